From an optimization exercise on the open Yosys and OpenROAD flow, aimed at small area; shortcuts taken in it are not production practice.
Where RTL was checked, it was by simulation tests only, not by an equivalence proof against the original.
Order is by start time. A run may have started before the one above it ended, and the first run may already hold edits.
Not every run is shown, and edits may drop behaviour that the tests do not exercise.
Only the layout flow was run in runs 3 and 4; the RTL was not checked for function there.
No activity file was given, so power comes from the tool's default toggle rates. No driver is modelled on the clock port, so clocking that relies on it looks cheaper here than on a real chip.

`flow/config.mk`:
```
export PLATFORM = sky130hd
export DESIGN_NAME = sample_dsp
export DESIGN_NICKNAME = sample_dsp
export VERILOG_FILES = /design/flow/design.v
export SDC_FILE = /design/flow/constraint.sdc
export NUM_CORES = 4
export LEC_CHECK = 0
export CAP_MARGIN = 20
export CORE_MARGIN = 2
export CORE_UTILIZATION = 40
export SLEW_MARGIN = 20
```
`flow/constraint.sdc`:
```
create_clock -name core_clock -period 5.0 [get_ports {clk_20M}]
set_input_delay 1.0000 -clock core_clock [delete_from_list [all_inputs] [get_ports {clk_20M}]]
set_output_delay 1.0000 -clock core_clock [all_outputs]
set_load 0.01 [all_outputs]
```
`flow/design.v`:
```
	module clk_1M(clk0, rst_n, clk_1M, tick);
	input clk0, rst_n;
	output clk_1M;
	output tick;	 
	reg [7:0] cnt;
	reg clk_1M;
	assign tick = (cnt == 8'd19) && !clk_1M;
	always@(posedge clk0 or negedge rst_n)
	begin
		if(!rst_n)	
		begin
			cnt <= 0;
			clk_1M <= 0;
		end
		else
		begin
			if(cnt == 8'd19) 
			begin
				cnt <= 0;
				clk_1M <= ~clk_1M;
			end
			else	cnt <= cnt + 8'h1;
		end
	end
	endmodule
module Encoder(clk, en, clk_rd, chA, chB, rst_n, data);
  input       clk;
  input       en;
  input       rst_n;
  input       chA, chB;
  input       clk_rd;
  output[15:0] data;
  reg[15:0]    data;                                     
  reg[15:0]    databuf;
  reg[1:0]     state;                                     
  reg[1:0]	   state_r1, state_r2;
  wire         outputflag;                                
  reg          clk_rd_r1;
  reg		   	clk_rd_r0;
  wire [1:0]	state_pre, state_last;
  assign outputflag = (clk_rd_r0 & (~clk_rd_r1));
  assign state_pre = state & state_r1;
  assign state_last = state_r1 & state_r2;
  always@(posedge clk or negedge rst_n)
  begin
    if(!rst_n)
    begin
      state <= 0;
      databuf <= 0;
      data <= 0;
      clk_rd_r0 <= 0;
      clk_rd_r1 <= 0;
      state_r1 <= 0;
      state_r2 <= 0;
    end
    else if(en)
      begin
        state[0] <= chA;
        state[1] <= chB;
        clk_rd_r0 <= clk_rd;
        clk_rd_r1 <= clk_rd_r0;
        state_r1 <= state;
        state_r2 <= state_r1;
        if(outputflag)  
        begin
          data <= databuf;
          databuf <= 0;
        end
        else
        begin
			case({state_last, state_pre})
			4'b0010:  databuf <= databuf - 16'd1;
			4'b1011:  databuf <= databuf - 16'd1;
			4'b1101:  databuf <= databuf - 16'd1;
			4'b0100:  databuf <= databuf - 16'd1;
			4'b0001:  databuf <= databuf + 16'd1;
			4'b0111:  databuf <= databuf + 16'd1;
			4'b1110:  databuf <= databuf + 16'd1;
			4'b1000:  databuf <= databuf + 16'd1;
			default:  databuf <= databuf;
			endcase
		end
      end
  end
  endmodule
module IncEncoderGroup(clk_encoder, en, rst_n, RD, chA, chB,
								data_out0, data_out1, data_out2, data_out3, data_out4, data_out5, data_out6);
input clk_encoder, en, rst_n;
input RD;
input [6:0]chA;
input [6:0]chB;
output [15:0]data_out0;
output [15:0]data_out1;
output [15:0]data_out2;
output [15:0]data_out3;
output [15:0]data_out4;
output [15:0]data_out5;
output [15:0]data_out6;
	Encoder	encoder_0(
					.clk(clk_encoder), 
					.en(en), 
					.clk_rd(~RD), 
					.chA(chA[0]), 
					.chB(chB[0]), 
					.rst_n(rst_n), 
					.data(data_out0)
					);
	Encoder	encoder_1(
					.clk(clk_encoder), 
					.en(en), 
					.clk_rd(~RD), 
					.chA(chA[1]), 
					.chB(chB[1]), 
					.rst_n(rst_n), 
					.data(data_out1)
					);
	Encoder	encoder_2(
					.clk(clk_encoder), 
					.en(en), 
					.clk_rd(~RD), 
					.chA(chA[2]), 
					.chB(chB[2]), 
					.rst_n(rst_n), 
					.data(data_out2)
					);
	Encoder	encoder_3(
					.clk(clk_encoder), 
					.en(en), 
					.clk_rd(~RD), 
					.chA(chA[3]), 
					.chB(chB[3]), 
					.rst_n(rst_n), 
					.data(data_out3)
					);
	Encoder	encoder_4(
					.clk(clk_encoder), 
					.en(en), 
					.clk_rd(~RD), 
					.chA(chA[4]), 
					.chB(chB[4]), 
					.rst_n(rst_n), 
					.data(data_out4)
					);
	Encoder	encoder_5(
					.clk(clk_encoder), 
					.en(en), 
					.clk_rd(~RD), 
					.chA(chA[5]), 
					.chB(chB[5]), 
					.rst_n(rst_n), 
					.data(data_out5)
					);
	Encoder	encoder_6(
					.clk(clk_encoder), 
					.en(en), 
					.clk_rd(~RD), 
					.chA(chA[6]), 
					.chB(chB[6]), 
					.rst_n(rst_n), 
					.data(data_out6)
					);
	endmodule
module AbsEncoder(clk, 
						clk_rd, 
						rst_n, data_in, cs0_n, cs1_n, busy0, convst, enc_rst, 
						data_out0, data_out1, data_out2, data_out3, data_out4, data_out5, data_out6, data_out7, 
						data_out8, data_out9, data_outA, data_outB, data_outC, data_outD, data_outE, data_outF 
						);
	input clk, rst_n, busy0;
	input clk_rd;
	input[15:0] 	data_in;
	output 			convst, enc_rst, cs0_n, cs1_n;
	output[15:0]	data_out0;
	output[15:0]	data_out1;
	output[15:0]	data_out2;
	output[15:0]	data_out3;
	output[15:0]	data_out4;
	output[15:0]	data_out5;
	output[15:0]	data_out6;
	output[15:0]	data_out7;
	output[15:0]	data_out8;
	output[15:0]	data_out9;
	output[15:0]	data_outA;
	output[15:0]	data_outB;
	output[15:0]	data_outC;
	output[15:0]	data_outD;
	output[15:0]	data_outE;
	output[15:0]	data_outF;
	reg[15:0]		data_out0;	
	reg[15:0]		data_out1;
	reg[15:0]		data_out2;
	reg[15:0]		data_out3;
	reg[15:0]		data_out4;
	reg[15:0]		data_out5;
	reg[15:0]		data_out6;
	reg[15:0]		data_out7;
	reg[15:0]		data_out8;
	reg[15:0]		data_out9;
	reg[15:0]		data_outA;
	reg[15:0]		data_outB;
	reg[15:0]		data_outC;
	reg[15:0]		data_outD;
	reg[15:0]		data_outE;
	reg[15:0]		data_outF;
	reg				convst, enc_rst, cs0_n, cs1_n;
	reg[2:0]		enc_rst_cnt;
	reg[7:0]		data_cnt;
	reg[3:0]		convst_cnt;
	wire        outputflag;                                
	reg         clk_rd_r1;
	reg		   clk_rd_r0;
	assign outputflag = (clk_rd_r0 & (~clk_rd_r1));
	always@ (posedge clk or negedge rst_n)
	begin
		if(!rst_n)
		begin
			enc_rst <= 1'b1;
			enc_rst_cnt <= 0;
		end
		else
		begin
			if(enc_rst_cnt == 3'b111)
				enc_rst <= 0;
			else
				enc_rst_cnt <= enc_rst_cnt + 3'b001;
		end
	end
	reg busy0_r;
	reg rd_start;
	wire busy0_neg;
	assign busy0_neg = (busy0_r & (~busy0));	 
	always@ (posedge clk or negedge rst_n)
	begin
		if(!rst_n)
		begin
			busy0_r <= 1'b0;
			clk_rd_r0 <= 1'b0;
			clk_rd_r1 <= 1'b0;
		end
		else
		begin
			busy0_r <= busy0;
         clk_rd_r0 <= clk_rd;
         clk_rd_r1 <= clk_rd_r0;
		end
	end
	always@ (posedge clk or negedge rst_n)
	begin
		if(!rst_n)
		begin
			data_cnt <= 0;
		end
		else
		begin
			if(rd_start)
				data_cnt <= data_cnt + 8'h1;
			else
				data_cnt <= 8'd0;
		end
	end
	always@ (posedge clk or negedge rst_n)
	begin
		if(!rst_n)
		begin
			convst_cnt <= 0;
		end
		else
		begin
			if(!convst)
				convst_cnt <= convst_cnt + 4'h1;
			else
				convst_cnt <= 4'd0;
		end
	end	
	always@ (posedge clk or negedge rst_n)
	begin
		if(!rst_n)
		begin
			data_out0 <= 0;
			data_out1 <= 0;
			data_out2 <= 0;
			data_out3 <= 0;
			data_out4 <= 0;
			data_out5 <= 0;
			data_out6 <= 0;
			data_out7 <= 0;
			data_out8 <= 0;
			data_out9 <= 0;
			data_outA <= 0;
			data_outB <= 0;
			data_outC <= 0;
			data_outD <= 0;
			data_outE <= 0;
			data_outF <= 0;
			convst <= 1'b1;			
			cs0_n <= 1'b1;
			cs1_n <= 1'b1;
			rd_start <= 1'b0;
		end
		else
		begin
			if(outputflag && (!enc_rst))
			begin
				convst <= 1'b0;		 
			end
			if(convst_cnt == 4'd4)
				convst <= 1'b1;		 
			if(busy0_neg)				 
			begin
				rd_start <= 1'b1;
			end
			if(rd_start)
			begin
				case(data_cnt)
					8'd0:	
					begin
						cs0_n <= 0;
						cs1_n <= 1;
					end
					8'd1:
					begin
						cs0_n <= 1;
						cs1_n <= 1;
						data_out0 <= data_in;
					end
					8'd2:	
					begin
						cs0_n <= 0;
						cs1_n <= 1;
					end
					8'd3:
					begin
						cs0_n <= 1;
						cs1_n <= 1;
						data_out1 <= data_in;
					end
					8'd4:	
					begin
						cs0_n <= 0;
						cs1_n <= 1;
					end
					8'd5:
					begin
						cs0_n <= 1;
						cs1_n <= 1;
						data_out2 <= data_in;
					end
					8'd6:	
					begin
						cs0_n <= 0;
						cs1_n <= 1;
					end
					8'd7:
					begin
						cs0_n <= 1;
						cs1_n <= 1;
						data_out3 <= data_in;
					end
					8'd8:	
					begin
						cs0_n <= 0;
						cs1_n <= 1;
					end
					8'd9:
					begin
						cs0_n <= 1;
						cs1_n <= 1;
						data_out4 <= data_in;
					end
					8'd10:	
					begin
						cs0_n <= 0;
						cs1_n <= 1;
					end
					8'd11:
					begin
						cs0_n <= 1;
						cs1_n <= 1;
						data_out5 <= data_in;
					end
					8'd12:
					begin
						cs0_n <= 0;
						cs1_n <= 1;
					end
					8'd13:
					begin
						cs0_n <= 1;
						cs1_n <= 1;
						data_out6 <= data_in;
					end
					8'd14:	
					begin
						cs0_n <= 0;
						cs1_n <= 1;
					end
					8'd15:
					begin
						cs0_n <= 1;
						cs1_n <= 1;
						data_out7 <= data_in;
					end
					8'd16:
					begin
						cs0_n <= 1;
						cs1_n <= 0;				
					end
					8'd17:
					begin
						cs0_n <= 1;
						cs1_n <= 1;
						data_out8 <= data_in;
					end
					8'd18:
					begin
						cs0_n <= 1;
						cs1_n <= 0;
					end
					8'd19:
					begin
						cs0_n <= 1;
						cs1_n <= 1;
						data_out9 <= data_in;
					end
					8'd20:	
					begin
						cs0_n <= 1;
						cs1_n <= 0;
					end
					8'd21:
					begin
						cs0_n <= 1;
						cs1_n <= 1;
						data_outA <= data_in;
					end
					8'd22:
					begin
						cs0_n <= 1;
						cs1_n <= 0;
					end
					8'd23:
					begin
						cs0_n <= 1;
						cs1_n <= 1;
						data_outB <= data_in;
					end
					8'd24:
					begin
						cs0_n <= 1;
						cs1_n <= 0;
					end
					8'd25:
					begin
						cs0_n <= 1;
						cs1_n <= 1;
						data_outC <= data_in;
					end
					8'd26:
					begin
						cs0_n <= 1;
						cs1_n <= 0;					
					end
					8'd27:
					begin
						cs0_n <= 1;
						cs1_n <= 1;
						data_outD <= data_in;
					end
					8'd28:
					begin
						cs0_n <= 1;
						cs1_n <= 0;	
					end
					8'd29:
					begin
						cs0_n <= 1;
						cs1_n <= 1;	
						data_outE <= data_in;
					end
					8'd30:
					begin
						cs0_n <= 1;
						cs1_n <= 0;
					end
					8'd31:
					begin
						cs0_n <= 1;
						cs1_n <= 1;	
						data_outF <= data_in;
						rd_start <= 0;
					end
					default:
					begin
						cs0_n <= 1;
						cs1_n <= 1;
					end
				endcase
			end
		end
	end
endmodule
module ParaBus(clk, rst_n, DSP_Add, DSP_Data_in, DSP_Data_out, DSP_Data_oe, WR, RD, CS0, LED,
					IncEncoder1, IncEncoder2, IncEncoder3, IncEncoder4,
					IncEncoder5, IncEncoder6, IncEncoder7, IncEncoderRd,
					AbsEncoder0, AbsEncoder1, AbsEncoder2, AbsEncoder3,
					AbsEncoder4, AbsEncoder5, AbsEncoder6, AbsEncoder7,
					AbsEncoder8, AbsEncoder9, AbsEncoderA, AbsEncoderB,
					AbsEncoderC, AbsEncoderD, AbsEncoderE, AbsEncoderF); 
input clk, rst_n;
input [7:0] DSP_Add;			 
input WR,RD,CS0;				 
input [15:0] IncEncoder1;
input [15:0] IncEncoder2;
input [15:0] IncEncoder3;
input [15:0] IncEncoder4;
input [15:0] IncEncoder5;
input [15:0] IncEncoder6;
input [15:0] IncEncoder7;
input [15:0] AbsEncoder0;
input [15:0] AbsEncoder1;
input [15:0] AbsEncoder2;
input [15:0] AbsEncoder3;
input [15:0] AbsEncoder4;
input [15:0] AbsEncoder5;
input [15:0] AbsEncoder6;
input [15:0] AbsEncoder7;
input [15:0] AbsEncoder8;
input [15:0] AbsEncoder9;
input [15:0] AbsEncoderA;
input [15:0] AbsEncoderB;
input [15:0] AbsEncoderC;
input [15:0] AbsEncoderD;
input [15:0] AbsEncoderE;
input [15:0] AbsEncoderF;
output [3:0] LED;				 
output IncEncoderRd;
input [15:0] DSP_Data_in;
output [15:0] DSP_Data_out;
output DSP_Data_oe;		 
reg [15:0] DSP_Data_reg;
reg [15:0] Control_reg;
reg [3:0] LED_reg; 
reg WR_r, RD_r, oe_reg;
wire wr_rise = WR & ~WR_r;
wire rd_fall = ~RD & RD_r;
always @ (posedge clk or negedge rst_n) 
begin 
	if(!rst_n)
	begin
		Control_reg <= 16'h0000;
		LED_reg <= 4'h0;
	end
	else if(wr_rise && CS0==1'b0)	 
	begin 
		case(DSP_Add)
			6'h00:	
			begin
				Control_reg <= DSP_Data_in;
			end
			6'h01: 		 
			begin 
				LED_reg <= DSP_Data_in[3:0]; 
			end
		endcase 
	end 
end 
always @ (posedge clk or negedge rst_n)
begin 
if(!rst_n)
    DSP_Data_reg <= 16'h0000;
else if(rd_fall && CS0 == 1'b0)	 
    begin
		case(DSP_Add)
			6'h00:
			begin
				DSP_Data_reg <= Control_reg;
			end
        	6'h10:	
			begin 
				DSP_Data_reg <= IncEncoder1;	
			end
        	6'h11:	
			begin 
				DSP_Data_reg <= IncEncoder2;	
			end
        	6'h12:	
			begin 
				DSP_Data_reg <= IncEncoder3;	
			end
        	6'h13:	
			begin 
				DSP_Data_reg <= IncEncoder4;	
			end
        	6'h14:	
			begin 
				DSP_Data_reg <= IncEncoder5;	
			end
        	6'h15:	
			begin 
				DSP_Data_reg <= IncEncoder6;	
			end
        	6'h16:	
			begin 
				DSP_Data_reg <= IncEncoder7;	
			end
        	6'h20:	
			begin 
				DSP_Data_reg <= AbsEncoder0;	
			end
        	6'h21:	
			begin 
				DSP_Data_reg <= AbsEncoder1;	
			end
        	6'h22:	
			begin 
				DSP_Data_reg <= AbsEncoder2;	
			end
        	6'h23:	
			begin 
				DSP_Data_reg <= AbsEncoder3;	
			end
        	6'h24:	
			begin 
				DSP_Data_reg <= AbsEncoder4;	
			end
        	6'h25:	
			begin 
				DSP_Data_reg <= AbsEncoder5;	
			end
        	6'h26:	
			begin 
				DSP_Data_reg <= AbsEncoder6;	
			end			
       	6'h27:	
			begin 
				DSP_Data_reg <= AbsEncoder7;	
			end
        	6'h28:	
			begin 
				DSP_Data_reg <= AbsEncoder8;	
			end
        	6'h29:	
			begin 
				DSP_Data_reg <= AbsEncoder9;	
			end
        	6'h2A:	
			begin 
				DSP_Data_reg <= AbsEncoderA;	
			end
        	6'h2B:	
			begin 
				DSP_Data_reg <= AbsEncoderB;	
			end
        	6'h2C:	
			begin 
				DSP_Data_reg <= AbsEncoderC;	
			end
        	6'h2D:	
			begin 
				DSP_Data_reg <= AbsEncoderD;	
			end
        	6'h2E:	
			begin 
				DSP_Data_reg <= AbsEncoderE;	
			end			
       	6'h2F:	
			begin 
				DSP_Data_reg <= AbsEncoderF;	
			end	
			endcase 
	end 
end
assign IncEncoderRd = Control_reg[0];
assign LED = LED_reg;
always @ (posedge clk or negedge rst_n)
begin
	if(!rst_n)
	begin
		WR_r <= 1'b1;
		RD_r <= 1'b1;
		oe_reg <= 1'b0;
	end
	else
	begin
		WR_r <= WR;
		RD_r <= RD;
		oe_reg <= (CS0 == 1'b0 && RD == 1'b0);
	end
end
assign DSP_Data_out = DSP_Data_reg;
assign DSP_Data_oe = oe_reg;
endmodule 
module sample_dsp(
	input         clk_20M,
	input         rst_n,
	input         WR,
	input         RD,
	input         CS0,
	input  [7:0]  DSP_Add,
	input  [15:0] DSP_Data_in,
	output [15:0] DSP_Data_out,
	output        DSP_Data_oe,
	input  [6:0]  chAn,
	input  [6:0]  chBn,
	input  [15:0] data_in,
	input         busy0,
	output [3:0]  LED,
	output        cs0_n,
	output        cs1_n,
	output        convst,
	output        enc_rst
);
	wire        clk_1M, tick_1M;
	wire        IncEncoderRd;
	wire [15:0] inc0, inc1, inc2, inc3, inc4, inc5, inc6;
	wire [15:0] abs0, abs1, abs2, abs3, abs4, abs5, abs6, abs7;
	wire [15:0] abs8, abs9, absA, absB, absC, absD, absE, absF;
	clk_1M inst45(.clk0(clk_20M), .rst_n(rst_n), .clk_1M(clk_1M), .tick(tick_1M));
	IncEncoderGroup inst(
		.clk_encoder(clk_20M), .en(tick_1M), .rst_n(rst_n), .RD(IncEncoderRd),
		.chA(~chAn), .chB(~chBn),
		.data_out0(inc0), .data_out1(inc1), .data_out2(inc2), .data_out3(inc3),
		.data_out4(inc4), .data_out5(inc5), .data_out6(inc6));
	AbsEncoder inst1(
		.clk(clk_20M), .clk_rd(IncEncoderRd), .rst_n(rst_n),
		.data_in(data_in), .cs0_n(cs0_n), .cs1_n(cs1_n), .busy0(busy0),
		.convst(convst), .enc_rst(enc_rst),
		.data_out0(abs0), .data_out1(abs1), .data_out2(abs2), .data_out3(abs3),
		.data_out4(abs4), .data_out5(abs5), .data_out6(abs6), .data_out7(abs7),
		.data_out8(abs8), .data_out9(abs9), .data_outA(absA), .data_outB(absB),
		.data_outC(absC), .data_outD(absD), .data_outE(absE), .data_outF(absF));
	ParaBus ParaBusInst(
		.clk(clk_20M), .rst_n(rst_n),
		.DSP_Add(DSP_Add), .DSP_Data_in(DSP_Data_in), .DSP_Data_out(DSP_Data_out),
		.DSP_Data_oe(DSP_Data_oe), .WR(WR), .RD(RD), .CS0(CS0), .LED(LED),
		.IncEncoder1(inc0), .IncEncoder2(inc1), .IncEncoder3(inc2), .IncEncoder4(inc3),
		.IncEncoder5(inc4), .IncEncoder6(inc5), .IncEncoder7(inc6), .IncEncoderRd(IncEncoderRd),
		.AbsEncoder0(abs0), .AbsEncoder1(abs1), .AbsEncoder2(abs2), .AbsEncoder3(abs3),
		.AbsEncoder4(abs4), .AbsEncoder5(abs5), .AbsEncoder6(abs6), .AbsEncoder7(abs7),
		.AbsEncoder8(abs8), .AbsEncoder9(abs9), .AbsEncoderA(absA), .AbsEncoderB(absB),
		.AbsEncoderC(absC), .AbsEncoderD(absD), .AbsEncoderE(absE), .AbsEncoderF(absF));
endmodule
```
`flow/run.sh`:
```
#!/bin/bash
# synth_recipe.tcl (not shown) runs the flow's synth.tcl, then flattens the netlist and writes it again
# the make line also repeats each setting of config.mk as NAME=value (left out here)
make -C /OpenROAD-flow-scripts/flow DESIGN_CONFIG=/design/flow/config.mk WORK_HOME=/design/flow/orfs CLKGATE_MAP_FILE= SYNTH_SCRIPT=/design/flow/synth_recipe.tcl finish
```
==> flow_summary.ini, run 1 <==
[setup_path]
slowest_stage = o41ai_1
cpPeakStageDelay_ns = 0.56
cp-end-kind = register
worstPathArrival_ns = 4.87
rr_endpoint = inst.encoder_2.databuf[15]$_DFFE_PN0P_
rr_worst_depth = 16
rrSetupSlack_ns = 0.61
crit_family = compound AO/OA/AOI/OAI gates
crit_path_start_kind = register
crit_chain = nand3_1 -> o21a_1 -> o22ai_1 -> a21oi_1 -> o21ai_0 -> inv_1 -> ha_1 -> and3_1 -> a2111oi_2 -> o41ai_1 -> a21oi_1 -> o21ai_0 -> xnor2_1 -> a21oi_1 -> o21ai_0 -> o31ai_1
worstPathRequired_ns = 5.48
cp_num_buf_inv = 1
path_class = reg2reg
r2r_start = inst.encoder_2.state[1]$_DFFE_PN0P_
cp_max_fo = 14

[layout]
area_delta_synth_final_pct = 14.3
n_antenna_cell = 0
final_common_cell = dfrtp_1
postLayoutCellArea_sq_mm = 0.0348
final_net_count = 2958
final_cell_mix = 589 x dfrtp_1, 401 x mux2_2, 298 x nand2_1
drive_gt1_share_pct = 21.5

[global_route]
grt_pass1_wl_microns = 134000
antenna_found_initial = 5
gr-total-overflow = 0
grtUsageTotal_pct = 22.0
grt_pass1_vias = 22294
grt_max_degree = 113

[detailed_routing]
dr.first_iter.drc_count = 1851
num_vias = 22216
viasPerCell = 5.82
wl_microns = 85400
drt_pass1_iterations = 6
drc = 0
drt-wirelength-per-cell_microns = 22.4
ant_nets = 0

[power]
fin_total_pwr_w = 0.0143
p_leak_nw = 15.6
power-per-cell-area_mw_per_mm2 = 412
peakVddDrop_v = 0.000262

[sta]
post-route-min-period_ns = 4.39
worst_pin_slew_ns = 1.13
final_max_slew_viol_count = 0
clock_skew_ns = 0.0244
grt_setup_unrepaired = no
finalSetupViolCount = 0
hold_viol = 0
fmax_mhz = 228
fin_crit_sh_pct = 87.7
slew_headroom_pct = 24.5
fin_setup_tns_ns = 0

[floorplan]
ios = 85
rows = 101
die_w_microns = 280
die_area_sq_mm = 0.0784
coreArea_sq_mm = 0.0757
die_height_microns = 280
start_util_pct = 40.2

[yosys]
synth.avg_cell_area_sq_um = 11.2
synth_warnings = 4
synth.distinct_cells = 76
synth_area_leaders = dfrtp_1 48%, mux2_2 15%, ha_1 4.4%
syn-num-nets = 2900
ys_seq_area_share_pct = 48.9
synthCells = 2726
ys_ff_latch = 595
synth_enable_flop_cells = 0
synthFlopType = dfrtp_1
synth_top_area_cell = dfrtp_1
async_reset_ff_share_pct = 100
synth_top_area_share_pct = 48.4
netlist_area_sq_mm = 0.0305

[cts]
clockBufferDepth = 3
cts_setup_buffers = 0
clkTransAtPathRegs_ns = 0.06
holdBufCountCts = 0
clockRootBuffer = clkbuf_16
cts_tree = done
cts_sinks = 595
htree_num_levels = 3
insertion_delay_ns = 0.63
cts_resized = 0
cts-buffers-inserted = 71

[worst_hold_path]
min_path_cells = 0
hold_path_class = reg2reg
hold_end = inst1.clk_rd_r1$_DFF_PN0_
hold_path.startpoint = inst1.clk_rd_r0$_DFF_PN0_

[run]
max_cap_violations = 0

[place]
place_area_sq_mm = 0.0324
place_congestion = 0.961
port_buffers = 84
hpwl_microns = 59100

[status]
outcome = finished clean
==> cell usage after synthesis, drive strengths merged, types with 50 or more instances <==
cell	count
nand3	55
dfrtp	589
clkbuf	108
ha	107
o21ai	146
mux2	407
nor2	99
a21oi	96
nand2	298
a22oi	53
buf	50
xnor2	64
==> area by class of cell <==
type	instances	area [sq um]
clock buffer	103	2090
timing repair buffer	143	1370
sequential	595	14900
inverter	48	180
multi-input combinational	1925	14700
clock inverter	27	348
fill	6762	40900
tap	978	1220
==> through the flow <==
step	hold slack (ns)	cells	utilization [%]	setup WS [ns]
3_5_place_dp	0.374	3689	42.8	0.710
5_1_grt	0.420	3819	46.0	0.308
6_report	0.397	3819	46.0	0.613
3_3_place_gp	0.380	3689	42.8	0.767
2_1_floorplan	0.354	2726	-	1.19
4_1_cts	0.393	3819	46.0	0.688
==> report_power, final <==
group          leakage, nW  internal (W)  switching [W]  total (W)
sequential            7.56       0.00595       0.000621    0.00657
combinational         6.83       0.00134        0.00107    0.00242
clock                 1.21       0.00323        0.00212    0.00535
==> worst max path at each step <==
stage,start,end,cells after the start
detailed placement,inst.encoder_2.state[1]$_DFFE_PN0P_,inst.encoder_2.databuf[15]$_DFFE_PN0P_,16
floorplan,inst.encoder_1.state[1]$_DFFE_PN0P_,inst.encoder_1.databuf[15]$_DFFE_PN0P_,17
global route,inst.encoder_2.state[1]$_DFFE_PN0P_,inst.encoder_2.databuf[15]$_DFFE_PN0P_,16
CTS,inst.encoder_2.state[1]$_DFFE_PN0P_,inst.encoder_2.databuf[15]$_DFFE_PN0P_,16
finish,inst.encoder_2.state[1]$_DFFE_PN0P_,inst.encoder_2.databuf[15]$_DFFE_PN0P_,16
global placement,inst.encoder_2.state[1]$_DFFE_PN0P_,inst.encoder_2.databuf[15]$_DFFE_PN0P_,16
==> kinds of logic after synthesis <==
logic type | Yosys count | synth area share (%)
mux | 450 | 16.6
buf+inv | 206 | 2.90
compound gates | 630 | 14.2
simple gates | 619 | 9.31
flops | 595 | 48.9
xor+xnor | 112 | 3.22
fa+ha+maj | 114 | 4.86
==> routing by layer <==
layer	global-route usage [%]	routed length (microns)	vias to the layer above
li1	-	-	10147
met1	31.4	39000	11205
met2	34.2	38800	695
met3	3.39	4920	161
met4	7.34	2680	8
met5	0	51	-
==> inputs of run 2 (changes only) <==
==> flow/design.v (replaced) <==
module clk_1M(clk0, rst_n, c80, tick);
	input clk0, rst_n;
	output [6:0] c80;
	output tick;
	reg [6:0] c80;
	assign tick = (c80 == 7'd19) || (c80 == 7'd59);
	always @(posedge clk0 or negedge rst_n)
	begin
		if (!rst_n)
			c80 <= 7'd0;
		else if (c80 == 7'd79)
			c80 <= 7'd0;
		else
			c80 <= c80 + 7'd1;
	end
endmodule
module Encoder(clk, rst_n, tick, latch, act, clr_g, go0, k15, chA, chB, snap);
	input clk, rst_n;
	input tick;      
	input latch;     
	input act;       
	input clr_g;     
	input go0;       
	input k15;       
	input chA, chB;
	output [15:0] snap;
	reg [1:0] state, state_r1, state_r2;
	reg [15:0] acc;
	reg [15:0] snap;
	reg t;
	wire [1:0] state_pre  = state & state_r1;
	wire [1:0] state_last = state_r1 & state_r2;
	reg inc, dec;
	always @(*) begin
		inc = 1'b0; dec = 1'b0;
		case ({state_last, state_pre})
			4'b0010, 4'b1011, 4'b1101, 4'b0100: dec = 1'b1;
			4'b0001, 4'b0111, 4'b1110, 4'b1000: inc = 1'b1;
			default: ;
		endcase
	end
	wire q     = acc[0] & ~clr_g;
	wire t_eff = t | ((inc | dec) & go0);
	wire sbit  = q ^ t_eff;
	always @(posedge clk or negedge rst_n)
	begin
		if (!rst_n) begin
			state <= 2'b00;
			state_r1 <= 2'b00;
			state_r2 <= 2'b00;
			t <= 1'b0;
		end else begin
			t <= t_eff & (q ^ dec) & ~k15;
			if (tick) begin
				state <= {chB, chA};
				state_r1 <= state;
				state_r2 <= state_r1;
			end
		end
	end
	always @(posedge clk)
	begin
		acc <= {sbit, acc[15:1]};
		if (latch)
			snap <= {acc[12:0], acc[15:13]};
	end
endmodule
module IncEncoderGroup(clk_encoder, rst_n, c80, tick, RD, chA, chB,
								rd_sel, data_out, snap_ok);
input clk_encoder, rst_n;
input [6:0] c80;
input tick;
input RD;
input [6:0] chA;
input [6:0] chB;
input [2:0] rd_sel;
output [15:0] data_out;
output snap_ok;
	reg clk_rd_r0, clk_rd_r1;
	reg clr;
	reg snap_ok;
	reg rot;
	wire outputflag = clk_rd_r0 & ~clk_rd_r1;
	wire latch = tick & outputflag;
	wire act   = ~c80[6] & ~c80[4];             
	wire k0    = (c80[3:0] == 4'd0);
	wire k15   = (c80[3:0] == 4'd15);
	wire clr_g = act & clr;
	wire go0   = act & k0 & ~outputflag;
	always @(posedge clk_encoder or negedge rst_n)
	begin
		if (!rst_n) begin
			clk_rd_r0 <= 1'b0;
			clk_rd_r1 <= 1'b0;
			clr <= 1'b1;
			snap_ok <= 1'b0;
		end else if (tick) begin
			clk_rd_r0 <= ~RD;
			clk_rd_r1 <= clk_rd_r0;
			clr <= outputflag;
			if (outputflag)
				snap_ok <= 1'b1;
		end
	end
	always @(posedge clk_encoder)
		if (latch)
			rot <= c80[5];
	wire [15:0] s0, s1, s2, s3, s4, s5, s6;
	Encoder encoder_0(.clk(clk_encoder), .rst_n(rst_n), .tick(tick), .latch(latch), .act(act), .clr_g(clr_g), .go0(go0), .k15(k15), .chA(chA[0]), .chB(chB[0]), .snap(s0));
	Encoder encoder_1(.clk(clk_encoder), .rst_n(rst_n), .tick(tick), .latch(latch), .act(act), .clr_g(clr_g), .go0(go0), .k15(k15), .chA(chA[1]), .chB(chB[1]), .snap(s1));
	Encoder encoder_2(.clk(clk_encoder), .rst_n(rst_n), .tick(tick), .latch(latch), .act(act), .clr_g(clr_g), .go0(go0), .k15(k15), .chA(chA[2]), .chB(chB[2]), .snap(s2));
	Encoder encoder_3(.clk(clk_encoder), .rst_n(rst_n), .tick(tick), .latch(latch), .act(act), .clr_g(clr_g), .go0(go0), .k15(k15), .chA(chA[3]), .chB(chB[3]), .snap(s3));
	Encoder encoder_4(.clk(clk_encoder), .rst_n(rst_n), .tick(tick), .latch(latch), .act(act), .clr_g(clr_g), .go0(go0), .k15(k15), .chA(chA[4]), .chB(chB[4]), .snap(s4));
	Encoder encoder_5(.clk(clk_encoder), .rst_n(rst_n), .tick(tick), .latch(latch), .act(act), .clr_g(clr_g), .go0(go0), .k15(k15), .chA(chA[5]), .chB(chB[5]), .snap(s5));
	Encoder encoder_6(.clk(clk_encoder), .rst_n(rst_n), .tick(tick), .latch(latch), .act(act), .clr_g(clr_g), .go0(go0), .k15(k15), .chA(chA[6]), .chB(chB[6]), .snap(s6));
	reg [15:0] s;
	always @(*) begin
		case (rd_sel)
			3'd0: s = s0;
			3'd1: s = s1;
			3'd2: s = s2;
			3'd3: s = s3;
			3'd4: s = s4;
			3'd5: s = s5;
			default: s = s6;
		endcase
	end
	assign data_out = rot ? {s[7:0], s[15:8]} : s;
endmodule
module AbsEncoder(clk, clk_rd, rst_n, c80, data_in, cs0_n, cs1_n, busy0, convst, enc_rst,
						rd_sel, data_out, word_ok);
	input clk, rst_n, busy0;
	input clk_rd;
	input [6:0] c80;
	input [15:0] data_in;
	input [3:0] rd_sel;
	output convst, enc_rst, cs0_n, cs1_n;
	output [15:0] data_out;
	output word_ok;
	reg enc_rst;
	reg [4:0] data_cnt;
	reg [2:0] cv;
	reg rd_start;
	reg busy0_r, clk_rd_r0, clk_rd_r1;
	reg abs_all;
	reg [15:0] w [0:15];
	wire outputflag = clk_rd_r0 & ~clk_rd_r1;
	wire busy0_neg = busy0_r & ~busy0;
	assign convst = (cv == 3'd0);
	assign cs0_n = ~(data_cnt[0] & ~data_cnt[4]);
	assign cs1_n = ~(data_cnt[0] & data_cnt[4]);
	always @(posedge clk or negedge rst_n)
	begin
		if (!rst_n) begin
			enc_rst <= 1'b1;
			busy0_r <= 1'b0;
			clk_rd_r0 <= 1'b0;
			clk_rd_r1 <= 1'b0;
			data_cnt <= 5'd0;
			rd_start <= 1'b0;
			cv <= 3'd0;
			abs_all <= 1'b0;
		end else begin
			if (c80 == 7'd7)
				enc_rst <= 1'b0;
			busy0_r <= busy0;
			clk_rd_r0 <= clk_rd;
			clk_rd_r1 <= clk_rd_r0;
			if (rd_start)
				data_cnt <= data_cnt + 5'd1;
			else
				data_cnt <= 5'd0;
			if (rd_start && data_cnt == 5'd31)
				rd_start <= 1'b0;
			else if (busy0_neg)
				rd_start <= 1'b1;
			if (data_cnt == 5'd31)
				abs_all <= 1'b1;
			if (cv == 3'd0) begin
				if (outputflag && !enc_rst)
					cv <= 3'd1;
			end else if (cv == 3'd5)
				cv <= 3'd0;
			else
				cv <= cv + 3'd1;
		end
	end
	integer k;
	always @(posedge clk)
		for (k = 0; k < 16; k = k + 1)
			if (data_cnt[0] && data_cnt[4:1] == k)
				w[k] <= data_in;
	assign data_out = w[rd_sel];
	assign word_ok = abs_all | (data_cnt[4:1] > rd_sel);
endmodule
module ParaBus(clk, rst_n, DSP_Add, DSP_Data_in, DSP_Data_out, DSP_Data_oe, WR, RD, CS0, LED,
					IncEncoderRd, inc_data, inc_ok, abs_data, abs_ok);
input clk, rst_n;
input [7:0] DSP_Add;
input WR, RD, CS0;
input [15:0] DSP_Data_in;
input [15:0] inc_data;
input inc_ok;
input [15:0] abs_data;
input abs_ok;
output [15:0] DSP_Data_out;
output DSP_Data_oe;
output [3:0] LED;
output IncEncoderRd;
reg [15:0] DSP_Data_reg;
reg Control0;
reg [15:1] Control_hi;      
reg ctrl_ok;
reg [3:0] LED_reg;
reg WR_r, RD_r, oe_reg;
wire wr_en = WR & ~WR_r & ~CS0;
wire rd_en = ~RD & RD_r & ~CS0;
wire a_ctrl = (DSP_Add == 8'h00);
wire a_inc  = (DSP_Add[7:4] == 4'h1) && (DSP_Add[3:0] < 4'd7);
wire a_abs  = (DSP_Add[7:4] == 4'h2);
always @(posedge clk or negedge rst_n)
begin
	if (!rst_n) begin
		Control0 <= 1'b0;
		ctrl_ok <= 1'b0;
		LED_reg <= 4'h0;
	end else if (wr_en) begin
		if (DSP_Add == 8'h00) begin
			Control0 <= DSP_Data_in[0];
			ctrl_ok <= 1'b1;
		end
		if (DSP_Add == 8'h01)
			LED_reg <= DSP_Data_in[3:0];
	end
end
always @(posedge clk)
	if (wr_en && DSP_Add == 8'h00)
		Control_hi <= DSP_Data_in[15:1];
wire [15:0] rdata = ({16{a_ctrl & ctrl_ok}} & {Control_hi, Control0}) |
                    ({16{a_inc & inc_ok}} & inc_data) |
                    ({16{a_abs & abs_ok}} & abs_data);
always @(posedge clk or negedge rst_n)
begin
	if (!rst_n)
		DSP_Data_reg <= 16'h0000;
	else if (rd_en && (a_ctrl || a_inc || a_abs))
		DSP_Data_reg <= rdata;
end
always @(posedge clk or negedge rst_n)
begin
	if (!rst_n) begin
		WR_r <= 1'b1;
		RD_r <= 1'b1;
		oe_reg <= 1'b0;
	end else begin
		WR_r <= WR;
		RD_r <= RD;
		oe_reg <= (CS0 == 1'b0 && RD == 1'b0);
	end
end
assign IncEncoderRd = Control0;
assign LED = LED_reg;
assign DSP_Data_out = DSP_Data_reg;
assign DSP_Data_oe = oe_reg;
endmodule
module sample_dsp(
	input         clk_20M,
	input         rst_n,
	input         WR,
	input         RD,
	input         CS0,
	input  [7:0]  DSP_Add,
	input  [15:0] DSP_Data_in,
	output [15:0] DSP_Data_out,
	output        DSP_Data_oe,
	input  [6:0]  chAn,
	input  [6:0]  chBn,
	input  [15:0] data_in,
	input         busy0,
	output [3:0]  LED,
	output        cs0_n,
	output        cs1_n,
	output        convst,
	output        enc_rst
);
	wire [6:0]  c80;
	wire        tick;
	wire        IncEncoderRd;
	wire [15:0] inc_data, abs_data;
	wire        inc_ok, abs_ok;
	clk_1M inst45(.clk0(clk_20M), .rst_n(rst_n), .c80(c80), .tick(tick));
	IncEncoderGroup inst(
		.clk_encoder(clk_20M), .rst_n(rst_n), .c80(c80), .tick(tick), .RD(IncEncoderRd),
		.chA(~chAn), .chB(~chBn), .rd_sel(DSP_Add[2:0]), .data_out(inc_data), .snap_ok(inc_ok));
	AbsEncoder inst1(
		.clk(clk_20M), .clk_rd(IncEncoderRd), .rst_n(rst_n), .c80(c80),
		.data_in(data_in), .cs0_n(cs0_n), .cs1_n(cs1_n), .busy0(busy0),
		.convst(convst), .enc_rst(enc_rst), .rd_sel(DSP_Add[3:0]), .data_out(abs_data), .word_ok(abs_ok));
	ParaBus ParaBusInst(
		.clk(clk_20M), .rst_n(rst_n),
		.DSP_Add(DSP_Add), .DSP_Data_in(DSP_Data_in), .DSP_Data_out(DSP_Data_out),
		.DSP_Data_oe(DSP_Data_oe), .WR(WR), .RD(RD), .CS0(CS0), .LED(LED),
		.IncEncoderRd(IncEncoderRd), .inc_data(inc_data), .inc_ok(inc_ok),
		.abs_data(abs_data), .abs_ok(abs_ok));
endmodule
==> run 2 against run 1 <==
- via count is 43% lower
- global-route usage is 3.1 points lower
- area after synthesis shrank 27%
- flip-flop and latch count unchanged
- final cell count shrank 39%
- critical path depth is 7 lower
- non-clock buffer count fell by 27
- critical endpoint is now ParaBusInst.DSP_Data_reg[12]$_DFFE_PN0P_
==> flow_summary.ini, run 2 <==
[detailed_routing]
num_vias = 12644
drt-wirelength-per-cell_microns = 23.2
drc = 0
drt_pass1_iterations = 5
dr.first_iter.drc_count = 1148
wl_microns = 53900
viasPerCell = 5.44
ant_nets = 0

[setup_path]
crit_path_start_kind = primary input
path_class = in2reg
cp_max_fo = 23
r2r_start = inst1.data_cnt[1]$_DFF_PN0_
endpoint = ParaBusInst.DSP_Data_reg[12]$_DFFE_PN0P_
worstPathArrival_ns = 3.87
crit_chain = buf_2 -> inv_1 -> buf_4 -> ha_1 -> nand3_1 -> o2111ai_1 -> nor2_1 -> o221ai_1 -> a31oi_1
cp-end-kind = register
critPathLaunch = DSP_Add[2]
rr_worst_depth = 7
worstPathRequired_ns = 5.54
rr_endpoint = ParaBusInst.DSP_Data_reg[12]$_DFFE_PN0P_
rrSetupSlack_ns = 1.93
cpPeakStageDelay_ns = 0.74
slowest_stage = nor2_1

[cts]
cts_resized = 0
cts_setup_buffers = 0
cts-buffers-inserted = 59
cts_sinks = 595
clockRootBuffer = clkbuf_16
clkTransAtPathRegs_ns = 0.06
clockBufferDepth = 3
htree_num_levels = 2
insertion_delay_ns = 0.62
holdBufCountCts = 0
cts_tree = done

[sta]
fin_setup_tns_ns = 0
setup_slack_ns = 1.67
final_max_slew_viol_count = 0
fin_crit_sh_pct = 66.6
worst_pin_slew_ns = 1.07
finalSetupViolCount = 0
slew_headroom_pct = 28.4
post-route-min-period_ns = 3.33
grt_setup_unrepaired = no
fmax_mhz = 300
clock_skew_ns = 0.0287
hold_viol = 0

[power]
p_leak_nw = 9.12
peakVddDrop_v = 0.000294
power-per-cell-area_mw_per_mm2 = 436

[yosys]
synth_top_area_cell = edfxtp_1
async_reset_ff_share_pct = 16.6
synthFlopType = edfxtp_1
synth.avg_cell_area_sq_um = 15.7
synth_warnings = 6
ys_ff_latch = 595
syn-num-nets = 1491
synthCells = 1423
ys_seq_area_share_pct = 72.7
yosysMostFrequentCell = edfxtp_1
synth.distinct_cells = 83
synthTopCellsByCount = 384 x edfxtp_1, 112 x dfxtp_1, 95 x dfrtp_1
netlist_area_sq_mm = 0.0224
synth_top_area_share_pct = 51.6
synth_enable_flop_cells = 384
synth_area_leaders = edfxtp_1 52%, dfrtp_1 11%, dfxtp_1 10%

[place]
place_congestion = 0.880
port_buffers = 84
dp_slack_ns = 1.15
hpwl_microns = 35400
place_area_sq_mm = 0.0240

[run]
max_cap_violations = 0

[layout]
final_net_count = 1596
largest_reg_flops = 256
finish.utilization_pct = 47.3
drive_gt1_share_pct = 15.3
n_antenna_cell = 0
final_common_cell = edfxtp_1
final_cell_mix = 384 x edfxtp_1, 112 x dfxtp_1, 95 x dfrtp_1
regMostFlops = inst1.w
postLayoutCellArea_sq_mm = 0.0261
area_delta_synth_final_pct = 16.7
fillers = 4706

[status]
outcome = finished clean

[floorplan]
start_util_pct = 40.5
die_area_sq_mm = 0.0578
coreArea_sq_mm = 0.0552
ios = 85
rows = 86
die_w_microns = 240
die_height_microns = 240

[global_route]
grtUsageTotal_pct = 18.9
gr-total-overflow = 0
antenna_found_initial = 3
grt_pass1_wl_microns = 80800
grt_max_degree = 116
grt_pass1_vias = 12597

[worst_hold_path]
hold_path_class = reg2reg
## run 2: layer usage
layer / vias to the layer above / part of all wire [%] / GRT usage (%)
met2: 409 / 46 / 29.3
met4: 6 / 3.0 / 6.96
li1: 5728 / - / -
met1: 6406 / 44 / 26.6
met3: 95 / 6.3 / 3.50
met5: - / 0.078 / 0
## run 2: cells by family after synthesis
family / count (synthesis) / synth area share, %
xor gates and xnor gates: 34 / 1.33
adders and majority gates: 8 / 0.448
DFF: 595 / 72.7
and+or+nand+nor: 293 / 7.07
muxes: 110 / 6.57
buffers and inverters: 88 / 2.26
AOI/OAI and AO/OA: 295 / 9.60
## run 2: layout make-up
class | count | area (sq um) | share of cell area, %
clock buffers | 85 | 1720 | 6.57
repair buffers | 116 | 1100 | 4.21
flip-flops and latches | 595 | 16300 | 62.3
well taps | 748 | 936 | 3.59
clock inverters | 26 | 335 | 1.29
multi-input cells | 740 | 5690 | 21.8
inverters | 16 | 60.1 | 0.230
## run 2: worst min path at each step
stage                                         startpoint                        endpoint  slack, ns  cells after the start
after floorplan            inst.encoder_0.acc[1]$_DFF_P_   inst.encoder_0.acc[0]$_DFF_P_       0.33                      0
after global placement    inst.encoder_6.acc[14]$_DFF_P_  inst.encoder_6.acc[13]$_DFF_P_       0.33                      0
after detailed placement   inst.encoder_6.acc[8]$_DFF_P_   inst.encoder_6.acc[7]$_DFF_P_       0.33                      0
after CTS                 inst.encoder_4.acc[14]$_DFF_P_  inst.encoder_4.acc[13]$_DFF_P_       0.35                      0
after global routing       inst.encoder_5.acc[9]$_DFF_P_   inst.encoder_5.acc[8]$_DFF_P_       0.35                      0
final                     inst.encoder_4.acc[14]$_DFF_P_  inst.encoder_4.acc[13]$_DFF_P_       0.34                      0
## run 2: critical path: cells and delay by family
kind	cells	cell delay [ns]
and+or+nand+nor	2	0.85
buffers and inverters	3	0.78
adders and majority gates	1	0.35
AOI/OAI and AO/OA	3	0.85
## run 2: metrics by stage
step                hold WS, ns  power [W]  instances
floorplan                 0.327    0.00632       1423
global placement          0.330    0.00685       2213
detailed placement        0.334    0.00688       2214
CTS                       0.345     0.0115       2325
global route              0.345     0.0118       2326
finish                    0.345     0.0114       2326
## run 2: where the power goes
part	switching [W]	internal (W)	total [W]	leakage, nW
Clock	0.00186	0.00274	0.00460	1.01
Combinational	0.000626	0.000391	0.00102	2.53
Sequential	0.000210	0.00555	0.00576	5.58
==> inputs of run 3 (changes only) <==
--- a/flow/design.v
+++ b/flow/design.v
@@ -14,7 +14,7 @@
 			c80 <= c80 + 7'd1;
 	end
 endmodule
-module Encoder(clk, rst_n, tick, latch, act, clr_g, go0, k15, chA, chB, snap);
+module Encoder(clk, rst_n, tick, latch, act, clr_g, go0, k15, v2, v3, chAn, chBn, snap);
 	input clk, rst_n;
 	input tick;      
 	input latch;     
@@ -22,14 +22,15 @@
 	input clr_g;     
 	input go0;       
 	input k15;       
-	input chA, chB;
+	input v2, v3;    
+	input chAn, chBn;    
 	output [15:0] snap;
-	reg [1:0] state, state_r1, state_r2;
+	reg [1:0] state_n, state_r1_n, state_r2_n;
 	reg [15:0] acc;
 	reg [15:0] snap;
 	reg t;
-	wire [1:0] state_pre  = state & state_r1;
-	wire [1:0] state_last = state_r1 & state_r2;
+	wire [1:0] state_pre  = ~state_n & ~state_r1_n & {2{v2}};
+	wire [1:0] state_last = ~state_r1_n & ~state_r2_n & {2{v3}};
 	reg inc, dec;
 	always @(*) begin
 		inc = 1'b0; dec = 1'b0;
@@ -45,34 +46,31 @@
 	always @(posedge clk or negedge rst_n)
 	begin
 		if (!rst_n) begin
-			state <= 2'b00;
-			state_r1 <= 2'b00;
-			state_r2 <= 2'b00;
 			t <= 1'b0;
 		end else begin
 			t <= t_eff & (q ^ dec) & ~k15;
-			if (tick) begin
-				state <= {chB, chA};
-				state_r1 <= state;
-				state_r2 <= state_r1;
-			end
 		end
 	end
 	always @(posedge clk)
 	begin
 		acc <= {sbit, acc[15:1]};
+		if (tick) begin
+			state_n <= {chBn, chAn};
+			state_r1_n <= state_n;
+			state_r2_n <= state_r1_n;
+		end
 		if (latch)
 			snap <= {acc[12:0], acc[15:13]};
 	end
 endmodule
-module IncEncoderGroup(clk_encoder, rst_n, c80, tick, RD, chA, chB,
+module IncEncoderGroup(clk_encoder, rst_n, c80, tick, RD, chAn, chBn,
 								rd_sel, data_out, snap_ok);
 input clk_encoder, rst_n;
 input [6:0] c80;
 input tick;
 input RD;
-input [6:0] chA;
-input [6:0] chB;
+input [6:0] chAn;
+input [6:0] chBn;
 input [2:0] rd_sel;
 output [15:0] data_out;
 output snap_ok;
@@ -80,6 +78,9 @@
 	reg clr;
 	reg snap_ok;
 	reg rot;
+	reg [1:0] ntick;     
+	wire v2 = ntick[1];
+	wire v3 = &ntick;
 	wire outputflag = clk_rd_r0 & ~clk_rd_r1;
 	wire latch = tick & outputflag;
 	wire act   = ~c80[6] & ~c80[4];             
@@ -94,7 +95,10 @@
 			clk_rd_r1 <= 1'b0;
 			clr <= 1'b1;
 			snap_ok <= 1'b0;
+			ntick <= 2'd0;
 		end else if (tick) begin
+			if (ntick != 2'd3)
+				ntick <= ntick + 2'd1;
 			clk_rd_r0 <= ~RD;
 			clk_rd_r1 <= clk_rd_r0;
 			clr <= outputflag;
@@ -106,13 +110,13 @@
 		if (latch)
 			rot <= c80[5];
 	wire [15:0] s0, s1, s2, s3, s4, s5, s6;
-	Encoder encoder_0(.clk(clk_encoder), .rst_n(rst_n), .tick(tick), .latch(latch), .act(act), .clr_g(clr_g), .go0(go0), .k15(k15), .chA(chA[0]), .chB(chB[0]), .snap(s0));
-	Encoder encoder_1(.clk(clk_encoder), .rst_n(rst_n), .tick(tick), .latch(latch), .act(act), .clr_g(clr_g), .go0(go0), .k15(k15), .chA(chA[1]), .chB(chB[1]), .snap(s1));
-	Encoder encoder_2(.clk(clk_encoder), .rst_n(rst_n), .tick(tick), .latch(latch), .act(act), .clr_g(clr_g), .go0(go0), .k15(k15), .chA(chA[2]), .chB(chB[2]), .snap(s2));
-	Encoder encoder_3(.clk(clk_encoder), .rst_n(rst_n), .tick(tick), .latch(latch), .act(act), .clr_g(clr_g), .go0(go0), .k15(k15), .chA(chA[3]), .chB(chB[3]), .snap(s3));
-	Encoder encoder_4(.clk(clk_encoder), .rst_n(rst_n), .tick(tick), .latch(latch), .act(act), .clr_g(clr_g), .go0(go0), .k15(k15), .chA(chA[4]), .chB(chB[4]), .snap(s4));
-	Encoder encoder_5(.clk(clk_encoder), .rst_n(rst_n), .tick(tick), .latch(latch), .act(act), .clr_g(clr_g), .go0(go0), .k15(k15), .chA(chA[5]), .chB(chB[5]), .snap(s5));
-	Encoder encoder_6(.clk(clk_encoder), .rst_n(rst_n), .tick(tick), .latch(latch), .act(act), .clr_g(clr_g), .go0(go0), .k15(k15), .chA(chA[6]), .chB(chB[6]), .snap(s6));
+	Encoder encoder_0(.clk(clk_encoder), .rst_n(rst_n), .tick(tick), .latch(latch), .act(act), .clr_g(clr_g), .go0(go0), .k15(k15), .v2(v2), .v3(v3), .chAn(chAn[0]), .chBn(chBn[0]), .snap(s0));
+	Encoder encoder_1(.clk(clk_encoder), .rst_n(rst_n), .tick(tick), .latch(latch), .act(act), .clr_g(clr_g), .go0(go0), .k15(k15), .v2(v2), .v3(v3), .chAn(chAn[1]), .chBn(chBn[1]), .snap(s1));
+	Encoder encoder_2(.clk(clk_encoder), .rst_n(rst_n), .tick(tick), .latch(latch), .act(act), .clr_g(clr_g), .go0(go0), .k15(k15), .v2(v2), .v3(v3), .chAn(chAn[2]), .chBn(chBn[2]), .snap(s2));
+	Encoder encoder_3(.clk(clk_encoder), .rst_n(rst_n), .tick(tick), .latch(latch), .act(act), .clr_g(clr_g), .go0(go0), .k15(k15), .v2(v2), .v3(v3), .chAn(chAn[3]), .chBn(chBn[3]), .snap(s3));
+	Encoder encoder_4(.clk(clk_encoder), .rst_n(rst_n), .tick(tick), .latch(latch), .act(act), .clr_g(clr_g), .go0(go0), .k15(k15), .v2(v2), .v3(v3), .chAn(chAn[4]), .chBn(chBn[4]), .snap(s4));
+	Encoder encoder_5(.clk(clk_encoder), .rst_n(rst_n), .tick(tick), .latch(latch), .act(act), .clr_g(clr_g), .go0(go0), .k15(k15), .v2(v2), .v3(v3), .chAn(chAn[5]), .chBn(chBn[5]), .snap(s5));
+	Encoder encoder_6(.clk(clk_encoder), .rst_n(rst_n), .tick(tick), .latch(latch), .act(act), .clr_g(clr_g), .go0(go0), .k15(k15), .v2(v2), .v3(v3), .chAn(chAn[6]), .chBn(chBn[6]), .snap(s6));
 	reg [15:0] s;
 	always @(*) begin
 		case (rd_sel)
@@ -291,7 +295,7 @@
 	clk_1M inst45(.clk0(clk_20M), .rst_n(rst_n), .c80(c80), .tick(tick));
 	IncEncoderGroup inst(
 		.clk_encoder(clk_20M), .rst_n(rst_n), .c80(c80), .tick(tick), .RD(IncEncoderRd),
-		.chA(~chAn), .chB(~chBn), .rd_sel(DSP_Add[2:0]), .data_out(inc_data), .snap_ok(inc_ok));
+		.chAn(chAn), .chBn(chBn), .rd_sel(DSP_Add[2:0]), .data_out(inc_data), .snap_ok(inc_ok));
 	AbsEncoder inst1(
 		.clk(clk_20M), .clk_rd(IncEncoderRd), .rst_n(rst_n), .c80(c80),
 		.data_in(data_in), .cs0_n(cs0_n), .cs1_n(cs1_n), .busy0(busy0),
--- a/flow/config.mk
+++ b/flow/config.mk
@@ -8,4 +8,5 @@
 export CAP_MARGIN = 20
 export CORE_MARGIN = 2
 export CORE_UTILIZATION = 40
+export CTS_BUF_LIST = sky130_fd_sc_hd__clkbuf_4
 export SLEW_MARGIN = 20
==> run 3 against run 2 <==
- still clean
- total power is 3.3% lower
- via count is 4.7% higher
- non-clock buffer count is 7 higher
- critical endpoint is now ParaBusInst.DSP_Data_reg[2]$_DFFE_PN0P_
- area after synthesis is 1.9% lower
- worst hold slack worse by 0.025 ns
- sequential power hardly changed
- critical path type unchanged
==> flow_summary.ini, run 3 <==
[status]
outcome = finished clean

[cts]
cts_setup_buffers = 0
htree_num_levels = 4
insertion_delay_ns = 0.86
cts_resized = 0
clkTransAtPathRegs_ns = 0.07
cts-buffers-inserted = 151
cts_sinks = 597
cts_tree = done
clockBufferDepth = 3
clockRootBuffer = clkbuf_4
holdBufCountCts = 0

[setup_path]
worstPathRequired_ns = 5.72
cp_max_fo = 36
cp-end-kind = register
worstPathArrival_ns = 3.86
rr_worst_depth = 7
rrSetupSlack_ns = 2.46
r2r_start = inst.ntick[1]$_DFFE_PN0P_
crit_path_start_kind = primary input
rr_endpoint = inst.encoder_0.t$_DFF_PN0_
path_class = in2reg

[detailed_routing]
ant_nets = 0
viasPerCell = 5.45
drc = 0
num_vias = 13243
drt_pass1_iterations = 7
dr.first_iter.drc_count = 1431
drt-wirelength-per-cell_microns = 23.2
wl_microns = 56400

[run]
max_cap_violations = 0

[global_route]
antenna_found_initial = 1
grt_max_degree = 66
grt_pass1_vias = 13531
grt_pass1_wl_microns = 83800
grtUsageTotal_pct = 20.0
gr-total-overflow = 0

[yosys]
synth_top_area_cell = edfxtp_1
synthCells = 1401
synth_enable_flop_cells = 426
async_reset_ff_share_pct = 9.88
ys_ff_latch = 597
synthTopCellsByCount = 426 x edfxtp_1, 112 x dfxtp_1, 85 x nor2_1
netlist_area_sq_mm = 0.0219
yosysMostFrequentCell = edfxtp_1
ys_seq_area_share_pct = 75.3
synth.distinct_cells = 69
synth_area_leaders = edfxtp_1 58%, dfxtp_1 10%, dfrtp_1 6.3%
synth_top_area_share_pct = 58.3
synth_warnings = 6
synthFlopType = edfxtp_1
syn-num-nets = 1470
synth.avg_cell_area_sq_um = 15.7

[layout]
area_delta_synth_final_pct = 16.7
final_cell_mix = 426 x edfxtp_1, 227 x clkbuf_4, 112 x dfxtp_1
seq_area_sq_mm = 0.0165
largest_reg_flops = 256
final_common_cell = edfxtp_1
drive_gt1_share_pct = 19.8
regMostFlops = inst1.w
multi_input_area_sq_mm = 0.00497
final_net_count = 1681
fillers = 4763

[sta]
worst_pin_slew_ns = 1.01
fmax_mhz = 318
finalSetupViolCount = 0
hold_viol = 0
slew_headroom_pct = 32.3
fin_setup_tns_ns = 0
post-route-min-period_ns = 3.14
fin_crit_sh_pct = 62.8
grt_setup_unrepaired = no
clock_skew_ns = 0.0494
final_max_slew_viol_count = 0

[floorplan]
ios = 85
coreArea_sq_mm = 0.0540
rows = 85
die_w_microns = 238
die_area_sq_mm = 0.0567
start_util_pct = 40.6
die_height_microns = 238

[place]
port_buffers = 84
place_congestion = 0.868
hpwl_microns = 36100

[power]
p_leak_nw = 9.29
peakVddDrop_v = 0.000221
power-per-cell-area_mw_per_mm2 = 430
fin_total_pwr_w = 0.0110

[worst_hold_path]
hold_path_class = in2async
[run 3: cell families (layout without fill, tap and decap cells)]
| kind of cell | count (synthesis) | after routing | share of synthesized area [%] |
|---|---|---|---|
| AOI/OAI and AO/OA | 289 | 289 | 9.25 |
| xor gates and xnor gates | 34 | 34 | 1.36 |
| adders and majority gates | 9 | 9 | 0.513 |
| buffers and inverters | 81 | 413 | 2.17 |
| DFF | 597 | 597 | 75.3 |
| muxes | 87 | 87 | 4.44 |
| other | 0 | 1 | 0 |
| and+or+nand+nor | 304 | 304 | 6.95 |
[run 3: area by class of cell]
class / count / area share (%)
antenna: 1 / 0.00978
clock buffer: 227 / 6.66
clock inverter: 47 / 1.20
inverter: 16 / 0.235
multi-input combinational: 723 / 19.4
sequential: 597 / 64.5
tap: 696 / 3.40
timing repair buffer: 123 / 4.56
[run 3: routing by layer]
metal / track usage (%) / vias up / share of wire (%)
met5: 0 / - / 0
met4: 7.52 / 0 / 3.0
met3: 5.46 / 114 / 8.7
met2: 31.8 / 674 / 47
met1: 26.4 / 6526 / 41
li1: - / 5929 / -
[run 3: worst max-delay path by stage]
stage,from,to,cells after the start,slack [ns]
final,DSP_Add[3],ParaBusInst.DSP_Data_reg[2]$_DFFE_PN0P_,11,1.86
after global routing,DSP_Add[3],ParaBusInst.DSP_Data_reg[2]$_DFFE_PN0P_,11,1.76
after CTS,inst1.cv[0]$_DFFE_PN0P_,convst,2,1.85
after detailed placement,DSP_Add[3],ParaBusInst.DSP_Data_reg[2]$_DFFE_PN0P_,11,1.05
after global placement,DSP_Add[3],ParaBusInst.DSP_Data_reg[15]$_DFFE_PN0P_,7,1.10
after floorplan,inst45.c80[5]$_DFF_PN0_,inst.encoder_0.snap[0]$_DFFE_PP_,4,0.62
[run 3: per-stage QoR]
| stage | utilization (%) | area, sq um | hold slack [ns] | std cells | worst slack [ns] |
|---|---|---|---|---|---|
| 2_1_floorplan | - | 21900 | 0.327 | 1401 | 0.621 |
| 3_5_place_dp | 43.6 | 23600 | 0.333 | 2154 | 1.05 |
| 5_1_grt | 47.4 | 25600 | 0.320 | 2430 | 1.76 |
| 4_1_cts | 47.3 | 25600 | 0.284 | 2428 | 1.85 |
| 6_report | 47.4 | 25600 | 0.320 | 2430 | 1.86 |
| 3_3_place_gp | 43.6 | 23600 | 0.329 | 2154 | 1.10 |
[run 3: worst max-delay path, cell delays in order]
cell and delay (ns):
clkdlybuf4s50_1 0.46, buf_4 0.41, inv_1 0.31, ha_1 0.39, nand3_1 0.09, o311ai_0 0.29
a21oi_1 0.08, buf_4 0.22, o21ai_0 0.11, a31oi_1 0.10, o32a_1 0.38
[run 3: report_power, final]
part / switching, W / internal (W) / total (W)
Combinational: 0.000601 / 0.000367 / 0.000968
Clock: 0.00195 / 0.00229 / 0.00424
Sequential: 0.000179 / 0.00561 / 0.00579
==> inputs of run 4 (changes only) <==
--- a/flow/config.mk
+++ b/flow/config.mk
@@ -7,6 +7,7 @@
 export LEC_CHECK = 0
 export CAP_MARGIN = 20
 export CORE_MARGIN = 2
-export CORE_UTILIZATION = 40
-export CTS_BUF_LIST = sky130_fd_sc_hd__clkbuf_4
+export CORE_UTILIZATION = 60
+export CTS_BUF_LIST = sky130_fd_sc_hd__clkbuf_8
+export CTS_CLUSTER_SIZE = 40
 export SLEW_MARGIN = 20
==> run 4 against run 3 <==
- utilization is 22 points higher
- sequential power hardly changed
- critical path depth stayed put
- non-clock buffer count stayed put
- worst hold slack worse by 0.097 ns
- largest cell class unchanged
==> flow_summary.ini, run 4 <==
[setup_path]
critPathLaunch = DSP_Add[3]
crit_path_start_kind = primary input
worstPathRequired_ns = 5.54
worstPathArrival_ns = 3.71
cp-end-kind = register
r2r_start = inst.ntick[1]$_DFFE_PN0P_
path_class = in2reg
cp_max_fo = 36

[power]
peakVddDrop_v = 0.000362
power-per-cell-area_mw_per_mm2 = 424
p_leak_nw = 9.15

[cts]
clockBufferDepth = 3
htree_num_levels = 3
cts_resized = 0
insertion_delay_ns = 0.67
clkTransAtPathRegs_ns = 0.06
cts-buffers-inserted = 91
cts_tree = done
cts_sinks = 597
holdBufCountCts = 0
cts_setup_buffers = 0
clockRootBuffer = clkbuf_8

[yosys]
synth_warnings = 6
synth_top_area_cell = edfxtp_1
netlist_area_sq_mm = 0.0219
synth_area_leaders = edfxtp_1 58%, dfxtp_1 10%, dfrtp_1 6.3%
synthCells = 1401
synth.avg_cell_area_sq_um = 15.7
synth.distinct_cells = 69
async_reset_ff_share_pct = 9.88
synthFlopType = edfxtp_1
synthTopCellsByCount = 426 x edfxtp_1, 112 x dfxtp_1, 85 x nor2_1
ys_seq_area_share_pct = 75.3
synth_top_area_share_pct = 58.3
synth_enable_flop_cells = 426
yosysMostFrequentCell = edfxtp_1
syn-num-nets = 1470
ys_ff_latch = 597

[status]
outcome = finished clean

[floorplan]
start_util_pct = 60.5
ios = 85
die_area_sq_mm = 0.0381
die_height_microns = 195
rows = 70
die_w_microns = 195
coreArea_sq_mm = 0.0363

[global_route]
gr-total-overflow = 0
grtUsageTotal_pct = 28.6
grt_pass1_wl_microns = 79200
grt_pass1_vias = 12653
grt_max_degree = 82
antenna_found_initial = 0

[place]
port_buffers = 84
hpwl_microns = 35100
place_congestion = 0.873

[sta]
fin_crit_sh_pct = 63.4
clock_skew_ns = 0.0239
finalSetupViolCount = 0
final_max_slew_viol_count = 0
worst_pin_slew_ns = 0.933
worst_hold_slack_ns = 0.223
grt_setup_unrepaired = no
fin_setup_tns_ns = 0
hold_viol = 0
post-route-min-period_ns = 3.17
fmax_mhz = 316
slew_headroom_pct = 37.6

[detailed_routing]
ant_nets = 0
num_vias = 12866
dr.first_iter.drc_count = 1393
viasPerCell = 6.14
drt-wirelength-per-cell_microns = 25.6
drt_pass1_iterations = 5
drc = 0
wl_microns = 53700

[layout]
largest_reg_flops = 256
final_cell_mix = 426 x edfxtp_1, 112 x dfxtp_1, 105 x clkbuf_8
regMostFlops = inst1.w
drive_gt1_share_pct = 13.6
fillers = 2580
area_delta_synth_final_pct = 14.3
final_net_count = 1621
final_common_cell = edfxtp_1
n_antenna_cell = 0

[run]
max_cap_violations = 0

[worst_hold_path]
hold_path_class = in2async
-- run 4: cell counts after synthesis --
No cell type changed its count.
-- run 4: final timing paths --
kind	end	slack, ns	cells past startpoint
max in group asynchronous	ParaBusInst.DSP_Data_reg[1]$_DFFE_PN0P_	3.84	2
hold reg to reg	inst.encoder_1.acc[7]$_DFF_P_	0.35	0
hold / removal	inst.ntick[0]$_DFFE_PN0P_	0.22	1
setup reg to reg	inst.encoder_0.acc[15]$_DFF_P_	2.36	6
min in group core_clock	inst.encoder_1.acc[7]$_DFF_P_	0.35	0
setup / recovery	ParaBusInst.DSP_Data_reg[0]$_DFFE_PN0P_	1.83	11
-- run 4: layer usage --
| metal | routed length [microns] | part of all wire (%) | vias up | track usage [%] |
|---|---|---|---|---|
| met5 | 0 | 0 | - | 0 |
| met4 | 2030 | 3.8 | 0 | 12.6 |
| met3 | 4350 | 8.1 | 126 | 4.99 |
| met2 | 26500 | 49 | 651 | 46.7 |
| met1 | 20800 | 39 | 6387 | 38.1 |
| li1 | - | - | 5702 | - |
-- run 4: cells by family after synthesis --
logic type	synth area share [%]
flip-flops	75.3
AND/OR/NAND/NOR	6.95
AO/OA/AOI/OAI	9.25
multiplexers	4.44
buffers and inverters	2.17
XOR/XNOR	1.36
adder cells (fa/ha/maj)	0.513
-- run 4: power by group --
group | internal (W) | switching (W)
sequential | 0.00562 | 0.000170
combinational | 0.000366 | 0.000594
clock | 0.00203 | 0.00184
-- run 4: layout make-up --
class                   count  area (sq um)  area share [%]
clock buffers             105          1450            5.76
clock inverters            62           337            1.34
inverters                  16          60.1           0.240
multi-input cells         723          4970            19.8
flip-flops and latches    597         16500            65.9
well taps                 468           586            2.34
repair buffers            123          1160            4.63
-- run 4: critical path, cell delays in order --
cell,delay [ns]
clkdlybuf4s50_1,0.51
buf_12,0.23
inv_1,0.25
ha_1,0.37
nand3_1,0.09
o311ai_0,0.38
a21oi_1,0.10
buf_4,0.21
o21ai_0,0.09
a21oi_1,0.08
o32a_1,0.36
-- run 4: per-stage QoR --
step           utilization (%)  setup slack, ns  cell area [sq um]  instances  power [W]
3_3_place_gp              64.2             1.33              23300       1926    0.00682
6_report                  69.1             1.83              25100       2094     0.0106
5_1_grt                   69.1             1.73              25100       2094     0.0110
2_1_floorplan                -            0.621              21900       1401    0.00632
4_1_cts                   69.1             1.93              25100       2093     0.0107
3_5_place_dp              64.2             1.22              23300       1926    0.00684
==> inputs of run 5 (changes only) <==
--- a/flow/design.v
+++ b/flow/design.v
@@ -64,15 +64,15 @@
 	end
 endmodule
 module IncEncoderGroup(clk_encoder, rst_n, c80, tick, RD, chAn, chBn,
-								rd_sel, data_out, snap_ok);
+								snaps, rot, snap_ok);
 input clk_encoder, rst_n;
 input [6:0] c80;
 input tick;
 input RD;
 input [6:0] chAn;
 input [6:0] chBn;
-input [2:0] rd_sel;
-output [15:0] data_out;
+output [111:0] snaps;
+output rot;
 output snap_ok;
 	reg clk_rd_r0, clk_rd_r1;
 	reg clr;
@@ -109,45 +109,31 @@
 	always @(posedge clk_encoder)
 		if (latch)
 			rot <= c80[5];
-	wire [15:0] s0, s1, s2, s3, s4, s5, s6;
-	Encoder encoder_0(.clk(clk_encoder), .rst_n(rst_n), .tick(tick), .latch(latch), .act(act), .clr_g(clr_g), .go0(go0), .k15(k15), .v2(v2), .v3(v3), .chAn(chAn[0]), .chBn(chBn[0]), .snap(s0));
-	Encoder encoder_1(.clk(clk_encoder), .rst_n(rst_n), .tick(tick), .latch(latch), .act(act), .clr_g(clr_g), .go0(go0), .k15(k15), .v2(v2), .v3(v3), .chAn(chAn[1]), .chBn(chBn[1]), .snap(s1));
-	Encoder encoder_2(.clk(clk_encoder), .rst_n(rst_n), .tick(tick), .latch(latch), .act(act), .clr_g(clr_g), .go0(go0), .k15(k15), .v2(v2), .v3(v3), .chAn(chAn[2]), .chBn(chBn[2]), .snap(s2));
-	Encoder encoder_3(.clk(clk_encoder), .rst_n(rst_n), .tick(tick), .latch(latch), .act(act), .clr_g(clr_g), .go0(go0), .k15(k15), .v2(v2), .v3(v3), .chAn(chAn[3]), .chBn(chBn[3]), .snap(s3));
-	Encoder encoder_4(.clk(clk_encoder), .rst_n(rst_n), .tick(tick), .latch(latch), .act(act), .clr_g(clr_g), .go0(go0), .k15(k15), .v2(v2), .v3(v3), .chAn(chAn[4]), .chBn(chBn[4]), .snap(s4));
-	Encoder encoder_5(.clk(clk_encoder), .rst_n(rst_n), .tick(tick), .latch(latch), .act(act), .clr_g(clr_g), .go0(go0), .k15(k15), .v2(v2), .v3(v3), .chAn(chAn[5]), .chBn(chBn[5]), .snap(s5));
-	Encoder encoder_6(.clk(clk_encoder), .rst_n(rst_n), .tick(tick), .latch(latch), .act(act), .clr_g(clr_g), .go0(go0), .k15(k15), .v2(v2), .v3(v3), .chAn(chAn[6]), .chBn(chBn[6]), .snap(s6));
-	reg [15:0] s;
-	always @(*) begin
-		case (rd_sel)
-			3'd0: s = s0;
-			3'd1: s = s1;
-			3'd2: s = s2;
-			3'd3: s = s3;
-			3'd4: s = s4;
-			3'd5: s = s5;
-			default: s = s6;
-		endcase
-	end
-	assign data_out = rot ? {s[7:0], s[15:8]} : s;
+	genvar g;
+	generate
+		for (g = 0; g < 7; g = g + 1) begin : enc
+			Encoder encoder(.clk(clk_encoder), .rst_n(rst_n), .tick(tick), .latch(latch), .act(act),
+				.clr_g(clr_g), .go0(go0), .k15(k15), .v2(v2), .v3(v3),
+				.chAn(chAn[g]), .chBn(chBn[g]), .snap(snaps[16*g +: 16]));
+		end
+	endgenerate
 endmodule
 module AbsEncoder(clk, clk_rd, rst_n, c80, data_in, cs0_n, cs1_n, busy0, convst, enc_rst,
-						rd_sel, data_out, word_ok);
+						words, word_ok);
 	input clk, rst_n, busy0;
 	input clk_rd;
 	input [6:0] c80;
 	input [15:0] data_in;
-	input [3:0] rd_sel;
 	output convst, enc_rst, cs0_n, cs1_n;
-	output [15:0] data_out;
-	output word_ok;
+	output [255:0] words;
+	output [15:0] word_ok;
 	reg enc_rst;
 	reg [4:0] data_cnt;
 	reg [2:0] cv;
 	reg rd_start;
 	reg busy0_r, clk_rd_r0, clk_rd_r1;
 	reg abs_all;
-	reg [15:0] w [0:15];
+	reg [255:0] words;
 	wire outputflag = clk_rd_r0 & ~clk_rd_r1;
 	wire busy0_neg = busy0_r & ~busy0;
 	assign convst = (cv == 3'd0);
@@ -189,24 +175,27 @@
 				cv <= cv + 3'd1;
 		end
 	end
-	integer k;
-	always @(posedge clk)
-		for (k = 0; k < 16; k = k + 1)
-			if (data_cnt[0] && data_cnt[4:1] == k)
-				w[k] <= data_in;
-	assign data_out = w[rd_sel];
-	assign word_ok = abs_all | (data_cnt[4:1] > rd_sel);
+	genvar k;
+	generate
+		for (k = 0; k < 16; k = k + 1) begin : wd
+			always @(posedge clk)
+				if (data_cnt[0] && data_cnt[4:1] == k)
+					words[16*k +: 16] <= data_in;
+			assign word_ok[k] = abs_all | (data_cnt[4:1] > k);
+		end
+	endgenerate
 endmodule
 module ParaBus(clk, rst_n, DSP_Add, DSP_Data_in, DSP_Data_out, DSP_Data_oe, WR, RD, CS0, LED,
-					IncEncoderRd, inc_data, inc_ok, abs_data, abs_ok);
+					IncEncoderRd, snaps, rot, inc_ok, words, word_ok);
 input clk, rst_n;
 input [7:0] DSP_Add;
 input WR, RD, CS0;
 input [15:0] DSP_Data_in;
-input [15:0] inc_data;
+input [111:0] snaps;
+input rot;
 input inc_ok;
-input [15:0] abs_data;
-input abs_ok;
+input [255:0] words;
+input [15:0] word_ok;
 output [15:0] DSP_Data_out;
 output DSP_Data_oe;
 output [3:0] LED;
@@ -240,15 +229,53 @@
 always @(posedge clk)
 	if (wr_en && DSP_Add == 8'h00)
 		Control_hi <= DSP_Data_in[15:1];
-wire [15:0] rdata = ({16{a_ctrl & ctrl_ok}} & {Control_hi, Control0}) |
-                    ({16{a_inc & inc_ok}} & inc_data) |
-                    ({16{a_abs & abs_ok}} & abs_data);
+wire [17:0] sel;
+wire [6:0] si;
+genvar k, i;
+generate
+	for (k = 0; k < 16; k = k + 1) begin : sa
+		assign sel[k] = rd_en & a_abs & (DSP_Add[3:0] == k) & word_ok[k];
+	end
+	for (k = 0; k < 7; k = k + 1) begin : sinc
+		assign si[k] = rd_en & a_inc & (DSP_Add[2:0] == k) & inc_ok;
+	end
+endgenerate
+assign sel[16] = rd_en & a_ctrl & ctrl_ok;
+assign sel[17] = ~(rd_en & (a_ctrl | a_inc | a_abs));
+wire [15:0] ctrl = {Control_hi, Control0};
+wire [15:0] m;       
+wire [15:0] d;
+generate
+	for (i = 0; i < 16; i = i + 1) begin : rb
+		wire [5:0] n;
+		for (k = 0; k < 5; k = k + 1) begin : t
+			rd_aoi222 u(.a1(sel[3*k]), .b1(words[16*(3*k) + i]),
+			            .a2(sel[3*k+1]), .b2(words[16*(3*k+1) + i]),
+			            .a3(sel[3*k+2]), .b3(words[16*(3*k+2) + i]), .y(n[k]));
+		end
+		rd_aoi222 u5(.a1(sel[15]), .b1(words[16*15 + i]), .a2(sel[16]), .b2(ctrl[i]),
+		             .a3(sel[17]), .b3(DSP_Data_reg[i]), .y(n[5]));
+		wire mn0, mn1, mn2;
+		rd_aoi222 ui0(.a1(si[0]), .b1(snaps[16*0 + i]), .a2(si[1]), .b2(snaps[16*1 + i]),
+		              .a3(si[2]), .b3(snaps[16*2 + i]), .y(mn0));
+		rd_aoi222 ui1(.a1(si[3]), .b1(snaps[16*3 + i]), .a2(si[4]), .b2(snaps[16*4 + i]),
+		              .a3(si[5]), .b3(snaps[16*5 + i]), .y(mn1));
+		rd_nand2 ui2(.a(si[6]), .b(snaps[16*6 + i]), .y(mn2));
+		rd_nand3 ui3(.a(mn0), .b(mn1), .c(mn2), .y(m[i]));
+		wire x0, x1;
+		rd_nand3 ux0(.a(n[0]), .b(n[1]), .c(n[2]), .y(x0));
+		rd_nand3 ux1(.a(n[3]), .b(n[4]), .c(n[5]), .y(x1));
+	end
+	for (i = 0; i < 16; i = i + 1) begin : rf
+		rd_fin uf(.x0(rb[i].x0), .x1(rb[i].x1), .ma(m[i]), .mb(m[(i + 8) % 16]), .rot(rot), .y(d[i]));
+	end
+endgenerate
 always @(posedge clk or negedge rst_n)
 begin
 	if (!rst_n)
 		DSP_Data_reg <= 16'h0000;
-	else if (rd_en && (a_ctrl || a_inc || a_abs))
-		DSP_Data_reg <= rdata;
+	else
+		DSP_Data_reg <= d;
 end
 always @(posedge clk or negedge rst_n)
 begin
@@ -267,6 +294,18 @@
 assign DSP_Data_out = DSP_Data_reg;
 assign DSP_Data_oe = oe_reg;
 endmodule
+module rd_aoi222(input a1, b1, a2, b2, a3, b3, output y);
+	assign y = ~((a1 & b1) | (a2 & b2) | (a3 & b3));
+endmodule
+module rd_nand2(input a, b, output y);
+	assign y = ~(a & b);
+endmodule
+module rd_nand3(input a, b, c, output y);
+	assign y = ~(a & b & c);
+endmodule
+module rd_fin(input x0, x1, ma, mb, rot, output y);
+	assign y = x0 | x1 | (rot ? mb : ma);
+endmodule
 module sample_dsp(
 	input         clk_20M,
 	input         rst_n,
@@ -287,23 +326,25 @@
 	output        convst,
 	output        enc_rst
 );
-	wire [6:0]  c80;
-	wire        tick;
-	wire        IncEncoderRd;
-	wire [15:0] inc_data, abs_data;
-	wire        inc_ok, abs_ok;
+	wire [6:0]   c80;
+	wire         tick;
+	wire         IncEncoderRd;
+	wire [111:0] snaps;
+	wire         rot, inc_ok;
+	wire [255:0] words;
+	wire [15:0]  word_ok;
 	clk_1M inst45(.clk0(clk_20M), .rst_n(rst_n), .c80(c80), .tick(tick));
 	IncEncoderGroup inst(
 		.clk_encoder(clk_20M), .rst_n(rst_n), .c80(c80), .tick(tick), .RD(IncEncoderRd),
-		.chAn(chAn), .chBn(chBn), .rd_sel(DSP_Add[2:0]), .data_out(inc_data), .snap_ok(inc_ok));
+		.chAn(chAn), .chBn(chBn), .snaps(snaps), .rot(rot), .snap_ok(inc_ok));
 	AbsEncoder inst1(
 		.clk(clk_20M), .clk_rd(IncEncoderRd), .rst_n(rst_n), .c80(c80),
 		.data_in(data_in), .cs0_n(cs0_n), .cs1_n(cs1_n), .busy0(busy0),
-		.convst(convst), .enc_rst(enc_rst), .rd_sel(DSP_Add[3:0]), .data_out(abs_data), .word_ok(abs_ok));
+		.convst(convst), .enc_rst(enc_rst), .words(words), .word_ok(word_ok));
 	ParaBus ParaBusInst(
 		.clk(clk_20M), .rst_n(rst_n),
 		.DSP_Add(DSP_Add), .DSP_Data_in(DSP_Data_in), .DSP_Data_out(DSP_Data_out),
 		.DSP_Data_oe(DSP_Data_oe), .WR(WR), .RD(RD), .CS0(CS0), .LED(LED),
-		.IncEncoderRd(IncEncoderRd), .inc_data(inc_data), .inc_ok(inc_ok),
-		.abs_data(abs_data), .abs_ok(abs_ok));
+		.IncEncoderRd(IncEncoderRd), .snaps(snaps), .rot(rot), .inc_ok(inc_ok),
+		.words(words), .word_ok(word_ok));
 endmodule
--- a/flow/config.mk
+++ b/flow/config.mk
@@ -8,6 +8,8 @@
 export CAP_MARGIN = 20
 export CORE_MARGIN = 2
 export CORE_UTILIZATION = 60
-export CTS_BUF_LIST = sky130_fd_sc_hd__clkbuf_8
-export CTS_CLUSTER_SIZE = 40
+export CTS_BUF_LIST = sky130_fd_sc_hd__clkbuf_16
+export CTS_CLUSTER_DIAMETER = 100
+export CTS_CLUSTER_SIZE = 28
 export SLEW_MARGIN = 20
+export SYNTH_HIERARCHICAL = 1
==> run 5 against run 4 <==
- clock skew grew 0.018 ns
- still clean
- worst hold slack gained 0.12 ns
- largest power group unchanged
- total power decreased by 19%
- area after synthesis is 5.8% lower
- wire length shrank 17%
- critical path depth is 2 lower
- fmax down 5.7%
- count of clock-buffer cells in the layout is 80 lower
- synthesized cell count decreased by 18%
- combinational power is 39% lower
- die area decreased by 5.7%
==> flow_summary.ini, run 5 <==
[status]
outcome = finished clean

[cts]
clockBufferDepth = 3
clkTransAtPathRegs_ns = 0.11
cts_sinks = 597
clockRootBuffer = clkbuf_16
insertion_delay_ns = 0.58
holdBufCountCts = 0
cts_resized = 0
cts_setup_buffers = 0
cts_tree = done
htree_num_levels = 1
cts-buffers-inserted = 25

[detailed_routing]
viasPerCell = 6.26
drt_pass1_iterations = 7
dr.first_iter.drc_count = 1294
num_vias = 11006
wl_microns = 44400
drt-wirelength-per-cell_microns = 25.2
drc = 0
ant_nets = 0

[sta]
grt_setup_unrepaired = no
worst_pin_slew_ns = 1.18
final_max_slew_viol_count = 0
slew_headroom_pct = 21.0
clock_skew_ns = 0.0422
finalSetupViolCount = 0
fin_crit_sh_pct = 67.2
hold_viol = 0
worst_hold_slack_ns = 0.340
fin_setup_tns_ns = 0
fmax_mhz = 298
post-route-min-period_ns = 3.36

[floorplan]
die_height_microns = 190
die_area_sq_mm = 0.0359
ios = 85
start_util_pct = 61.3
coreArea_sq_mm = 0.0337
die_w_microns = 190
rows = 67

[global_route]
grt_max_degree = 114
gr-total-overflow = 0
antenna_found_initial = 1
grt_pass1_vias = 10938
grtUsageTotal_pct = 25.1
grt_pass1_wl_microns = 67000

[yosys]
synth.distinct_cells = 60
synth_area_leaders = edfxtp_1 62%, dfxtp_1 11%, dfrtp_1 6.7%
async_reset_ff_share_pct = 9.88
synth_warnings = 11
synthCells = 1151
syn-num-nets = 1215
synth_enable_flop_cells = 426
synthFlopType = edfxtp_1
synth_top_area_share_pct = 61.9
netlist_area_sq_mm = 0.0207
yosysMostFrequentCell = edfxtp_1
synth.avg_cell_area_sq_um = 17.9
synthTopCellsByCount = 426 x edfxtp_1, 128 x a222oi_1, 112 x dfxtp_1
ys_seq_area_share_pct = 79.9
synth_top_area_cell = edfxtp_1
ys_ff_latch = 597

[layout]
final_common_cell = edfxtp_1
reg_top3 = inst1.words: 256 flops, inst.enc.encoder.acc: 112 flops, inst.enc.encoder.snap: 112 flops
largest_reg_flops = 256
final_cell_mix = 426 x edfxtp_1, 128 x a222oi_1, 112 x dfxtp_1
drive_gt1_share_pct = 10.7
final_net_count = 1356
regMostFlops = inst1.words
area_delta_synth_final_pct = 12.1

[setup_path]
worstPathArrival_ns = 3.86
cp-end-kind = register
path_class = in2reg
worstPathRequired_ns = 5.51
crit_path_start_kind = primary input
cp_max_fo = 9

[power]
p_leak_nw = 7.80
peakVddDrop_v = 0.000388
power-per-cell-area_mw_per_mm2 = 371

[run]
max_cap_violations = 0

[place]
place_congestion = 0.818
port_buffers = 84
hpwl_microns = 28500

[worst_hold_path]
hold_path_class = reg2reg
==> run 5: final cells by class <==
cell class	instances	area, sq um
inverters	16	63.8
clock inverters	20	91.3
clock buffers	25	626
flip-flops and latches	597	16500
multi-input cells	526	4130
diodes	1	2.50
well taps	448	561
fillers	2331	10500
repair buffers	126	1160
==> run 5: worst paths after layout <==
| kind | startpoint | to | slack (ns) | depth (start not counted) |
|---|---|---|---|---|
| hold / removal | inst.enc[6].encoder.acc[4]$_DFF_P_ | inst.enc[6].encoder.acc[3]$_DFF_P_ | 0.34 | 0 |
| setup reg to reg | inst1.data_cnt[3]$_DFF_PN0_ | ParaBusInst.DSP_Data_reg[0]$_DFF_PN0_ | 2.01 | 8 |
| min in group asynchronous | rst_n | inst1.rd_start$_DFFE_PN0P_ | 0.35 | 1 |
| hold reg to reg | inst.enc[6].encoder.acc[4]$_DFF_P_ | inst.enc[6].encoder.acc[3]$_DFF_P_ | 0.34 | 0 |
| setup / recovery | DSP_Add[3] | ParaBusInst.DSP_Data_reg[10]$_DFF_PN0_ | 1.64 | 9 |
| max in group asynchronous | rst_n | ParaBusInst.DSP_Data_reg[9]$_DFF_PN0_ | 3.62 | 2 |
==> run 5: routing by layer <==
metal | wire length, microns | vias up | GRT usage, %
li1 | - | 4977 | -
met1 | 17300 | 5558 | 33.5
met2 | 22500 | 405 | 43.5
met3 | 3360 | 66 | 4.10
met4 | 1250 | 0 | 6.80
met5 | 0 | - | 0
==> run 5: kinds of logic after synthesis <==
| kind of cell | share of synthesized area, % |
|---|---|
| AND/OR/NAND/NOR | 8.72 |
| multiplexers | 1.33 |
| XOR/XNOR | 1.70 |
| buffers and inverters | 0.612 |
| flip-flops | 79.9 |
| AO/OA/AOI/OAI | 7.46 |
| adder cells (fa/ha/maj) | 0.242 |
==> run 5: metrics by stage <==
step	setup slack, ns	power, W	utilization (%)	cell area (sq um)	instances
after floorplan	0.650	0.00605	-	20700	1151
after global placement	1.12	0.00635	66.6	22400	1713
after detailed placement	1.08	0.00637	66.6	22400	1713
after CTS	1.66	0.00863	68.7	23200	1758
after global routing	1.39	0.00887	68.7	23200	1758
final	1.64	0.00858	68.7	23200	1759
==> run 5: worst max-delay path: stages <==
cell and delay (ns):
clkdlybuf4s50_1 0.54, nor3b_1 0.39, nand4_1 0.33, nor3_2 0.73, buf_4 0.30, a222oi_1 0.11, nand3_1 0.14, mux2i_1 0.18
nand2_1 0.14
==> run 5: Yosys stat by module (local to each module, per instance), excerpt <==
module           times used  cell area (sq um)
AbsEncoder                1               8510
Encoder                   7               1140
IncEncoderGroup           1                314
ParaBus                   1               1610
clk_1M                    1                345
rd_aoi222               128               10.0
rd_fin                   16               17.5
rd_nand2                 16               3.75
rd_nand3                 48               5.00
==> run 5: power breakdown <==
| part | switching (W) | leakage [nW] | internal [W] |
|---|---|---|---|
| logic | 0.000359 | 2.26 | 0.000225 |
| registers | 0.000149 | 5.12 | 0.00553 |
| clock network | 0.00139 | 0.419 | 0.000930 |
| total | 0.00190 | 7.80 | 0.00668 |
==> inputs of run 6 (changes only) <==
--- a/flow/design.v
+++ b/flow/design.v
@@ -14,42 +14,35 @@
 			c80 <= c80 + 7'd1;
 	end
 endmodule
-module Encoder(clk, rst_n, tick, latch, act, clr_g, go0, k15, v2, v3, chAn, chBn, snap);
+module Encoder(clk, rst_n, tick, latch, clr_gn, go0, k15n, v2n, v3n, chAn, chBn, snap);
 	input clk, rst_n;
 	input tick;      
 	input latch;     
-	input act;       
-	input clr_g;     
+	input clr_gn;    
 	input go0;       
-	input k15;       
-	input v2, v3;    
+	input k15n;      
+	input v2n, v3n;  
 	input chAn, chBn;    
 	output [15:0] snap;
 	reg [1:0] state_n, state_r1_n, state_r2_n;
 	reg [15:0] acc;
 	reg [15:0] snap;
 	reg t;
-	wire [1:0] state_pre  = ~state_n & ~state_r1_n & {2{v2}};
-	wire [1:0] state_last = ~state_r1_n & ~state_r2_n & {2{v3}};
-	reg inc, dec;
-	always @(*) begin
-		inc = 1'b0; dec = 1'b0;
-		case ({state_last, state_pre})
-			4'b0010, 4'b1011, 4'b1101, 4'b0100: dec = 1'b1;
-			4'b0001, 4'b0111, 4'b1110, 4'b1000: inc = 1'b1;
-			default: ;
-		endcase
-	end
-	wire q     = acc[0] & ~clr_g;
-	wire t_eff = t | ((inc | dec) & go0);
-	wire sbit  = q ^ t_eff;
+	wire mv, dec;
+	enc_step ust(.s_n(state_n), .r1_n(state_r1_n), .r2_n(state_r2_n), .v2n(v2n), .v3n(v3n),
+	             .mv(mv), .dec(dec));
+	wire q, t_eff, sbit, qd, t_nx;
+	enc_and2 uq(.a(acc[0]), .b(clr_gn), .y(q));
+	enc_a21o  ut(.a1(mv), .a2(go0), .b1(t), .y(t_eff));
+	enc_xor2  us(.a(q), .b(t_eff), .y(sbit));
+	enc_xnor2 uqd(.a(q), .b(dec), .y(qd));
+	enc_and3b utn(.a(t_eff), .b(k15n), .cn(qd), .y(t_nx));
 	always @(posedge clk or negedge rst_n)
 	begin
-		if (!rst_n) begin
+		if (!rst_n)
 			t <= 1'b0;
-		end else begin
-			t <= t_eff & (q ^ dec) & ~k15;
-		end
+		else
+			t <= t_nx;
 	end
 	always @(posedge clk)
 	begin
@@ -63,6 +56,27 @@
 			snap <= {acc[12:0], acc[15:13]};
 	end
 endmodule
+module enc_step(input [1:0] s_n, r1_n, r2_n, input v2n, v3n, output mv, dec);
+	wire [1:0] pre  = ~(s_n | r1_n | {2{v2n}});
+	wire [1:0] last = ~(r1_n | r2_n | {2{v3n}});
+	assign mv  = pre[0] ^ pre[1] ^ last[0] ^ last[1];
+	assign dec = pre[1] ^ last[0];
+endmodule
+module enc_xor2(input a, b, output y);
+	assign y = a ^ b;
+endmodule
+module enc_xnor2(input a, b, output y);
+	assign y = ~(a ^ b);
+endmodule
+module enc_and2(input a, b, output y);
+	assign y = a & b;
+endmodule
+module enc_a21o(input a1, a2, b1, output y);
+	assign y = (a1 & a2) | b1;
+endmodule
+module enc_and3b(input a, b, cn, output y);
+	assign y = a & b & ~cn;
+endmodule
 module IncEncoderGroup(clk_encoder, rst_n, c80, tick, RD, chAn, chBn,
 								snaps, rot, snap_ok);
 input clk_encoder, rst_n;
@@ -79,14 +93,14 @@
 	reg snap_ok;
 	reg rot;
 	reg [1:0] ntick;     
-	wire v2 = ntick[1];
-	wire v3 = &ntick;
+	wire v2n = ~ntick[1];
+	wire v3n = ~(&ntick);
 	wire outputflag = clk_rd_r0 & ~clk_rd_r1;
 	wire latch = tick & outputflag;
 	wire act   = ~c80[6] & ~c80[4];             
 	wire k0    = (c80[3:0] == 4'd0);
-	wire k15   = (c80[3:0] == 4'd15);
-	wire clr_g = act & clr;
+	wire k15n  = ~(c80[3:0] == 4'd15);
+	wire clr_gn = ~(act & clr);
 	wire go0   = act & k0 & ~outputflag;
 	always @(posedge clk_encoder or negedge rst_n)
 	begin
@@ -112,8 +126,7 @@
 	genvar g;
 	generate
 		for (g = 0; g < 7; g = g + 1) begin : enc
-			Encoder encoder(.clk(clk_encoder), .rst_n(rst_n), .tick(tick), .latch(latch), .act(act),
-				.clr_g(clr_g), .go0(go0), .k15(k15), .v2(v2), .v3(v3),
+			Encoder encoder(.clk(clk_encoder), .rst_n(rst_n), .tick(tick), .latch(latch), .clr_gn(clr_gn), .go0(go0), .k15n(k15n), .v2n(v2n), .v3n(v3n),
 				.chAn(chAn[g]), .chBn(chBn[g]), .snap(snaps[16*g +: 16]));
 		end
 	endgenerate
@@ -200,7 +213,8 @@
 output DSP_Data_oe;
 output [3:0] LED;
 output IncEncoderRd;
-reg [15:0] DSP_Data_reg;
+reg [15:0] DSP_Data_reg;    
+reg dvalid;
 reg Control0;
 reg [15:1] Control_hi;      
 reg ctrl_ok;
@@ -241,7 +255,7 @@
 	end
 endgenerate
 assign sel[16] = rd_en & a_ctrl & ctrl_ok;
-assign sel[17] = ~(rd_en & (a_ctrl | a_inc | a_abs));
+assign sel[17] = ~(rd_en & (a_ctrl | a_inc | a_abs)) & dvalid;
 wire [15:0] ctrl = {Control_hi, Control0};
 wire [15:0] m;       
 wire [15:0] d;
@@ -270,12 +284,14 @@
 		rd_fin uf(.x0(rb[i].x0), .x1(rb[i].x1), .ma(m[i]), .mb(m[(i + 8) % 16]), .rot(rot), .y(d[i]));
 	end
 endgenerate
+always @(posedge clk)
+	DSP_Data_reg <= d;
 always @(posedge clk or negedge rst_n)
 begin
 	if (!rst_n)
-		DSP_Data_reg <= 16'h0000;
+		dvalid <= 1'b0;
 	else
-		DSP_Data_reg <= d;
+		dvalid <= 1'b1;
 end
 always @(posedge clk or negedge rst_n)
 begin
==> flow/flow/run.sh (new file) <==
#!/bin/bash
set -euo pipefail
export BUFFER_PORTS_ARGS="-buffer_cell sky130_fd_sc_hd__buf_1"
bash standard.sh > standard_flow.log 2>&1
==> flow/standard.sh (new file) <==
#!/bin/bash
# synth_recipe.tcl (not shown) runs the flow's synth.tcl, then flattens the netlist and writes it again
# the make line also repeats each setting of config.mk as NAME=value (left out here)
make -C /OpenROAD-flow-scripts/flow DESIGN_CONFIG=/design/flow/config.mk WORK_HOME=/design/flow/orfs CLKGATE_MAP_FILE= SYNTH_SCRIPT=/design/flow/synth_recipe.tcl "${@:-finish}"
removed: flow/run.sh
==> run 6 against run 5 <==
- largest power group unchanged
- clock skew decreased by 0.017 ns
- clock power is essentially flat
- area after synthesis shrank 1.7%
- final cell count fell by 2.8%
- critical path depth decreased by 1
- final area is 4.3% lower
- combinational power shrank 17%
- total power down 0.87%
- sequential power about the same
==> flow_summary.ini, run 6 <==
[yosys]
async_reset_ff_share_pct = 7.36
synthTopCellsByCount = 426 x edfxtp_1, 128 x a222oi_1, 128 x dfxtp_1
synth_compound_area_share_pct = 7.22
synth-xor-area-share_pct = 2.03
synth_top_area_cell = edfxtp_1
synth_fa_ha_area_share_pct = 0.247
synth_top_area_share_pct = 63.0
yosysMostFrequentCell = edfxtp_1
synthFlopType = edfxtp_1
synthCells = 1116
synth_warnings = 11
synth_enable_flop_cells = 426
synth.distinct_cells = 57
ys_ff_latch = 598
synth.avg_cell_area_sq_um = 18.2
synth_area_leaders = edfxtp_1 63%, dfxtp_1 13%, a222oi_1 6.3%
syn-num-nets = 1180
synth_top_family_by_area = simple AND/OR/NAND/NOR gates
yosys.area_share.simple_pct = 7.68
synth_mux_area_share_pct = 1.28
netlist_area_sq_mm = 0.0203
ys_seq_area_share_pct = 81.1

[sta]
finalSetupViolCount = 0
hold_viol = 0
setup_slack_ns = 1.76
clock_skew_ns = 0.0248
grt_setup_unrepaired = no
worst_pin_slew_ns = 1.10
post-route-min-period_ns = 3.24
fin_setup_tns_ns = 0
fin_crit_sh_pct = 64.8
slew_headroom_pct = 26.4
final_max_slew_viol_count = 0
fmax_mhz = 309

[cts]
cts_setup_buffers = 0
insertion_delay_ns = 0.58
holdBufCountCts = 0
cts_resized = 0
htree_num_levels = 1
clockRootBuffer = clkbuf_16
clockBufferDepth = 3
cts_tree = done
cts-buffers-inserted = 25
clkTransAtPathRegs_ns = 0.10
cts_sinks = 598

[setup_path]
worstPathRequired_ns = 5.45
crit_path_start_kind = primary input
cp-end-kind = register
cp_max_fo = 16
cp_num_buf_inv = 1
crit_chain = buf_1 -> nor4_1 -> nand4_1 -> and4_1 -> a222oi_1 -> nand3_1 -> nor2_1 -> nand2_1
worstPathArrival_ns = 3.69
cpPeakStageDelay_ns = 0.84
slowest_stage = nor4_1
crit_family = simple AND/OR/NAND/NOR gates
path_class = in2reg

[floorplan]
die_w_microns = 188
start_util_pct = 60.7
ios = 85
coreArea_sq_mm = 0.0334
die_area_sq_mm = 0.0353
die_height_microns = 188
rows = 67

[place]
place_congestion = 0.869
dp_slack_ns = 1.23
hpwl_microns = 28000
port_buffers = 84

[detailed_routing]
drt-wirelength-per-cell_microns = 25.7
drc = 0
num_vias = 10749
ant_nets = 0
viasPerCell = 6.29
wl_microns = 43900
drt_pass1_iterations = 7
dr.first_iter.drc_count = 1513

[run]
max_cap_violations = 0

[layout]
final_net_count = 1306
area_delta_synth_final_pct = 9.15
final_common_cell = edfxtp_1
reg_top3 = inst1.words: 256 flops, inst.enc.encoder.acc: 112 flops, inst.enc.encoder.snap: 112 flops
n_antenna_cell = 0
drive_gt1_share_pct = 9.12
regMostFlops = inst1.words
fillers = 2313
final_cell_mix = 426 x edfxtp_1, 128 x dfxtp_1, 128 x a222oi_1
largest_reg_flops = 256

[global_route]
grt_max_degree = 66
grt_pass1_wl_microns = 65600
antenna_found_initial = 0
grt_pass1_vias = 10643
gr-total-overflow = 0
grtUsageTotal_pct = 25.1

[power]
peakVddDrop_v = 0.000342
power-per-cell-area_mw_per_mm2 = 384
p_leak_nw = 7.99

[status]
outcome = finished clean

[worst_hold_path]
hold_path_class = reg2reg
-- run 6: changes by cell type in the layout (fill, tap and decap cells not counted), moves of 10 or more --
cell / change
buf_1: +83
dfrtp_1: -15
nor3_4: +12
dfxtp_1: +16
nor3b_1: -16
clkdlybuf4s50_1: -83
nor3_1: +17
nor2_1: -10
buf_4: -15
-- run 6: area by class of cell --
cell class                 instances  area, sq um  area share [%]
clock inverter                    21          100           0.452
timing repair buffer             110          512            2.31
clock buffer                      25          626            2.82
inverter                          10         41.3           0.186
multi-input combinational        497         3860            17.4
sequential                       598        16500            74.3
tap                              448          561            2.53
-- run 6: report_power, final --
| part | internal [W] | total [W] | leakage (nW) | switching (W) |
|---|---|---|---|---|
| clock network | 0.000934 | 0.00233 | 0.424 | 0.00140 |
| logic | 0.000143 | 0.000486 | 1.86 | 0.000343 |
| registers | 0.00553 | 0.00569 | 5.71 | 0.000159 |
-- run 6: Yosys stat by module, one instance, submodules excluded, a selection --
module           flip-flops and latches  area [sq um]  cells inside  times used
enc_a21o                              0          7.51             1           7
rd_fin                                0          17.5             3          16
ParaBus                              41          1460           109           1
enc_xor2                              0          8.76             1           7
clk_1M                                7           345            30           1
rd_aoi222                             0          10.0             1         128
IncEncoderGroup                       7           314            27           1
-- run 6: worst paths after layout --
| check | end | startpoint | slack, ns | depth (start not counted) |
|---|---|---|---|---|
| min reg2reg | inst.enc[6].encoder.acc[7]$_DFF_P_ | inst.enc[6].encoder.acc[8]$_DFF_P_ | 0.35 | 0 |
| min in group asynchronous | inst.ntick[1]$_DFFE_PN0P_ | rst_n | 0.52 | 2 |
| min | inst.enc[6].encoder.acc[7]$_DFF_P_ | inst.enc[6].encoder.acc[8]$_DFF_P_ | 0.35 | 0 |
| max reg2reg | ParaBusInst.DSP_Data_reg[1]$_DFF_P_ | ParaBusInst.RD_r$_DFF_PN1_ | 1.79 | 7 |
| max | ParaBusInst.DSP_Data_reg[1]$_DFF_P_ | DSP_Add[4] | 1.76 | 8 |
| max in group asynchronous | ParaBusInst.LED_reg[3]$_DFFE_PN0P_ | rst_n | 4.03 | 2 |
-- run 6: per-stage QoR --
stage | total power, W | utilization (%) | hold slack, ns | std cells | cell area [sq um]
final | 0.00850 | 66.2 | 0.347 | 1709 | 22200
after global routing | 0.00879 | 66.2 | 0.352 | 1709 | 22200
after CTS | 0.00855 | 66.2 | 0.347 | 1709 | 22200
after detailed placement | 0.00628 | 64.1 | 0.333 | 1663 | 21400
after global placement | 0.00627 | 64.1 | 0.328 | 1663 | 21400
after floorplan | 0.00602 | - | 0.327 | 1116 | 20300
-- run 6: per-layer routing --
layer | track usage [%] | part of all wire [%] | up-vias
met4 | 7.84 | 3.0 | 0
met3 | 3.43 | 6.9 | 65
met1 | 33.5 | 39 | 5466
met2 | 43.2 | 51 | 426
met5 | 0 | 0 | -
li1 | - | - | 4792
-- run 6: logic make-up after synthesis --
logic type      Yosys count
xor+xnor                 41
mux                      25
compound gates          153
buf+inv                  21
simple gates            273
fa+ha+maj                 4
flops                   598
other cells               1
==> inputs of run 7 (changes only) <==
--- a/flow/design.v
+++ b/flow/design.v
@@ -57,10 +57,13 @@
 	end
 endmodule
 module enc_step(input [1:0] s_n, r1_n, r2_n, input v2n, v3n, output mv, dec);
-	wire [1:0] pre  = ~(s_n | r1_n | {2{v2n}});
-	wire [1:0] last = ~(r1_n | r2_n | {2{v3n}});
-	assign mv  = pre[0] ^ pre[1] ^ last[0] ^ last[1];
-	assign dec = pre[1] ^ last[0];
+	wire [1:0] pre_n  = s_n | r1_n | {2{v2n}};
+	wire [1:0] last_n = r1_n | r2_n | {2{v3n}};
+	wire dp, dl;
+	enc_xor2 x0(.a(pre_n[0]), .b(pre_n[1]), .y(dp));
+	enc_xor2 x1(.a(last_n[0]), .b(last_n[1]), .y(dl));
+	enc_xor2 x2(.a(dp), .b(dl), .y(mv));
+	enc_xor2 x3(.a(pre_n[1]), .b(last_n[0]), .y(dec));
 endmodule
 module enc_xor2(input a, b, output y);
 	assign y = a ^ b;
@@ -276,12 +279,9 @@
 		              .a3(si[5]), .b3(snaps[16*5 + i]), .y(mn1));
 		rd_nand2 ui2(.a(si[6]), .b(snaps[16*6 + i]), .y(mn2));
 		rd_nand3 ui3(.a(mn0), .b(mn1), .c(mn2), .y(m[i]));
-		wire x0, x1;
-		rd_nand3 ux0(.a(n[0]), .b(n[1]), .c(n[2]), .y(x0));
-		rd_nand3 ux1(.a(n[3]), .b(n[4]), .c(n[5]), .y(x1));
 	end
 	for (i = 0; i < 16; i = i + 1) begin : rf
-		rd_fin uf(.x0(rb[i].x0), .x1(rb[i].x1), .ma(m[i]), .mb(m[(i + 8) % 16]), .rot(rot), .y(d[i]));
+		rd_fin uf(.n(rb[i].n), .ma(m[i]), .mb(m[(i + 8) % 16]), .rot(rot), .y(d[i]));
 	end
 endgenerate
 always @(posedge clk)
@@ -319,8 +319,8 @@
 module rd_nand3(input a, b, c, output y);
 	assign y = ~(a & b & c);
 endmodule
-module rd_fin(input x0, x1, ma, mb, rot, output y);
-	assign y = x0 | x1 | (rot ? mb : ma);
+module rd_fin(input [5:0] n, input ma, mb, rot, output y);
+	assign y = ~(&n) | (rot ? mb : ma);
 endmodule
 module sample_dsp(
 	input         clk_20M,
--- a/flow/config.mk
+++ b/flow/config.mk
@@ -10,6 +10,6 @@
 export CORE_UTILIZATION = 60
 export CTS_BUF_LIST = sky130_fd_sc_hd__clkbuf_16
 export CTS_CLUSTER_DIAMETER = 100
-export CTS_CLUSTER_SIZE = 28
+export CTS_CLUSTER_SIZE = 30
 export SLEW_MARGIN = 20
 export SYNTH_HIERARCHICAL = 1
==> run 7 against run 6 <==
- still clean
- clock power shrank 4%
- final area shrank 0.78%
- via count shrank 1.1%
- final cell count shrank 1.9%
- sequential power is essentially flat
- critical path depth shrank 1
- global-route usage shrank 0.13 points
- largest power group unchanged
- highest routed layer unchanged
==> flow_summary.ini, run 7 <==
[layout]
area_delta_synth_final_pct = 8.88
postLayoutCellArea_sq_mm = 0.0220
reg_top3 = inst1.words: 256 flops, inst.enc.encoder.acc: 112 flops, inst.enc.encoder.snap: 112 flops
seq_area_sq_mm = 0.0165
regMostFlops = inst1.words
final_cell_mix = 426 x edfxtp_1, 128 x dfxtp_1, 128 x a222oi_1
largest_reg_flops = 256
multi_input_area_sq_mm = 0.00377
fillers = 2377
n_antenna_cell = 0
finish.utilization_pct = 65.9
drive_gt1_share_pct = 7.24
final_common_cell = edfxtp_1
final_net_count = 1276

[setup_path]
rrSetupSlack_ns = 1.88
slowest_stage = and3_1
cp_max_fo = 16
worstPathRequired_ns = 5.50
crit_chain = buf_1 -> or4b_4 -> nor3_1 -> and3_1 -> a222oi_1 -> and4_1 -> nand4_1
worstPathArrival_ns = 3.65
path_class = in2reg
cp-end-kind = register
crit_path_start_kind = primary input
cpPeakStageDelay_ns = 0.92

[power]
p_int_w = 0.00652
power-per-cell-area_mw_per_mm2 = 382
p_leak_nw = 7.72
combPwrFrac_pct = 5.8
p_clk_share_pct = 26.5
sw_frac_of_total_pct = 22.3
fin_total_pwr_w = 0.00840
p_sw_w = 0.00187
power_frac_seq_pct = 67.7
peakVddDrop_v = 0.000305

[detailed_routing]
num_vias = 10632
drt_pass1_iterations = 5
dr.first_iter.drc_count = 1624
wl_microns = 43700
viasPerCell = 6.34
drc = 0
ant_nets = 0
drt-wirelength-per-cell_microns = 26.1

[yosys]
yosysMostFrequentCell = edfxtp_1
ys_ff_latch = 598
synth_top_area_share_pct = 63.4
synth.distinct_cells = 55
synthFlopType = edfxtp_1
synth_top_area_cell = edfxtp_1
synthTopCellsByCount = 426 x edfxtp_1, 128 x a222oi_1, 128 x dfxtp_1
synthCells = 1091
synth_warnings = 11
synth.avg_cell_area_sq_um = 18.5
synth_enable_flop_cells = 426
synth_area_leaders = edfxtp_1 63%, dfxtp_1 13%, a222oi_1 6.3%
netlist_area_sq_mm = 0.0202
async_reset_ff_share_pct = 7.36
ys_seq_area_share_pct = 81.5
syn-num-nets = 1155

[global_route]
grt_max_degree = 53
grt_pass1_wl_microns = 65300
gr-total-overflow = 0
antenna_found_initial = 0
grt_pass1_vias = 10293
grtUsageTotal_pct = 24.9

[floorplan]
die_height_microns = 187
ios = 85
die_w_microns = 187
coreArea_sq_mm = 0.0334
rows = 67
die_area_sq_mm = 0.0351
start_util_pct = 60.5

[cts]
holdBufCountCts = 0
htree_num_levels = 1
cts_resized = 0
clkTransAtPathRegs_ns = 0.11
cts_setup_buffers = 0
cts-buffers-inserted = 23
clockBufferDepth = 3
cts_sinks = 598
clockRootBuffer = clkbuf_16
cts_tree = done
insertion_delay_ns = 0.57

[sta]
worst_hold_slack_ns = 0.354
clock_skew_ns = 0.0156
fmax_mhz = 318
slew_headroom_pct = 21.9
finalSetupViolCount = 0
fin_setup_tns_ns = 0
grt_setup_unrepaired = no
post-route-min-period_ns = 3.14
hold_viol = 0
final_max_slew_viol_count = 0
fin_crit_sh_pct = 62.9
worst_pin_slew_ns = 1.17

[place]
place_area_sq_mm = 0.0213
hpwl_microns = 28000
place_congestion = 0.832
port_buffers = 84

[worst_hold_path]
hold_path_class = reg2reg

[run]
max_cap_violations = 0

[status]
outcome = finished clean
## run 7: worst paths after layout
check,from,end,cells after the start
min,inst.enc[3].encoder.acc[10]$_DFF_P_,inst.enc[3].encoder.acc[9]$_DFF_P_,0
min reg2reg,inst.enc[3].encoder.acc[10]$_DFF_P_,inst.enc[3].encoder.acc[9]$_DFF_P_,0
max,DSP_Add[4],ParaBusInst.DSP_Data_reg[7]$_DFF_P_,7
max in group asynchronous,rst_n,inst1.data_cnt[2]$_DFF_PN0_,2
min in group asynchronous,rst_n,inst.ntick[1]$_DFFE_PN0P_,2
max reg2reg,ParaBusInst.RD_r$_DFF_PN1_,ParaBusInst.DSP_Data_reg[7]$_DFF_P_,6
## run 7: per-module statistics from Yosys (local to each module, per instance), a selection
module / cells inside / flip-flops and latches / cell area (sq um) / copies in the design
AbsEncoder: 353 / 270 / 8510 / 1
ParaBus: 109 / 41 / 1460 / 1
clk_1M: 30 / 7 / 345 / 1
enc_a21o: 1 / 0 / 7.51 / 7
enc_and2: 1 / 0 / 6.26 / 7
enc_xnor2: 1 / 0 / 8.76 / 7
enc_xor2: 1 / 0 / 8.76 / 35
rd_fin: 3 / 0 / 25.0 / 16
rd_nand2: 1 / 0 / 3.75 / 16
## run 7: cell families (layout without fill, tap and decap cells)
family	count (synthesis)	in the layout	synth area share, %
flip-flops	598	598	81.5
AND/OR/NAND/NOR	241	241	7.13
AO/OA/AOI/OAI	153	153	7.26
XOR/XNOR	48	48	2.08
multiplexers	25	25	1.28
buffers and inverters	21	159	0.446
adder cells (fa/ha/maj)	4	4	0.248
other	1	1	0.0186
## run 7: cell type report
type	count	area share (%)
Tap cell	448	2.55
Sequential cell	598	74.9
Timing Repair Buffer	107	2.28
Inverter	10	0.188
Multi-Input combinational cell	472	17.1
Clock buffer	23	2.62
Clock inverter	19	0.347
## run 7: worst max-delay path: cells and delay by family
family | cells | cell delay, ns
buf+inv | 1 | 0.10
compound gates | 1 | 0.26
simple gates | 5 | 2.26
## run 7: through the flow
step / worst slack [ns] / std cells
6_report: 1.86 / 1677
5_1_grt: 1.74 / 1677
4_1_cts: 1.94 / 1677
3_5_place_dp: 1.35 / 1635
3_3_place_gp: 1.07 / 1635
2_1_floorplan: 0.643 / 1091
## run 7: power groups by stage
stage	clock (W)	sequential, W	combinational [W]
CTS	0.00227	0.00568	0.000486
floorplan	0	0.00570	0.000319
detailed placement	0	0.00579	0.000487
global route	0.00242	0.00571	0.000532
global placement	0	0.00579	0.000480
finish	0.00223	0.00569	0.000485
## run 7: per-layer routing
layer | vias up | share of wire [%] | GRT usage (%)
li1 | 4735 | - | -
met1 | 5386 | 42 | 35.4
met2 | 443 | 48 | 41.5
met3 | 68 | 7.3 | 3.62
met4 | 0 | 2.5 | 5.97
met5 | - | 0 | 0
==> inputs of run 8 (changes only) <==
--- a/flow/design.v
+++ b/flow/design.v
@@ -191,16 +191,26 @@
 				cv <= cv + 3'd1;
 		end
 	end
+	wire [3:0] pa, pb;
 	genvar k;
 	generate
+		for (k = 0; k < 4; k = k + 1) begin : pd
+			assign pa[k] = data_cnt[0] & (data_cnt[2:1] == k);
+			assign pb[k] = (data_cnt[4:3] == k);
+		end
 		for (k = 0; k < 16; k = k + 1) begin : wd
+			wire en;
+			abs_and2 ue(.a(pa[k % 4]), .b(pb[k / 4]), .y(en));
 			always @(posedge clk)
-				if (data_cnt[0] && data_cnt[4:1] == k)
+				if (en)
 					words[16*k +: 16] <= data_in;
 			assign word_ok[k] = abs_all | (data_cnt[4:1] > k);
 		end
 	endgenerate
 endmodule
+module abs_and2(input a, b, output y);
+	assign y = a & b;
+endmodule
 module ParaBus(clk, rst_n, DSP_Add, DSP_Data_in, DSP_Data_out, DSP_Data_oe, WR, RD, CS0, LED,
 					IncEncoderRd, snaps, rot, inc_ok, words, word_ok);
 input clk, rst_n;
@@ -250,11 +260,19 @@
 wire [6:0] si;
 genvar k, i;
 generate
+	wire [3:0] lo, hi_abs;
+	wire [1:0] hi_inc;
+	for (k = 0; k < 4; k = k + 1) begin : pd
+		assign lo[k] = (DSP_Add[1:0] == k);
+		assign hi_abs[k] = rd_en & a_abs & (DSP_Add[3:2] == k);
+	end
+	assign hi_inc[0] = rd_en & a_inc & inc_ok & ~DSP_Add[2];
+	assign hi_inc[1] = rd_en & a_inc & inc_ok & DSP_Add[2];
 	for (k = 0; k < 16; k = k + 1) begin : sa
-		assign sel[k] = rd_en & a_abs & (DSP_Add[3:0] == k) & word_ok[k];
+		rd_and3 us(.a(hi_abs[k / 4]), .b(lo[k % 4]), .c(word_ok[k]), .y(sel[k]));
 	end
 	for (k = 0; k < 7; k = k + 1) begin : sinc
-		assign si[k] = rd_en & a_inc & (DSP_Add[2:0] == k) & inc_ok;
+		rd_and2 us(.a(hi_inc[k / 4]), .b(lo[k % 4]), .y(si[k]));
 	end
 endgenerate
 assign sel[16] = rd_en & a_ctrl & ctrl_ok;
@@ -322,6 +340,12 @@
 module rd_fin(input [5:0] n, input ma, mb, rot, output y);
 	assign y = ~(&n) | (rot ? mb : ma);
 endmodule
+module rd_and3(input a, b, c, output y);
+	assign y = a & b & c;
+endmodule
+module rd_and2(input a, b, output y);
+	assign y = a & b;
+endmodule
 module sample_dsp(
 	input         clk_20M,
 	input         rst_n,
==> run 8 against run 7 <==
- flip-flop and latch count unchanged
- clock power about the same
- setup slack got worse by 0.25 ns
- via count decreased by 1.2%
- synthesized cell count unchanged
- combinational power decreased by 14%
- die area increased by 0.27%
- critical path depth unchanged
- clock skew decreased by 0.0023 ns
- count of clock-buffer cells in the layout unchanged
- register-to-register slack improved by 0.04 ns
- largest cell class unchanged
==> flow_summary.ini, run 8 <==
[yosys]
yosysMostFrequentCell = edfxtp_1
synth.avg_cell_area_sq_um = 18.6
netlist_area_sq_mm = 0.0202
synth.distinct_cells = 60
synth_top_area_cell = edfxtp_1
syn-num-nets = 1155
synth_area_leaders = edfxtp_1 63%, dfxtp_1 13%, a222oi_1 6.3%
synth_top_area_share_pct = 63.2
ys_ff_latch = 598
synthTopCellsByCount = 426 x edfxtp_1, 128 x a222oi_1, 128 x dfxtp_1
async_reset_ff_share_pct = 7.36
synth_enable_flop_cells = 426
ys_seq_area_share_pct = 81.3
synthCells = 1091
synthFlopType = edfxtp_1
synth_warnings = 11

[setup_path]
path_class = in2reg
cp-end-kind = register
worstPathArrival_ns = 3.90
worstPathRequired_ns = 5.50
cp_max_fo = 16
crit_path_start_kind = primary input

[place]
port_buffers = 84
hpwl_microns = 26900
place_congestion = 0.834

[layout]
area_delta_synth_final_pct = 7.68
n_antenna_cell = 0
final_cell_mix = 426 x edfxtp_1, 128 x dfxtp_1, 128 x a222oi_1
regMostFlops = inst1.words
drive_gt1_share_pct = 4.53
reg_top3 = inst1.words: 256 flops, inst.enc.encoder.acc: 112 flops, inst.enc.encoder.snap: 112 flops
final_common_cell = edfxtp_1
seq_area_sq_mm = 0.0165
multi_input_area_sq_mm = 0.00371
fillers = 2403
largest_reg_flops = 256
final_net_count = 1262

[cts]
holdBufCountCts = 0
clockBufferDepth = 3
cts_resized = 0
insertion_delay_ns = 0.57
cts-buffers-inserted = 23
cts_tree = done
htree_num_levels = 1
clkTransAtPathRegs_ns = 0.10
cts_setup_buffers = 0
clockRootBuffer = clkbuf_16
cts_sinks = 598

[global_route]
gr-total-overflow = 0
grt_pass1_vias = 10157
antenna_found_initial = 1
grtUsageTotal_pct = 23.6
grt_pass1_wl_microns = 62500
grt_max_degree = 114

[sta]
fin_setup_tns_ns = 0
slew_headroom_pct = 32.3
worst_pin_slew_ns = 1.02
finalSetupViolCount = 0
fmax_mhz = 294
final_max_slew_viol_count = 0
fin_crit_sh_pct = 68.0
clock_skew_ns = 0.0133
grt_setup_unrepaired = no
post-route-min-period_ns = 3.40
hold_viol = 0

[floorplan]
rows = 67
die_height_microns = 188
ios = 85
die_area_sq_mm = 0.0352
start_util_pct = 60.7
die_w_microns = 188
coreArea_sq_mm = 0.0334

[detailed_routing]
drc = 0
wl_microns = 41400
drt_pass1_iterations = 6
wl_met3_microns = 3070
dr.first_iter.drc_count = 1540
ant_nets = 0
wl_met2_microns = 20000
top_layer = met5
drt-wirelength-per-cell_microns = 24.9
num_vias = 10501
viasPerCell = 6.31
wl_met1_microns = 17300

[power]
p_leak_nw = 7.69
power_frac_seq_pct = 68.2
p_sw_w = 0.00179
fin_total_pwr_w = 0.00830
sw_frac_of_total_pct = 21.6
peakVddDrop_v = 0.000269
combPwrFrac_pct = 5.0
power-per-cell-area_mw_per_mm2 = 381
p_clk_share_pct = 26.8
p_int_w = 0.00651

[status]
outcome = finished clean

[worst_hold_path]
hold_path_class = reg2reg

[run]
max_cap_violations = 0
run 8: critical path: stages:
cell,delay (ns)
buf_1,0.14
or4b_1,0.62
nor4_1,0.57
and3_1,0.77
a222oi_1,0.34
and4_1,0.34
nand4_1,0.10
run 8: logic make-up after synthesis:
group	Yosys count	share of synthesized area, %
buf+inv	20	0.463
flops	598	81.3
compound gates	158	7.45
simple gates	237	7.16
fa+ha+maj	4	0.247
other cells	1	0.0185
xor+xnor	48	2.08
mux	25	1.28
run 8: final cells by class:
class | count | share of cell area, %
flip-flops and latches | 598 | 75.5
well taps | 448 | 2.57
multi-input cells | 473 | 17.0
clock buffers | 23 | 2.64
repair buffers | 89 | 1.68
inverters | 13 | 0.241
clock inverters | 19 | 0.350
run 8: path summary, 6_finish.rpt:
check,start,endpoint,slack (ns),depth (start not counted)
hold reg to reg,inst.enc[4].encoder.acc[12]$_DFF_P_,inst.enc[4].encoder.acc[11]$_DFF_P_,0.35,0
min in group asynchronous,rst_n,inst1.cv[1]$_DFFE_PN0P_,0.50,2
setup reg to reg,ParaBusInst.RD_r$_DFF_PN1_,ParaBusInst.DSP_Data_reg[2]$_DFF_P_,1.92,8
max in group asynchronous,rst_n,inst.enc[4].encoder.t$_DFF_PN0_,4.09,2
setup / recovery,DSP_Add[4],ParaBusInst.DSP_Data_reg[7]$_DFF_P_,1.60,7
hold / removal,inst.enc[4].encoder.acc[12]$_DFF_P_,inst.enc[4].encoder.acc[11]$_DFF_P_,0.35,0
run 8: power groups by stage:
stage / Combinational [W] / Sequential, W / Clock [W]
2_1_floorplan: 0.000299 / 0.00570 / 0
3_3_place_gp: 0.000410 / 0.00578 / 0
3_5_place_dp: 0.000421 / 0.00577 / 0
4_1_cts: 0.000419 / 0.00566 / 0.00227
5_1_grt: 0.000463 / 0.00569 / 0.00242
6_report: 0.000416 / 0.00567 / 0.00222
run 8: layer usage:
metal	GRT usage [%]	up-vias
met5	0	-
met4	5.60	2
li1	-	4699
met2	38.9	439
met3	3.11	57
met1	34.0	5304
run 8: Yosys stat by module (local to each module, per instance), excerpt:
| module | flip-flops and latches | copies in the design |
|---|---|---|
| abs_and2 | 0 | 16 |
| rd_fin | 0 | 16 |
| enc_and3b | 0 | 7 |
| rd_nand3 | 0 | 16 |
| enc_xor2 | 0 | 35 |
| enc_xnor2 | 0 | 7 |
| ParaBus | 41 | 1 |
| enc_step | 0 | 7 |
run 8: metrics by stage:
stage / cells / worst slack, ns / util (%) / instance area, sq um / hold slack, ns
CTS: 1663 / 1.74 / 65.3 / 21800 / 0.349
floorplan: 1091 / 0.643 / - / 20300 / 0.327
finish: 1663 / 1.60 / 65.3 / 21800 / 0.351
global route: 1663 / 1.56 / 65.3 / 21800 / 0.358
global placement: 1621 / 1.23 / 63.4 / 21100 / 0.330
detailed placement: 1621 / 1.17 / 63.4 / 21100 / 0.333
==> inputs of run 9 (changes only) <==
==> flow/flow/run.sh (replaced) <==
#!/bin/bash
set -euo pipefail
export BUFFER_PORTS_ARGS="-buffer_cell sky130_fd_sc_hd__buf_1"
export CTS_ARGS="-sink_clustering_enable -repair_clock_nets -sink_clustering_size 30 -sink_clustering_max_diameter 100 -buf_list sky130_fd_sc_hd__clkbuf_16 -root_buf sky130_fd_sc_hd__clkbuf_8 -dont_use_dummy_load"
bash standard.sh > standard_flow.log 2>&1
==> run 9 against run 8 <==
- critical path type unchanged
- sequential power about the same
- still clean on timing, DRC and antenna
- largest cell class unchanged
- clock skew up 0.0098 ns
- via count decreased by 1.1%
- critical endpoint unchanged
==> flow_summary.ini, run 9 <==
[sta]
fin_crit_sh_pct = 66.4
slew_headroom_pct = 30.9
fmax_mhz = 301
clock_skew_ns = 0.0231
final_max_slew_viol_count = 0
worst_pin_slew_ns = 1.04
worst_hold_slack_ns = 0.352
grt_setup_unrepaired = no
post-route-min-period_ns = 3.32
finalSetupViolCount = 0
hold_viol = 0
fin_setup_tns_ns = 0

[setup_path]
crit_path_start_kind = primary input
cp-end-kind = register
worstPathRequired_ns = 5.57
worstPathArrival_ns = 3.89
cp_max_fo = 16
rr_worst_depth = 8
path_class = in2reg

[status]
outcome = finished clean

[layout]
final_net_count = 1262
regMostFlops = inst1.words
fillers = 2406
area_delta_synth_final_pct = 7.14
drive_gt1_share_pct = 4.43
final_common_cell = edfxtp_1
largest_reg_flops = 256
final_cells = 1644
n_antenna_cell = 0
reg_top3 = inst1.words: 256 flops, inst.enc.encoder.acc: 112 flops, inst.enc.encoder.snap: 112 flops
final_cell_mix = 426 x edfxtp_1, 128 x dfxtp_1, 128 x a222oi_1

[place]
hpwl_microns = 26900
place_congestion = 0.834
place_inst = 1621
port_buffers = 84

[floorplan]
ios = 85
die_height_microns = 188
rows = 67
start_util_pct = 60.7
die_area_sq_mm = 0.0352
coreArea_sq_mm = 0.0334
die_w_microns = 188

[yosys]
synth.avg_cell_area_sq_um = 18.6
yosysMostFrequentCell = edfxtp_1
synth.distinct_cells = 60
ys_ff_latch = 598
synthTopCellsByCount = 426 x edfxtp_1, 128 x a222oi_1, 128 x dfxtp_1
synth_top_area_share_pct = 63.2
async_reset_ff_share_pct = 7.36
synth_warnings = 11
synth_enable_flop_cells = 426
synthFlopType = edfxtp_1
synthCells = 1091
synth_top_area_cell = edfxtp_1
netlist_area_sq_mm = 0.0202
ys_seq_area_share_pct = 81.3
syn-num-nets = 1155
synth_area_leaders = edfxtp_1 63%, dfxtp_1 13%, a222oi_1 6.3%

[global_route]
grt_pass1_wl_microns = 62300
grt_max_degree = 114
gr-total-overflow = 0
antenna_found_initial = 0
grtUsageTotal_pct = 23.5
grt_pass1_vias = 10193

[worst_hold_path]
min_path_cells = 0
hold_path_class = reg2reg

[detailed_routing]
dr.first_iter.drc_count = 1485
num_vias = 10387
ant_nets = 0
drt_pass1_iterations = 6
drt-wirelength-per-cell_microns = 25.1
viasPerCell = 6.32
drc = 0
wl_microns = 41200

[cts]
htree_num_levels = 1
clockBufferDepth = 3
cts-buffers-inserted = 23
holdBufCountCts = 0
clkTransAtPathRegs_ns = 0.10
insertion_delay_ns = 0.65
cts_sinks = 598
cts_tree = done
clockRootBuffer = clkbuf_8
cts_resized = 0
cts_setup_buffers = 0

[power]
power-per-cell-area_mw_per_mm2 = 376
p_leak_nw = 7.57
fin_total_pwr_w = 0.00816
peakVddDrop_v = 0.000291

[run]
max_cap_violations = 0
-- run 9: critical path: stages --
cell and delay (ns):
buf_1 0.14, or4b_1 0.62, nor4_1 0.56, and3_1 0.78, a222oi_1 0.34, and4_1 0.33, nand4_1 0.10
-- run 9: metal layers --
metal / part of all wire (%) / GRT usage, % / up-vias
met5: 0 / 0 / -
met4: 2.1 / 5.30 / 0
met3: 6.9 / 3.24 / 48
met2: 49 / 39.0 / 424
met1: 42 / 33.7 / 5232
li1: - / - / 4683
-- run 9: metrics by stage --
step	area [sq um]	worst slack (ns)	util (%)
after CTS	21700	1.82	65.0
after global routing	21700	1.63	65.0
after global placement	21100	1.23	63.4
final	21700	1.68	65.0
after floorplan	20300	0.643	-
after detailed placement	21100	1.17	63.4
-- run 9: worst paths after layout --
path / slack, ns / end / from
max in group asynchronous: 4.16 / inst1.abs_all$_DFFE_PN0N_ / rst_n
min in group asynchronous: 0.42 / inst.enc[0].encoder.t$_DFF_PN0_ / rst_n
hold reg to reg: 0.35 / inst.enc[4].encoder.acc[11]$_DFF_P_ / inst.enc[4].encoder.acc[12]$_DFF_P_
setup / recovery: 1.68 / ParaBusInst.DSP_Data_reg[7]$_DFF_P_ / DSP_Add[4]
hold / removal: 0.35 / inst.enc[4].encoder.acc[11]$_DFF_P_ / inst.enc[4].encoder.acc[12]$_DFF_P_
setup reg to reg: 1.97 / ParaBusInst.DSP_Data_reg[6]$_DFF_P_ / ParaBusInst.RD_r$_DFF_PN1_
-- run 9: Yosys stat by module, one instance, submodules excluded, a selection --
module / cell area [sq um] / cells inside
clk_1M: 345 / 30
enc_xor2: 8.76 / 1
AbsEncoder: 8460 / 339
rd_and3: 6.26 / 1
enc_xnor2: 8.76 / 1
Encoder: 1010 / 39
rd_nand2: 3.75 / 1
rd_nand3: 5.00 / 1
enc_step: 25.0 / 4
ParaBus: 1320 / 84
enc_and2: 6.26 / 1
enc_a21o: 7.51 / 1
-- run 9: power by group --
part	total [W]	leakage, nW	internal [W]	switching (W)
Combinational	0.000416	1.59	0.000125	0.000291
Sequential	0.00567	5.72	0.00553	0.000135
Clock	0.00208	0.268	0.000769	0.00131
-- run 9: cell families after synthesis --
| logic type | count (synthesis) | share of synthesized area (%) |
|---|---|---|
| compound gates | 158 | 7.45 |
| xor+xnor | 48 | 2.08 |
| fa+ha+maj | 4 | 0.247 |
| buf+inv | 20 | 0.463 |
| flops | 598 | 81.3 |
| mux | 25 | 1.28 |
| other cells | 1 | 0.0185 |
| simple gates | 237 | 7.16 |
-- run 9: final cells by class --
type	instances	area, sq um	share of cell area, %
inverters	13	52.6	0.242
flip-flops and latches	598	16500	75.9
multi-input cells	473	3710	17.1
well taps	448	561	2.58
clock buffers	23	542	2.50
repair buffers	89	367	1.69

-- re-timing with driven ports --
The flow's constraints put no driver on any port. The routed layouts listed below were extracted and timed again, unchanged, in two steps. Step 1, drivers: a clkbuf_16 drives clk_20M and a buf_2 each remaining input, both assumed. Step 2 also shifts input and output timing later by t, the mid clock arrival at the registers, as if the neighbouring blocks saw the same clock. Three values: ideal, step 1, step 2; two values: the first two.
run	shift t [ns]	slack for setup (ns)	worst setup path after step 2	clock arrival spread, ns	slew at the worst register clock pin (ns)
run 1	0.677	0.613 / 0.613 / 0.408	input to register	0.026 / 0.026	0.06 / 0.06
run 2	0.657	1.669 / 1.644 / 1.043	input to register	0.029 / 0.030	0.07 / 0.07
run 3	0.890	1.859 / 1.887 / 0.997	input to register	0.060 / 0.060	0.08 / 0.08
run 4	0.710	1.832 / 1.858 / 1.148	input to register	0.028 / 0.027	0.07 / 0.07
run 5	0.607	1.642 / 1.651 / 1.044	input to register	0.043 / 0.043	0.11 / 0.11
run 6	0.623	1.760 / 1.786 / 1.171	input to register	0.025 / 0.025	0.11 / 0.11
run 7	0.616	1.856 / 1.878 / 1.267	input to register	0.017 / 0.018	0.12 / 0.12
run 8	0.617	1.602 / 1.634 / 1.017	input to register	0.015 / 0.016	0.12 / 0.12
run 9	0.686	1.680 / 1.708 / 1.022	input to register	0.027 / 0.028	0.12 / 0.12
After both steps every run listed still meets setup and hold. For run 3, which loses most, drivers alone change the setup slack by +0.028 ns; drivers and shift together by -0.862 ns.
